From an optimization exercise on the open Yosys and OpenROAD flow, aimed at small area; shortcuts taken in it are not production practice. At most, simulation tests tie the RTL to the original design; equivalence was not proved. Order is by start time. A run may have started before the one above it ended, and the first run may already hold edits. The series may have gaps, and a smaller design here may also do less where the tests do not look. No functional check of the RTL was part of run 11. The clock cells of runs 5 to 13 come from the design's own scripts or RTL, not from TritonCTS. The clock input has no modelled driver; a real chip could not lean on it and would need a root buffer or a full tree.

==> flow/design.v <==
module ckDiv(
    input clkin,
    input rst,
    output reg clkout
);
reg [31:0] countp;
always @(posedge clkin) begin
    if (rst) begin
        countp <= 0;
        clkout <= 0;
    end
    else if (countp < 3) begin
        countp <= countp + 1;
        clkout <= 0;
    end
    else begin
        clkout <= 1;
        countp <= 0;
    end
end
endmodule
module Simon(
    input clk,
    input tick,
    input rst,
    input gen,
    input in1,
    input in2,
    input in3,
    input in4,
    output reg rgen,
    output reg led1,
    output reg led2,
    output reg led3,
    output reg led4,
    output reg win,
    output reg lose
);
reg [7:0] cs;
reg [7:0] ns;
reg [31:0] counter, counterP, timer, timerP, timerOFF, timerOFFP;
reg [2:0] reg1, reg2, reg3, reg4, leds;
reg [2:0] reg1_q, reg2_q, reg3_q, reg4_q, leds_q;
reg rgen_q, led1_q, led2_q, led3_q, led4_q, win_q, lose_q;
always @ (posedge clk) begin
    if(rst)
        cs <= 8'd0;
    else if (tick)
        cs <= ns;
end
always @ (*) begin
    case(cs)
        8'd0: ns = 8'd1;
        8'd1: begin
            if (counter > 32'd160)
                ns = 8'd2;
            else if(gen && reg1 == 0)
                ns = 8'd3;
            else if(gen && reg2 == 0)
                ns = 8'd4;
            else if(gen && reg3 == 0)
                ns = 8'd5;
            else if(gen && reg4 == 0)
                ns = 8'd6;
            else
                ns = 8'd1;
        end
        8'd2: ns = 8'd1;
        8'd3: begin
            if(timer > 15)
                ns = 8'd2;
            else
                ns = 8'd3;
        end
        8'd4: begin
            if(timer > 15)
                ns = 8'd2;
            else
                ns = 8'd4;
        end
        8'd5: begin
            if(timer > 15)
                ns = 8'd2;
            else
                ns = 8'd5;
        end
        8'd6: begin
            if(timer > 15)
                ns = 8'd7;
            else
                ns = 8'd6;
        end
        8'd7: ns = 8'd8;
        8'd8: begin
            if(timer > 15)
                ns = 8'd9;
            else if(in1 == 1 || in2 == 1 || in3 == 1 || in4 == 1)
                ns = 8'd14;
            else
                ns = 8'd8;
        end
        8'd9: begin
            if(timerOFF > 15) begin
                case(leds)
                    3'd1: ns = 8'd10;
                    3'd2: ns = 8'd11;
                    3'd3: ns = 8'd12;
                    default: ns = 8'd0;
                endcase
            end
            else
                ns = 8'd9;
        end
        8'd10: begin
            if(timer > 15)
                ns = 8'd9;
            else if(in1 == 1 || in2 == 1 || in3 == 1 || in4 == 1)
                ns = 8'd14;
            else
                ns = 8'd10;
        end
        8'd11: begin
            if(timer > 15)
                ns = 8'd9;
            else if(in1 == 1 || in2 == 1 || in3 == 1 || in4 == 1)
                ns = 8'd14;
            else
                ns = 8'd11;
        end
        8'd12: begin
            if(timer > 15)
                ns = 8'd13;
            else if(in1 == 1 || in2 == 1 || in3 == 1 || in4 == 1)
                ns = 8'd14;
            else
                ns = 8'd12;
        end
        8'd13: begin
            if(timerOFF > 15)
                ns = 8'd7;
            else
                ns = 8'd13;
        end
        8'd14: begin
            case(reg1)
                3'd1: ns = in1 ? 8'd15 : 8'd16;
                3'd2: ns = in2 ? 8'd15 : 8'd16;
                3'd3: ns = in3 ? 8'd15 : 8'd16;
                3'd4: ns = in4 ? 8'd15 : 8'd16;
                default: ns = 8'd0;
            endcase
        end
        8'd15: begin
            if(in1 == 0 && in2 == 0 && in3 == 0 && in4 == 0)
                ns = 8'd17;
            else
                ns = 8'd15;
        end
        8'd16: ns = 8'd16;
        8'd17: begin
            if(in1 == 0 && in2 == 0 && in3 == 0 && in4 == 0)
                ns = 8'd17;
            else
                ns = 8'd18;
        end
        8'd18: ns = 8'd19;
        8'd19: begin
            case(reg2)
                3'd1: ns = (in1 == 1 && in2 == 0 && in3 == 0 && in4 == 0) ? 8'd20 : 8'd16;
                3'd2: ns = (in1 == 0 && in2 == 1 && in3 == 0 && in4 == 0) ? 8'd20 : 8'd16;
                3'd3: ns = (in1 == 0 && in2 == 0 && in3 == 1 && in4 == 0) ? 8'd20 : 8'd16;
                3'd4: ns = (in1 == 0 && in2 == 0 && in3 == 0 && in4 == 1) ? 8'd20 : 8'd16;
                default: ns = 8'd17;
            endcase
        end
        8'd20: begin
            if(in1 == 0 && in2 == 0 && in3 == 0 && in4 == 0)
                ns = 8'd21;
            else
                ns = 8'd20;
        end
        8'd21: begin
            if(in1 == 0 && in2 == 0 && in3 == 0 && in4 == 0)
                ns = 8'd21;
            else
                ns = 8'd22;
        end
        8'd22: ns = 8'd23;
        8'd23: begin
            case(reg3)
                3'd1: ns = (in1 == 1 && in2 == 0 && in3 == 0 && in4 == 0) ? 8'd24 : 8'd16;
                3'd2: ns = (in1 == 0 && in2 == 1 && in3 == 0 && in4 == 0) ? 8'd24 : 8'd16;
                3'd3: ns = (in1 == 0 && in2 == 0 && in3 == 1 && in4 == 0) ? 8'd24 : 8'd16;
                3'd4: ns = (in1 == 0 && in2 == 0 && in3 == 0 && in4 == 1) ? 8'd24 : 8'd16;
                default: ns = 8'd17;
            endcase
        end
        8'd24: begin
            if(in1 == 0 && in2 == 0 && in3 == 0 && in4 == 0)
                ns = 8'd25;
            else
                ns = 8'd24;
        end
        8'd25: begin
            if(in1 == 0 && in2 == 0 && in3 == 0 && in4 == 0)
                ns = 8'd25;
            else
                ns = 8'd26;
        end
        8'd26: ns = 8'd27;
        8'd27: begin
            case(reg4)
                3'd1: ns = (in1 == 1 && in2 == 0 && in3 == 0 && in4 == 0) ? 8'd28 : 8'd16;
                3'd2: ns = (in1 == 0 && in2 == 1 && in3 == 0 && in4 == 0) ? 8'd28 : 8'd16;
                3'd3: ns = (in1 == 0 && in2 == 0 && in3 == 1 && in4 == 0) ? 8'd28 : 8'd16;
                3'd4: ns = (in1 == 0 && in2 == 0 && in3 == 0 && in4 == 1) ? 8'd28 : 8'd16;
                default: ns = 8'd17;
            endcase
        end
        8'd28: ns = 8'd29;
        8'd29: ns = 8'd29;
        default: ns = 8'd0;
    endcase
end
always @ (*) begin
    counterP = counter;
    timerP = timer;
    timerOFFP = timerOFF;
    reg1 = reg1_q;
    reg2 = reg2_q;
    reg3 = reg3_q;
    reg4 = reg4_q;
    leds = leds_q;
    rgen = rgen_q;
    led1 = led1_q;
    led2 = led2_q;
    led3 = led3_q;
    led4 = led4_q;
    win = win_q;
    lose = lose_q;
    case(cs)
    8'd0: begin
        counterP = 0;
        timerP = 0;
        reg1 = 0;
        reg2 = 0;
        reg3 = 0;
        reg4 = 0;
        led1 = 0;
        led2 = 0;
        led3 = 0;
        led4 = 0;
        rgen = 0;
        win = 0;
        lose = 0;
    end
    8'd1: begin
        counterP = counter + 1;
        rgen = 1;
    end
    8'd2: begin
        timerP = 0;
        counterP = 0;
        rgen = 0;
    end
    8'd3: begin
        timerP = timer + 1;
        reg1 = (counter%4)+1;
        rgen = 1;
    end
    8'd4: begin
        timerP = timer + 1;
        reg2 = (counter%4)+1;
        rgen = 1;
    end
    8'd5: begin
        timerP = timer + 1;
        reg3 = (counter%4)+1;
        rgen = 1;
    end
    8'd6: begin
        timerP = timer + 1;
        reg4 = (counter%4)+1;
        rgen = 1;
    end
    8'd7: begin
        rgen = 0;
        timerP = 0;
        leds = 3'd0;
    end
    8'd8: begin
        timerP = timer + 1;
        timerOFFP = 0;
        leds = 3'd1;
        case(reg1)
            3'd1: led1 = 1;
            3'd2: led2 = 1;
            3'd3: led3 = 1;
            3'd4: led4 = 1;
            default: led1 = 1;
        endcase
    end
    8'd9: begin
        timerP = 0;
        timerOFFP = timerOFF + 1;
        led1 = 0;
        led2 = 0;
        led3 = 0;
        led4 = 0;
    end
    8'd10: begin
        timerP = timer + 1;
        timerOFFP = 0;
        leds = 3'd2;
        case(reg2)
            3'd1: led1 = 1;
            3'd2: led2 = 1;
            3'd3: led3 = 1;
            3'd4: led4 = 1;
            default: led1 = 1;
        endcase
    end
    8'd11: begin
        timerP = timer + 1;
        timerOFFP = 0;
        leds = 3'd3;
        case(reg3)
            3'd1: led1 = 1;
            3'd2: led2 = 1;
            3'd3: led3 = 1;
            3'd4: led4 = 1;
            default: led1 = 1;
        endcase
    end
    8'd12: begin
        timerP = timer + 1;
        timerOFFP = 0;
        case(reg4)
            3'd1: led1 = 1;
            3'd2: led2 = 1;
            3'd3: led3 = 1;
            3'd4: led4 = 1;
            default: led1 = 1;
        endcase
    end
    8'd13: begin
        timerOFFP = timerOFF + 1;
        rgen = 1;
        led1 = 0;
        led2 = 0;
        led3 = 0;
        led4 = 0;
    end
    8'd14: begin
        rgen = 0;
        timerP = 0;
    end
    8'd15: begin
        case(reg1)
            3'd1: led1 = 1;
            3'd2: led2 = 1;
            3'd3: led3 = 1;
            3'd4: led4 = 1;
            default: led1 = 1;
        endcase
    end
    8'd16: lose = 1;
    8'd18: begin
        led1 = 0;
        led2 = 0;
        led3 = 0;
        led4 = 0;
    end
    8'd20: begin
        case(reg2)
            3'd1: led1 = 1;
            3'd2: led2 = 1;
            3'd3: led3 = 1;
            3'd4: led4 = 1;
            default: led1 = 1;
        endcase
    end
    8'd23: begin
        led1 = 0;
        led2 = 0;
        led3 = 0;
        led4 = 0;
    end
    8'd24: begin
        case(reg3)
            3'd1: led1 = 1;
            3'd2: led2 = 1;
            3'd3: led3 = 1;
            3'd4: led4 = 1;
            default: led1 = 1;
        endcase
    end
    8'd27: begin
        case(reg4)
            3'd1: led1 = 1;
            3'd2: led2 = 1;
            3'd3: led3 = 1;
            3'd4: led4 = 1;
            default: led1 = 1;
        endcase
    end
    8'd29: begin
        win = 1;
        led1 = 1;
        led2 = 1;
        led3 = 1;
        led4 = 1;
    end
    default: led1 = 1;
    endcase
end
always @ (posedge clk) begin
    if (tick) begin
        counter <= counterP;
        timer <= timerP;
        timerOFF <= timerOFFP;
        reg1_q <= reg1;
        reg2_q <= reg2;
        reg3_q <= reg3;
        reg4_q <= reg4;
        leds_q <= leds;
        rgen_q <= rgen;
        led1_q <= led1;
        led2_q <= led2;
        led3_q <= led3;
        led4_q <= led4;
        win_q <= win;
        lose_q <= lose;
    end
end
endmodule
module DIG_Counter_Nbit
#(
    parameter Bits = 2
)
(
    output [(Bits-1):0] out,
    output ovf,
    input C,
    input rst,
    input ce,
    input en,
    input clr
);
    reg [(Bits-1):0] count;
    always @ (posedge C) begin
        if (rst)
            count <= 'h0;
        else if (ce) begin
            if (clr)
                count <= 'h0;
            else if (en)
                count <= count + 1'b1;
        end
    end
    assign out = count;
    assign ovf = en? &count : 1'b0;
endmodule
module NoteSelector
(
    input cdo,
    input cre,
    input cmi,
    input cfa,
    input csol,
    input cla,
    input bdo,
    input bre,
    input bmi,
    input bfa,
    input bsol,
    input bla,
    output reg cout,
    output eni
);
  assign eni = bdo | bre | bmi | bfa | bsol | bla;
  always @ (*) begin
       cout = 1'b0;
       if (bdo) begin
          cout = cdo;
       end
       else if(bre) begin
          cout = cre;
       end
       else if(bmi) begin
          cout = cmi;
       end
       else if(bfa) begin
          cout = cfa;
       end
       else if(bsol) begin
          cout = csol;
       end
       else if(bla) begin
          cout = cla;
       end
  end
endmodule
module CompUnsigned #(
    parameter Bits = 1
)
(
    input [(Bits -1):0] a,
    input [(Bits -1):0] b,
    output gt,
    output eq,
    output lt
);
    assign gt = a > b;
    assign eq = a == b;
    assign lt = a < b;
endmodule
module DIG_ROM_32X4 (
    input [4:0] A,
    input sel,
    output reg [3:0] D
);
    always @ (*) begin
        case (A)
            5'd0: D = 4'h8;
            5'd1: D = 4'h9;
            5'd2: D = 4'ha;
            5'd3: D = 4'hc;
            5'd4: D = 4'hd;
            5'd5: D = 4'he;
            5'd6: D = 4'hf;
            5'd7: D = 4'hf;
            5'd8: D = 4'hf;
            5'd9: D = 4'hf;
            5'd10: D = 4'he;
            5'd11: D = 4'hd;
            5'd12: D = 4'hc;
            5'd13: D = 4'hb;
            5'd14: D = 4'ha;
            5'd15: D = 4'h8;
            5'd16: D = 4'h7;
            5'd17: D = 4'h5;
            5'd18: D = 4'h4;
            5'd19: D = 4'h3;
            5'd20: D = 4'h2;
            5'd21: D = 4'h1;
            5'd22: D = 4'h0;
            5'd23: D = 4'h0;
            5'd24: D = 4'h0;
            5'd25: D = 4'h0;
            5'd26: D = 4'h1;
            5'd27: D = 4'h2;
            5'd28: D = 4'h3;
            5'd29: D = 4'h5;
            5'd30: D = 4'h6;
            default: D = 4'h8;
        endcase
        if (~sel)
            D = 4'h0;
    end
endmodule
module simondicefinal (
  input rst,
  input clk,
  input gen,
  input in1,
  input in2,
  input in3,
  input in4,
  output rgen,
  output led1,
  output led2,
  output led3,
  output led4,
  output win,
  output lose,
  output [3:0] oute  
);
  wire s0;
  wire s1;
  wire s2;
  wire ndo;
  wire re;
  wire mi;
  wire fa;
  wire win_temp;
  wire lose_temp;
  wire [4:0] s4;
  wire eni;
  wire cout;
  reg cout_q;
  wire clk_divdo;
  wire [31:0] s5;
  wire clk_divre;
  wire [31:0] s6;
  wire clk_divmi;
  wire [31:0] s7;
  wire clk_divfa;
  wire [31:0] s8;
  wire clk_divsol;
  wire [31:0] s9;
  wire clk_divla;
  wire [31:0] s10;
  assign s1 = ~ rst;
  assign s2 = ~ gen;
  assign ndo = ~ in1;
  assign re = ~ in2;
  assign mi = ~ in3;
  assign fa = ~ in4;
  ckDiv ckDiv_i1 (
    .clkin( clk ),
    .rst( s1 ),
    .clkout( s0 )
  );
  Simon Simon_i2 (
    .clk( clk ),
    .tick( s0 ),
    .rst( s1 ),
    .gen( s2 ),
    .in1( ndo ),
    .in2( re ),
    .in3( mi ),
    .in4( fa ),
    .rgen( rgen ),
    .led1( led1 ),
    .led2( led2 ),
    .led3( led3 ),
    .led4( led4 ),
    .win( win_temp ),
    .lose( lose_temp )
  );
  DIG_Counter_Nbit #(
    .Bits(32)
  )
  DIG_Counter_Nbit_i3 (
    .en( 1'b1 ),
    .C( clk ),
    .rst( s1 ),
    .ce( s0 ),
    .clr( clk_divdo ),
    .out( s5 )
  );
  DIG_Counter_Nbit #(
    .Bits(32)
  )
  DIG_Counter_Nbit_i4 (
    .en( 1'b1 ),
    .C( clk ),
    .rst( s1 ),
    .ce( s0 ),
    .clr( clk_divre ),
    .out( s6 )
  );
  DIG_Counter_Nbit #(
    .Bits(32)
  )
  DIG_Counter_Nbit_i5 (
    .en( 1'b1 ),
    .C( clk ),
    .rst( s1 ),
    .ce( s0 ),
    .clr( clk_divmi ),
    .out( s7 )
  );
  DIG_Counter_Nbit #(
    .Bits(32)
  )
  DIG_Counter_Nbit_i6 (
    .en( 1'b1 ),
    .C( clk ),
    .rst( s1 ),
    .ce( s0 ),
    .clr( clk_divfa ),
    .out( s8 )
  );
  DIG_Counter_Nbit #(
    .Bits(32)
  )
  DIG_Counter_Nbit_i7 (
    .en( 1'b1 ),
    .C( clk ),
    .rst( s1 ),
    .ce( s0 ),
    .clr( clk_divsol ),
    .out( s9 )
  );
  DIG_Counter_Nbit #(
    .Bits(32)
  )
  DIG_Counter_Nbit_i8 (
    .en( 1'b1 ),
    .C( clk ),
    .rst( s1 ),
    .ce( s0 ),
    .clr( clk_divla ),
    .out( s10 )
  );
  NoteSelector NoteSelector_i9 (
    .cdo( clk_divdo ),
    .cre( clk_divre ),
    .cmi( clk_divmi ),
    .cfa( clk_divfa ),
    .csol( clk_divsol ),
    .cla( clk_divla ),
    .bdo( ndo ),
    .bre( re ),
    .bmi( mi ),
    .bfa( fa ),
    .bsol( win_temp ),
    .bla( lose_temp ),
    .cout( cout ),
    .eni( eni )
  );
  always @(posedge clk) begin
    if (s1)
      cout_q <= 1'b0;
    else
      cout_q <= cout;
  end
  DIG_Counter_Nbit #(
    .Bits(5)
  )
  DIG_Counter_Nbit_i10 (
    .en( eni ),
    .C( clk ),
    .rst( s1 ),
    .ce( cout & ~cout_q ),
    .clr( 1'b0 ),
    .out( s4 )
  );
  CompUnsigned #(
    .Bits(32)
  )
  CompUnsigned_i11 (
    .a( 32'b1011101010100 ),
    .b( s5 ),
    .eq( clk_divdo )
  );
  CompUnsigned #(
    .Bits(32)
  )
  CompUnsigned_i12 (
    .a( 32'b1001001011011 ),
    .b( s6 ),
    .eq( clk_divre )
  );
  CompUnsigned #(
    .Bits(32)
  )
  CompUnsigned_i13 (
    .a( 32'b1001010000100 ),
    .b( s7 ),
    .eq( clk_divmi )
  );
  CompUnsigned #(
    .Bits(32)
  )
  CompUnsigned_i14 (
    .a( 32'b1000101111010 ),
    .b( s8 ),
    .eq( clk_divfa )
  );
  CompUnsigned #(
    .Bits(32)
  )
  CompUnsigned_i15 (
    .a( 32'b111110010010 ),
    .b( s9 ),
    .eq( clk_divsol )
  );
  CompUnsigned #(
    .Bits(32)
  )
  CompUnsigned_i16 (
    .a( 32'b110111011111 ),
    .b( s10 ),
    .eq( clk_divla )
  );
  DIG_ROM_32X4 DIG_ROM_32X4_i17 (
    .A( s4 ),
    .sel( 1'b1 ),
    .D( oute )
  );
  assign win = win_temp;
  assign lose = lose_temp;
endmodule
==> flow/run.sh <==
#!/bin/bash
# synth_recipe.tcl (not shown) runs the flow's synth.tcl, then flattens the netlist and writes it again
# the make line also repeats each setting of config.mk as NAME=value (left out here)
make -C /OpenROAD-flow-scripts/flow DESIGN_CONFIG=/design/flow/config.mk WORK_HOME=/design/flow/orfs CLKGATE_MAP_FILE= SYNTH_SCRIPT=/design/flow/synth_recipe.tcl finish
==> flow/config.mk <==
export PLATFORM = sky130hd
export DESIGN_NAME = simondicefinal
export DESIGN_NICKNAME = simondicefinal
export VERILOG_FILES = /design/flow/design.v
export SDC_FILE = /design/flow/constraint.sdc
export NUM_CORES = 4
export LEC_CHECK = 0
export CAP_MARGIN = 20
export CORE_MARGIN = 2
export CORE_UTILIZATION = 40
export SLEW_MARGIN = 20
==> flow/constraint.sdc <==
create_clock -name core_clock -period 10.0 [get_ports {clk}]
set_input_delay 2.0000 -clock core_clock [delete_from_list [all_inputs] [get_ports {clk}]]
set_output_delay 2.0000 -clock core_clock [all_outputs]
set_load 0.01 [all_outputs]
==> results of run 1 <==
[synth_stat cells, drive strengths merged (15+ instances only)]
master	n	area [sq um]
nor2	357	1340
dfxtp	240	4800
xor2	184	1610
nand2	160	601
edfxtp	118	3540
nand3	111	556
nand4	80	500
xnor2	76	666
nor4	63	428
o21ai	62	310
and3	59	369
a21oi	58	290
clkbuf	46	173
inv	46	173
nor3	42	215
or3	36	225
ha	23	288
and4	18	160
mux2i	15	154
nand2b	15	93.8
nor2b	15	93.8
[area by class of cell]
| class | instances | area share, % |
|---|---|---|
| timing repair buffer | 39 | 1.72 |
| clock buffer | 59 | 6.24 |
| clock inverter | 17 | 0.560 |
| inverter | 47 | 0.868 |
| sequential | 358 | 41.1 |
| tap | 592 | 3.64 |
| multi-input combinational | 1551 | 45.9 |
[per-stage QoR]
step           util [%]  std cells
2_1_floorplan         -       2016
3_3_place_gp       42.8       2585
3_5_place_dp       42.8       2585
4_1_cts            45.9       2661
5_1_grt            46.0       2663
6_report           46.0       2663
[path summary, 6_finish.rpt]
check,to,startpoint,slack (ps),cells after the start
setup / recovery,led2,Simon_i2.cs[0],4450,10
hold / removal,ckDiv_i1.countp[0],ckDiv_i1.countp[0],430,1
setup reg to reg,oute[1],DIG_Counter_Nbit_i6.count[0],5840,14
hold reg to reg,ckDiv_i1.countp[0],ckDiv_i1.countp[0],430,1
[layer usage]
| layer | vias up | share of wire, % |
|---|---|---|
| met5 | - | 0 |
| met3 | 77 | 4.7 |
| met2 | 290 | 46 |
| met4 | 0 | 2.3 |
| li1 | 7145 | - |
| met1 | 6710 | 47 |
[sequential cells by signal (all words and copies together) (netlist names), 3 cells and up]
register	cells
DIG_Counter_Nbit_i8.count	32
oute	4
DIG_Counter_Nbit_i10.count	5
Simon_i2.counter	32
Simon_i2.leds_q	3
DIG_Counter_Nbit_i5.count	32
Simon_i2.reg1_q	3
DIG_Counter_Nbit_i4.count	32
Simon_i2.timer	32
Simon_i2.reg3_q	3
Simon_i2.reg2_q	3
Simon_i2.reg4_q	3
Simon_i2.timerOFF	32
Simon_i2.cs	5
DIG_Counter_Nbit_i7.count	32
DIG_Counter_Nbit_i3.count	32
DIG_Counter_Nbit_i6.count	32
ckDiv_i1.countp	32
[logic make-up (layout without fill, tap and decap cells)]
kind of cell	count (synthesis)	count (layout)
flops	358	358
mux	17	17
xor+xnor	260	260
buf+inv	107	162
other cells	1	30
compound gates	215	215
fa+ha+maj	23	23
simple gates	1006	1006
[worst max-delay path: stages, from the launching register on]
cell             delay, ps
dfxtp_1                300
buf_4                  350
nor2b_1                510
a22oi_1                160
nor2_1                 210
nor4bb_1               340
a2111oi_0              120
o21ai_0                100
a21oi_1                 60
a21oi_1                240
clkdlybuf4s50_1        580
==> results_dict.tcl, run 1 <==
set metrics [dict create \
    status "no timing/DRC/antenna violations" \
    async_reset_ff_share_pct 0 \
    finalSetupTns_ps 0 \
    ctsHoldBuffers 0 \
    final_common_cell "nor2_1" \
    syn_area_per_cell_sq_um 9.00 \
    initial_core_util_pct 40.5 \
    regArea_sq_um 8350 \
    first_pass_iters 7 \
    synth_top_family_by_area "simple AND/OR/NAND/NOR gates" \
    nFillCells 4232 \
    muxShareOfSynthArea_pct 1.05 \
    place_hpwl_mm 27.0 \
    cts.sinks 358 \
    min_period_ps 5550 \
    grt_pass1_vias 13500 \
    met2_usage_pct 27.8 \
    max_slew_margin_pct 33.9 \
    routedWlPerCell_um 15.0 \
    die_area_sq_um 46400 \
    slew_viol_final 0 \
    clk_latency_ps 550 \
    grt-ovfl-total 0 \
    layout_common_cells "nor2_1 (356), dfxtp_1 (239), xor2_1 (184)" \
    synthSimpleGateAreaFrac_pct 28.0 \
    startpoint_type "register" \
    hold_ws_ps 426 \
    viasPerCell 5.34 \
    core_area_sq_um 44200 \
    num_vias 14200 \
    setup_viol 0 \
    drive_above_1_share_pct 5.84 \
    synth_cells 1987 \
    place.gp.congestion 0.892 \
    numCtsBuffers 42 \
    worstPathMaxFanout 35 \
    die_w_um 215 \
    max_freq_ghz 0.180 \
    critPathArrivalTime_ps 3550 \
    io_pins 18 \
    grt_max_degree 43 \
    rsz0062_at_grt "false" \
    multi_input_area_sq_um 9330 \
    nets 2069 \
    path_clk_slew_ps 60 \
    dp_slack_ps 4320 \
    fin_crit_sh_pct 55.5 \
    cp-end-kind "primary output" \
    antennaDiodeCount 0 \
    areaGrowthSynthToFinish_pct 13.6 \
    finalWirelength_mm 39.9 \
    drv_cap 0 \
    cts_max_level 2 \
    postCtsSetupBuffers 0 \
    placed_area_sq_um 18900 \
    clockBufferDepth 3 \
    postCtsResizedCells 0 \
    drc 0 \
    grt_pass1_wl_mm 66.6 \
    placementRows 77 \
    required_ps 8000 \
    grt_util_met3_pct 3.33 \
    cts-root-buf "clkbuf_16" \
    hold_class "register to register" \
    grt_use_total_pct 17.0 \
    die_y_um 215 \
    met1_usage_pct 22.7 \
    ant_nets 0 \
    synth.distinct_cells 81 \
    critical_path_class "register to primary output" \
    yosysWarnings 7 \
    synth-compound-area-share_pct 7.67 \
    worst_pin_slew_ps 982 \
    synth_adder_area_share_pct 1.61 \
    synth_xor_area_share_pct 12.7 \
    antenna_found_initial 0 \
    numPortBuffers 17 \
    cts_tree "built" \
    hold_viol_final 0 \
    design_area_sq_um 20300 \
    synth-seq-cells 358 \
    synth_area_sq_um 17900 \
    clock_skew_ps 16.8 \
    ys.flop_type "dfxtp_1" \
    first_iter_violations 1061 \
    ys_seq_area_share_pct 46.7 \
    synth_edf_count 118 \
    top_usage_layer "met2" \
    fin_ws_ps 4450 \
]
Power of run 1 is not shown: the default activity estimate is doubtful for this run.
==> inputs of run 2 (changes only) <==
==> flow/design.v (replaced) <==
module simondicefinal (
  input rst,
  input clk,
  input gen,
  input in1,
  input in2,
  input in3,
  input in4,
  output rgen,
  output led1,
  output led2,
  output led3,
  output led4,
  output win,
  output lose,
  output [3:0] oute
);
  wire r = ~rst;
  wire g = ~gen;
  wire [3:0] b = ~{in4, in3, in2, in1};
  wire any = |b;
  reg [6:0] q;
  reg tk;                
  always @(posedge clk) begin
    if (r) begin
      q <= 7'h7f;
      tk <= 1'b0;
    end else begin
      q <= q + 7'd1;
      tk <= q[1] & ~q[0];
    end
  end
  localparam [3:0] S0 = 4'd0, S1 = 4'd1, S2 = 4'd2, ST = 4'd3, S7 = 4'd4, SH = 4'd5,
                   SP = 4'd6, S13 = 4'd7, S14 = 4'd8, AS = 4'd9, AW = 4'd10, AD = 4'd11,
                   AC = 4'd12, S16 = 4'd13, S28 = 4'd14, S29 = 4'd15;
  reg [3:0] st, ns;
  reg [7:0] c;           
  reg [1:0] k;           
  reg [1:0] c1, c2, c3, c4;    
  reg [3:0] lq;          
  reg [3:0] l;
  wire first = (st == S0);
  wire t16 = c[4];
  wire c161 = c[7] & c[5] & c[0];
  wire [1:0] ck = (k == 2'd0) ? c1 : (k == 2'd1) ? c2 : (k == 2'd2) ? c3 : c4;
  wire [3:0] ohs = 4'b1 << ck;
  wire [3:0] ohk = {ohs[2:0], ohs[3]};     
  wire k3 = (k == 2'd3);
  always @(*) begin
    ns = st;
    case (st)
      S0: ns = S1;
      S1: if (c161) ns = S2; else if (g) ns = ST;
      S2: ns = S1;
      ST: if (t16) ns = k3 ? S7 : S2;
      S7: ns = SH;
      SH: if (t16) ns = k3 ? S13 : SP; else if (any) ns = S14;
      SP: if (t16) ns = SH;
      S13: if (t16) ns = S7;
      S14: ns = (b & ohk) != 4'd0 ? AS : S16;
      AS: if (!any) ns = AW;
      AW: if (any) ns = AD;
      AD: ns = AC;
      AC: ns = (b == ohk) ? (k3 ? S28 : AS) : S16;
      S16: ns = S16;
      S28: ns = S29;
      default: ns = S29;
    endcase
  end
  always @(*) begin
    case (st)
      S0, S1, S2, ST, S7, SP, S13: l = 4'b0;
      SH, AS: l = lq | ohk;
      AW, S28: l = lq | 4'b0001;
      AD: l = (k == 2'd1) ? 4'b0 : lq | 4'b0001;
      AC: l = (k == 2'd1) ? lq | 4'b0001 : (k == 2'd2) ? 4'b0 : lq | ohk;
      S29: l = 4'b1111;
      default: l = lq;
    endcase
  end
  wire cnt = (st == S1) | (st == ST) | (st == SH) | (st == SP) | (st == S13);
  wire cclr = (st == S1) ? (c161 | g) : (t16 | ~cnt);
  always @(posedge clk) begin
    if (r)
      st <= S0;
    else if (tk)
      st <= ns;
  end
  always @(posedge clk) begin
    lq <= l;
    c <= (tk & cclr) ? 8'd0 : c + {7'd0, tk};
    if (tk) begin
      if (first)
        k <= 2'd0;
      else if (((st == ST || st == SH) && t16) || (st == AS && !any))
        k <= k + 2'd1;
      else if (st == SH && any)
        k <= 2'd0;
      if (st == S1) begin
        case (k)
          2'd0: c1 <= c[1:0];
          2'd1: c2 <= c[1:0];
          2'd2: c3 <= c[1:0];
          default: c4 <= c[1:0];
        endcase
      end
    end
  end
  assign rgen = (st == S1) | (st == ST) | (st == S13);
  assign {led4, led3, led2, led1} = l;
  assign win = (st == S29);
  assign lose = (st == S16);
  reg [1:0] m3, m3h;
  wire w3 = m3[1];
  wire w9 = m3[1] & m3h[1];
  always @(posedge clk) begin
    if (r) begin
      m3 <= 2'd0;
      m3h <= 2'd0;
    end else if (tk) begin
      m3 <= w3 ? 2'd0 : m3 + 2'd1;
      if (w3)
        m3h <= m3h[1] ? 2'd0 : m3h + 2'd1;
    end
  end
  wire w4 = q[3] & q[2];
  wire w32 = &q[6:2];
  wire [1:0] p = q[1:0];
  reg [8:0] a0, a1, a2, a3;
  reg f431, f443, f181, f179;
  wire wa = (p == 2'd0) ? f431 : (p == 2'd1) ? f443 : (p == 2'd2) ? f181 : f179;
  wire [8:0] na = first ? 9'd1 : wa ? 9'd0 : a0 + 9'd1;
  always @(posedge clk) begin
    a0 <= a1;
    a1 <= a2;
    a2 <= a3;
    a3 <= na;
  end
  reg [5:0] b0, b1, b2, b3;
  reg f47, f37, f25, f11;
  wire wb = (p == 2'd0) ? f47 : (p == 2'd1) ? f37 : (p == 2'd2) ? f25 : f11;
  wire [5:0] nb = first ? 6'd1 : wb ? 6'd0 : b0 + 6'd1;
  always @(posedge clk) begin
    b0 <= b1;
    b1 <= b2;
    b2 <= b3;
    b3 <= nb;
  end
  always @(posedge clk) begin
    if (r | (tk & first)) begin
      f431 <= 1'b0; f443 <= 1'b0; f181 <= 1'b0; f179 <= 1'b0;
      f47 <= 1'b0; f37 <= 1'b0; f25 <= 1'b0; f11 <= 1'b0;
    end else if (tk) begin
      f431 <= a1[8] & a1[7] & a1[5] & a1[3] & a1[2] & a1[1];    
      f443 <= a2[8] & a2[7] & a2[5] & a2[4] & a2[3] & a2[1];    
      f181 <= a3[7] & a3[5] & a3[4] & a3[2];                    
      f179 <= na[7] & na[5] & na[4] & na[1];                    
      f47 <= b1[5] & b1[3] & b1[2] & b1[1];                     
      f37 <= b2[5] & b2[2];                                     
      f25 <= b3[4] & b3[3];                                     
      f11 <= nb[3] & nb[1];                                     
    end
  end
  wire e_do  = w3 & f11 & f181;
  wire e_re  = w4 & f25 & f47;
  wire e_mi  = f11 & f431;
  wire e_fa  = f25 & f179;
  wire e_sol = w9 & f443;
  wire e_la  = w32 & w3 & f37;
  wire eni = any | win | lose;
  wire co = b[0] ? e_do : b[1] ? e_re : b[2] ? e_mi : b[3] ? e_fa :
            win ? e_sol : lose ? e_la : 1'b0;
  reg coq;
  reg [4:0] ni;
  always @(posedge clk) begin
    if (r) begin
      coq <= 1'b0;
      ni <= 5'd0;
    end else begin
      coq <= co;
      ni <= ni + {4'd0, co & ~coq & eni};
    end
  end
  reg [3:0] d;
  always @(*) begin
    case (ni)
      5'd0: d = 4'h8;  5'd1: d = 4'h9;  5'd2: d = 4'ha;  5'd3: d = 4'hc;
      5'd4: d = 4'hd;  5'd5: d = 4'he;  5'd6: d = 4'hf;  5'd7: d = 4'hf;
      5'd8: d = 4'hf;  5'd9: d = 4'hf;  5'd10: d = 4'he; 5'd11: d = 4'hd;
      5'd12: d = 4'hc; 5'd13: d = 4'hb; 5'd14: d = 4'ha; 5'd15: d = 4'h8;
      5'd16: d = 4'h7; 5'd17: d = 4'h5; 5'd18: d = 4'h4; 5'd19: d = 4'h3;
      5'd20: d = 4'h2; 5'd21: d = 4'h1; 5'd22: d = 4'h0; 5'd23: d = 4'h0;
      5'd24: d = 4'h0; 5'd25: d = 4'h0; 5'd26: d = 4'h1; 5'd27: d = 4'h2;
      5'd28: d = 4'h3; 5'd29: d = 4'h5; 5'd30: d = 4'h6; default: d = 4'h8;
    endcase
  end
  assign oute = d;
endmodule
==> run 2 against run 1 <==
Compared with the run above: still clean; routed wire length shrank 77%; via count shrank 76%; area after synthesis decreased by 74%; largest cell class is now flip-flops and latches.
==> results_dict.tcl, run 2 <==
set metrics [dict create \
    ctsHoldBuffers 0 \
    finalSetupTns_ps 0 \
    core_area_sq_um 11500 \
    synth_xor_area_share_pct 4.63 \
    hold_class "register to register" \
    num_vias 3368 \
    finalWirelength_mm 9.01 \
    multi_input_area_sq_um 2140 \
    r2r_start "st[0]" \
    areaGrowthSynthToFinish_pct 18.7 \
    antennaDiodeCount 0 \
    design_area_sq_um 5610 \
    first_pass_iters 4 \
    synth_top_family_by_area "simple AND/OR/NAND/NOR gates" \
    cts.sinks 116 \
    cts_max_level 4 \
    clk_latency_ps 410 \
    async_reset_ff_share_pct 0 \
    die_area_sq_um 12700 \
    rsz0062_at_grt "false" \
    synth_adder_area_share_pct 7.10 \
    r2r_setup_slack_ps 6050 \
    synth_edf_count 10 \
    regArea_sq_um 2420 \
    dp_slack_ps 4650 \
    synth_top_area_share_pct 44.9 \
    numCtsBuffers 17 \
    cts_tree "built" \
    grt-ovfl-total 0 \
    initial_core_util_pct 41.2 \
    nFillCells 1037 \
    critical_path_class "register to primary output" \
    synth-seq-cells 116 \
    critPathArrivalTime_ps 2980 \
    slew_viol_final 0 \
    ys.flop_type "dfxtp_1" \
    synthSimpleGateAreaFrac_pct 19.9 \
    grt_pass1_vias 3220 \
    placementRows 39 \
    synth_top_cells_by_count "dfxtp_1 (106), nor2_1 (54), nand2_1 (40), ha_1 (26), inv_1 (24)" \
    yosysTopAreaCell "dfxtp_1" \
    required_ps 8000 \
    endpoint "led2" \
    startpoint "k[0]" \
    synth_cells 482 \
    status "no timing/DRC/antenna violations" \
    max_freq_ghz 0.201 \
    viasPerCell 5.11 \
    cts-root-buf "clkbuf_16" \
    die_w_um 113 \
    numPortBuffers 17 \
    postCtsSetupBuffers 0 \
    muxShareOfSynthArea_pct 3.42 \
    clock_skew_ps 8.34 \
    worst_pin_slew_ps 814 \
    synth_area_sq_um 4730 \
    clockBufferDepth 2 \
    r2r_end "oute[1]" \
    max_slew_margin_pct 45.7 \
    synth.distinct_cells 59 \
    grt_pass1_wl_mm 15.4 \
    min_period_ps 4980 \
    drc 0 \
    io_pins 18 \
    routedWlPerCell_um 13.7 \
    final_common_cell "dfxtp_1" \
    drv_cap 0 \
    path_clk_slew_ps 50 \
    ff2ff_path_depth 12 \
    placed_area_sq_um 5010 \
    place_hpwl_mm 6.32 \
    setup_viol 0 \
    die_y_um 113 \
    first_iter_violations 192 \
    yosysWarnings 1 \
    startpoint_type "register" \
    ys_seq_area_share_pct 51.3 \
    worstPathMaxFanout 7 \
    hold_ws_ps 322 \
    drive_above_1_share_pct 8.53 \
    fin_ws_ps 5020 \
    hold_viol_final 0 \
    fin_crit_sh_pct 49.8 \
    yosysMostFrequentCell "dfxtp_1" \
    synth-compound-area-share_pct 10.2 \
    antenna_found_initial 0 \
    grt_use_total_pct 15.5 \
    nets 536 \
    grt_max_degree 27 \
    syn_area_per_cell_sq_um 9.80 \
    place.gp.congestion 0.830 \
    ant_nets 0 \
    cp-end-kind "primary output" \
    postCtsResizedCells 0 \
    layout_common_cells "dfxtp_1 (106), nor2_1 (54), nand2_1 (40)" \
    netlist_top_cells_area "dfxtp_1 (45%), ha_1 (6.9%), edfxtp_1 (6.4%)" \
]
run 2: changes by cell type after synthesis, sizes merged, moves of 37 or more:
cell / previous run / this run
edfxtp: 118 / 10
a21oi: 58 / 21
and3: 59 / 7
nor4: 63 / 4
dfxtp: 240 / 106
xnor2: 76 / 9
nand4: 80 / 9
nand2: 160 / 40
o21ai: 62 / 17
nor2: 357 / 54
clkbuf: 46 / 9
xor2: 184 / 16
nand3: 111 / 21
run 2: metal layers:
layer	track usage [%]	wire length, um	part of all wire, %	vias up
met1	20.4	4340	48	1575
met4	6.59	50	0.56	0
met5	0	0	0	-
met2	23.5	4230	47	64
li1	-	-	-	1723
met3	5.03	382	4.2	6
run 2: worst min path at each step:
stage / startpoint / endpoint / slack, ps / depth (start not counted)
after CTS: a3[1] / a2[1] / 320 / 0
after floorplan: a1[0] / a0[0] / 310 / 0
after global routing: b3[2] / b2[2] / 330 / 0
final: a3[1] / a2[1] / 320 / 0
after detailed placement: a1[4] / a0[4] / 310 / 0
after global placement: b3[2] / b2[2] / 310 / 0
run 2: cell type report:
| cell class | count | area share, % |
|---|---|---|
| flip-flops and latches | 116 | 43.2 |
| multi-input cells | 325 | 38.2 |
| clock buffers | 21 | 8.39 |
| well taps | 143 | 3.19 |
| repair buffers | 18 | 3.17 |
| clock inverters | 11 | 2.21 |
| inverters | 25 | 1.67 |
run 2: metrics by stage:
stage,utilization (%),instances
floorplan,-,482
global placement,43.7,627
detailed placement,43.7,627
CTS,48.9,659
global route,48.9,659
finish,48.9,659
run 2: logic make-up after synthesis:
| group | Yosys count |
|---|---|
| mux | 12 |
| flops | 116 |
| fa+ha+maj | 27 |
| simple gates | 188 |
| compound gates | 73 |
| buf+inv | 41 |
| xor+xnor | 25 |
run 2: critical path, stage by stage (launching register included):
cell             delay [ps]
edfxtp_1                450
inv_1                   120
ha_1                    310
mux2_2                  370
mux2i_1                 130
o21ai_1                 160
nor3_1                  280
a221o_1                 200
clkdlybuf4s50_1         530
Power of run 2 is not shown: the default activity estimate is doubtful for this run.
==> inputs of run 3 (changes only) <==
--- a/flow/config.mk
+++ b/flow/config.mk
@@ -7,5 +7,6 @@
 export LEC_CHECK = 0
 export CAP_MARGIN = 20
 export CORE_MARGIN = 2
-export CORE_UTILIZATION = 40
+export CORE_UTILIZATION = 60
+export CTS_BUF_LIST = sky130_fd_sc_hd__clkbuf_4
 export SLEW_MARGIN = 20
==> run 3 against run 2 <==
Compared with the run above: worst setup slack worse by 140 ps; area after synthesis unchanged; register-to-register slack about the same; clock skew up 6.6 ps; cell area down 5.6%; critical path depth unchanged; utilization up 20 points; first-iteration DRC count down 13%; die area down 32%; cell count down 6.4%; synthesized cell count unchanged; critical path type unchanged; largest cell class unchanged.
==> results_dict.tcl, run 3 <==
set metrics [dict create \
    cp_top_family "buffers and inverters" \
    r2r_start "st[0]" \
    yosysWarnings 1 \
    cts-root-buf "clkbuf_4" \
    max_slew_margin_pct 37.9 \
    critical-path-max-stage-delay_ps 530 \
    cts_max_level 4 \
    synth_area_sq_um 4730 \
    critPathArrivalTime_ps 3120 \
    num_vias 3413 \
    min_period_ps 5120 \
    postCtsResizedCells 0 \
    clock_skew_ps 14.9 \
    core_area_sq_um 7690 \
    netlist_top_cells_area "dfxtp_1 (45%), ha_1 (6.9%), edfxtp_1 (6.4%)" \
    place.gp.congestion 0.854 \
    critPathBufInv 2 \
    nets 535 \
    ys_seq_area_share_pct 51.3 \
    synth_top_cells_by_count "dfxtp_1 (106), nor2_1 (54), nand2_1 (40), ha_1 (26), inv_1 (24)" \
    synth_top_area_share_pct 44.9 \
    grt_use_total_pct 22.5 \
    areaGrowthSynthToFinish_pct 12.0 \
    routedWlPerCell_um 14.6 \
    grt_pass1_vias 3245 \
    die_y_um 92.8 \
    clk_latency_ps 500 \
    max_freq_ghz 0.195 \
    die_w_um 92.8 \
    layout_common_cells "dfxtp_1 (106), nor2_1 (54), nand2_1 (40)" \
    yosysMostFrequentCell "dfxtp_1" \
    rsz0062_at_grt "false" \
    synth.distinct_cells 59 \
    finalSetupTns_ps 0 \
    numCtsBuffers 17 \
    synth_cells 482 \
    postCtsSetupBuffers 0 \
    finalWirelength_mm 8.98 \
    yosysTopAreaCell "dfxtp_1" \
    grt_pass1_wl_mm 15.1 \
    final_common_cell "dfxtp_1" \
    drive_above_1_share_pct 8.54 \
    cp-end-kind "primary output" \
    grt-ovfl-total 0 \
    place_hpwl_mm 6.26 \
    die_area_sq_um 8600 \
    numPortBuffers 17 \
    cts_tree "built" \
    antenna_found_initial 0 \
    hold_depth 0 \
    viasPerCell 5.53 \
    clockBufferDepth 2 \
    drv_cap 0 \
    cpMaxStageDelayCell "clkdlybuf4s50_1" \
    cts.sinks 116 \
    syn_area_per_cell_sq_um 9.80 \
    io_pins 18 \
    critical_path_class "register to primary output" \
    startpoint_type "register" \
    first_pass_iters 4 \
    worstHoldStart "a1[4]" \
    initial_core_util_pct 61.5 \
    hold_end "a0[4]" \
    cp_cell_sequence "inv_1, ha_1, mux2_2, mux2i_1, o21ai_1, nor3_1, a221o_1, clkdlybuf4s50_1" \
    ctsHoldBuffers 0 \
    ff2ff_path_depth 13 \
    fin_crit_sh_pct 51.2 \
    status "no timing/DRC/antenna violations" \
    hold_viol_final 0 \
    ant_nets 0 \
    first_iter_violations 168 \
    worst_pin_slew_ps 929 \
    nFillCells 628 \
    r2r_end "oute[0]" \
    placementRows 32 \
    drc 0 \
    antennaDiodeCount 0 \
    setup_viol 0 \
    hold_class "register to register" \
    grt_max_degree 27 \
    synth_edf_count 10 \
    synth-seq-cells 116 \
    worstPathMaxFanout 7 \
    ys.flop_type "dfxtp_1" \
    async_reset_ff_share_pct 0 \
    required_ps 8000 \
    path_clk_slew_ps 120 \
    slew_viol_final 0 \
    r2r_setup_slack_ps 6050 \
]
## run 3: cell counts after synthesis
No cell type changed its count.
## run 3: routing by layer
layer	vias up	routed length (um)	track usage, %
met4	0	85	8.95
met2	67	4370	36.6
met3	8	349	6.43
met5	-	0	0
li1	1736	-	-
met1	1602	4180	28.2
## run 3: how the worst max path moves through the flow
stage | cells past startpoint | end | start | slack (ps)
floorplan | 11 | oute[1] | in4 | 5550
global placement | 13 | oute[1] | in4 | 4850
detailed placement | 13 | oute[1] | in4 | 4710
CTS | 8 | led2 | k[0] | 4800
global route | 8 | led2 | k[0] | 4610
finish | 8 | led2 | k[0] | 4880
## run 3: final cells by class
type | count | area, sq um | area share (%)
Clock buffer | 18 | 135 | 2.55
Clock inverter | 14 | 201 | 3.81
Inverter | 25 | 93.8 | 1.77
Multi-Input combinational cell | 325 | 2140 | 40.5
Sequential cell | 116 | 2420 | 45.8
Tap cell | 102 | 128 | 2.41
Timing Repair Buffer | 17 | 170 | 3.22
## run 3: kinds of logic after synthesis
family	Yosys count	share of synthesized area, %
xor gates and xnor gates	25	4.63
AOI/OAI and AO/OA	73	10.2
DFF	116	51.3
buffers and inverters	41	3.44
and+or+nand+nor	188	19.9
muxes	12	3.42
adders and majority gates	27	7.10
## run 3: per-stage QoR
step,worst slack (ps),hold slack [ps],cell area [sq um],util [%],std cells
final,4880,324,5290,68.8,617
after global routing,4610,324,5290,68.8,617
after CTS,4800,324,5290,68.8,617
after detailed placement,4710,314,4950,64.5,585
after global placement,4850,310,4950,64.5,585
after floorplan,5550,310,4730,-,482
Power of run 3 is not shown: the default activity estimate is doubtful for this run.
==> inputs of run 4 (changes only) <==
--- a/flow/design.v
+++ b/flow/design.v
@@ -172,27 +172,61 @@
             win ? e_sol : lose ? e_la : 1'b0;
   reg coq;
   reg [4:0] ni;
+  wire step = co & ~coq & eni;
+  reg nf;
+  always @(*) begin
+    case (ni)
+      5'd0, 5'd1, 5'd2, 5'd3, 5'd4, 5'd5, 5'd6, 5'd7, 5'd8, 5'd9, 5'd11, 5'd13, 5'd15, 5'd26, 5'd28, 5'd30: nf = 1'b1;
+      default: nf = 1'b0;
+    endcase
+  end
+  reg [3:0] d;
+  always @(*) begin
+    case (ni)
+      5'd3: d = 4'h8;
+      5'd7: d = 4'h9;
+      5'd15: d = 4'ha;
+      5'd31: d = 4'hc;
+      5'd30: d = 4'hd;
+      5'd29: d = 4'he;
+      5'd26: d = 4'hf;
+      5'd21: d = 4'hf;
+      5'd10: d = 4'hf;
+      5'd20: d = 4'hf;
+      5'd8: d = 4'he;
+      5'd17: d = 4'hd;
+      5'd2: d = 4'hc;
+      5'd5: d = 4'hb;
+      5'd11: d = 4'ha;
+      5'd23: d = 4'h8;
+      5'd14: d = 4'h7;
+      5'd28: d = 4'h5;
+      5'd25: d = 4'h4;
+      5'd18: d = 4'h3;
+      5'd4: d = 4'h2;
+      5'd9: d = 4'h1;
+      5'd19: d = 4'h0;
+      5'd6: d = 4'h0;
+      5'd13: d = 4'h0;
+      5'd27: d = 4'h0;
+      5'd22: d = 4'h1;
+      5'd12: d = 4'h2;
+      5'd24: d = 4'h3;
+      5'd16: d = 4'h5;
+      5'd0: d = 4'h6;
+      5'd1: d = 4'h8;
+      default: d = 4'h0;
+    endcase
+  end
   always @(posedge clk) begin
     if (r) begin
       coq <= 1'b0;
-      ni <= 5'd0;
+      ni <= 5'd3;
     end else begin
       coq <= co;
-      ni <= ni + {4'd0, co & ~coq & eni};
-    end
-  end
-  reg [3:0] d;
-  always @(*) begin
-    case (ni)
-      5'd0: d = 4'h8;  5'd1: d = 4'h9;  5'd2: d = 4'ha;  5'd3: d = 4'hc;
-      5'd4: d = 4'hd;  5'd5: d = 4'he;  5'd6: d = 4'hf;  5'd7: d = 4'hf;
-      5'd8: d = 4'hf;  5'd9: d = 4'hf;  5'd10: d = 4'he; 5'd11: d = 4'hd;
-      5'd12: d = 4'hc; 5'd13: d = 4'hb; 5'd14: d = 4'ha; 5'd15: d = 4'h8;
-      5'd16: d = 4'h7; 5'd17: d = 4'h5; 5'd18: d = 4'h4; 5'd19: d = 4'h3;
-      5'd20: d = 4'h2; 5'd21: d = 4'h1; 5'd22: d = 4'h0; 5'd23: d = 4'h0;
-      5'd24: d = 4'h0; 5'd25: d = 4'h0; 5'd26: d = 4'h1; 5'd27: d = 4'h2;
-      5'd28: d = 4'h3; 5'd29: d = 4'h5; 5'd30: d = 4'h6; default: d = 4'h8;
-    endcase
+      if (step)
+        ni <= {ni[3:0], nf};
+    end
   end
   assign oute = d;
 endmodule
--- a/flow/config.mk
+++ b/flow/config.mk
@@ -5,8 +5,9 @@
 export SDC_FILE = /design/flow/constraint.sdc
 export NUM_CORES = 4
 export LEC_CHECK = 0
+export ABC_AREA = 1
 export CAP_MARGIN = 20
 export CORE_MARGIN = 2
-export CORE_UTILIZATION = 60
-export CTS_BUF_LIST = sky130_fd_sc_hd__clkbuf_4
+export CORE_UTILIZATION = 80
+export CTS_BUF_LIST = sky130_fd_sc_hd__clkbuf_8
 export SLEW_MARGIN = 20
==> run 4 against run 3 <==
Compared with the run above: clock skew grew 0.67 ps; via count is 15% higher; cell count rose by 2.3%; critical endpoint is now led4; first-iteration DRC count is 110% higher; critical path type unchanged; cell area is 6.5% lower; routed wire length is 31% higher; sequential share of layout area is 1.6 points higher; count of clock-buffer cells in the layout fell by 9; synthesized cell count up 10%; non-clock buffer count unchanged; flip-flop and latch count down 4; highest routed layer unchanged; global-route usage increased by 17 points.
==> results_dict.tcl, run 4 <==
set metrics [dict create \
    io_pins 18 \
    critPathArrivalTime_ps 2920 \
    synth_top_family_by_area "simple AND/OR/NAND/NOR gates" \
    synth_adder_area_share_pct 6.38 \
    placementRows 27 \
    cp_cell_sequence "inv_1, ha_1, inv_1, nand2_1, nand3_1, o211ai_1, o21ai_0, inv_1, nor2_1, or2_2, a21oi_1, nand3_1, clkdlybuf4s50_1" \
    drv_cap 0 \
    synth-seq-cells 112 \
    max_freq_ghz 0.203 \
    fin_crit_sh_pct 49.2 \
    routedWlPerCell_um 18.7 \
    postCtsResizedCells 0 \
    finalNonFillerCells 631 \
    num_vias 3931 \
    synthSimpleGateAreaFrac_pct 21.8 \
    numCtsBuffers 9 \
    r2r_start "k[0]" \
    grt_max_degree 23 \
    hold_viol_final 0 \
    fin_ws_ps 5080 \
    syn_area_per_cell_sq_um 8.48 \
    areaGrowthSynthToFinish_pct 9.71 \
    status "no timing/DRC/antenna violations" \
    synth_cells 532 \
    initial_core_util_pct 82.4 \
    path_clk_slew_ps 110 \
    cts_tree "built" \
    synth-compound-area-share_pct 11.8 \
    synth_top_area_share_pct 45.3 \
    muxShareOfSynthArea_pct 0.444 \
    async_reset_ff_share_pct 0 \
    yosysMostFrequentCell "dfxtp_1" \
    hold_class "register to register" \
    first_iter_violations 358 \
    clockBufferDepth 2 \
    antenna_found_initial 0 \
    ant_nets 0 \
    numPortBuffers 17 \
    ctsHoldBuffers 0 \
    nFillCells 244 \
    worstHoldStart "b1[4]" \
    die_w_um 79.1 \
    cts.sinks 112 \
    synth_edf_count 10 \
    postCtsSetupBuffers 0 \
    clk_latency_ps 380 \
    drive_above_1_share_pct 6.08 \
    cp-end-kind "primary output" \
    max_slew_margin_pct 42.9 \
    ff2ff_path_depth 15 \
    rsz0062_at_grt "false" \
    netlist_top_cells_area "dfxtp_1 (45%), nand2_1 (7.2%), edfxtp_1 (6.7%)" \
    synth_area_sq_um 4510 \
    viasPerCell 6.23 \
    grt_pass1_wl_mm 18.8 \
    yosysTopAreaCell "dfxtp_1" \
    nets 584 \
    place.gp.congestion 0.947 \
    clock_skew_ps 15.6 \
    startpoint_type "register" \
    cts_max_level 3 \
    die_y_um 79.1 \
    grt_use_total_pct 39.9 \
    final_common_cell "dfxtp_1" \
    synth.distinct_cells 38 \
    setup_viol 0 \
    cts-root-buf "clkbuf_8" \
    hold_depth 0 \
    slew_viol_final 0 \
    ys.flop_type "dfxtp_1" \
    finalSetupTns_ps 0 \
    synth_xor_area_share_pct 1.75 \
    grt-ovfl-total 0 \
    drc 0 \
    required_ps 8000 \
    dp.cells 615 \
    dp_slack_ps 5580 \
    layout_common_cells "dfxtp_1 (102), nand2_1 (86), nor2_1 (72)" \
    cp_common_cell "inv_1" \
    worstPathMaxFanout 5 \
    ys_seq_area_share_pct 51.9 \
    first_pass_iters 7 \
    die_area_sq_um 6260 \
    critical-path-max-stage-delay_ps 500 \
    grt_pass1_vias 3896 \
    min_period_ps 4920 \
    worst_pin_slew_ps 846 \
    critical_path_class "register to primary output" \
    yosysWarnings 1 \
    synth_top_cells_by_count "dfxtp_1 (102), nand2_1 (86), nor2_1 (72), inv_1 (61)" \
    startpoint "k[0]" \
    finalWirelength_mm 11.8 \
    core_area_sq_um 5470 \
    cpMaxStageDelayCell "edfxtp_1" \
    antennaDiodeCount 0 \
    place_hpwl_mm 7.51 \
]
run 4: cell count changes in the layout (fill, tap and decap cells not counted), moves of 8 or more:
cell	delta
inv_1	+37
nor2_1	+18
and2_1	-15
clkbuf_4	-18
nand2_1	+46
clkbuf_8	+9
xor2_1	-9
nor2b_1	-8
o21ai_0	+21
a21oi_1	+13
run 4: worst max-delay path, delay by kind of cell, from the launching register on:
family,cells,cell delay (ps)
AO/OA/AOI/OAI,3,350
adder cells (fa/ha/maj),1,240
buffers and inverters,4,820
flip-flops,1,500
AND/OR/NAND/NOR,5,610
run 4: path summary, 6_finish.rpt:
kind | endpoint | slack (ps)
hold / removal | b0[4] | 340
setup / recovery | led4 | 5080
hold reg to reg | b0[4] | 340
setup reg to reg | st[1] | 6800
run 4: per-stage QoR:
stage	hold slack (ps)	cell area, sq um	util, %
after CTS	335	4950	90.4
after global placement	310	4740	86.7
after floorplan	310	4510	-
after global routing	340	4950	90.4
after detailed placement	312	4740	86.7
final	339	4950	90.4
run 4: layout make-up:
class / count / area [sq um] / share of cell area (%)
clock inverter: 7 / 80.1 / 1.62
tap: 72 / 90.1 / 1.82
multi-input combinational: 351 / 1910 / 38.5
sequential: 112 / 2340 / 47.3
inverter: 63 / 236 / 4.78
clock buffer: 9 / 124 / 2.50
timing repair buffer: 17 / 170 / 3.44
run 4: cells by family (layout without fill, tap and decap cells):
logic type / after synthesis / count (layout)
adder cells (fa/ha/maj): 23 / 23
AND/OR/NAND/NOR: 223 / 223
multiplexers: 2 / 2
flip-flops: 112 / 112
AO/OA/AOI/OAI: 94 / 94
buffers and inverters: 69 / 96
XOR/XNOR: 9 / 9
run 4: per-layer routing:
metal,up-vias,share of wire (%),GRT usage [%]
met3,63,7.6,9.20
li1,1790,-,-
met5,-,0,0
met1,1844,37,45.6
met2,234,49,68.9
met4,0,5.5,21.9
Power of run 4 is not shown: the default activity estimate is doubtful for this run.
==> inputs of run 5 (changes only) <==
==> flow/flow/run.sh (new file) <==
#!/bin/bash
# Layout flow: the standard flow (standard.sh) for synthesis, floorplan,
# placement, routing and finishing; only the clock tree step is replaced by
# clock_tree.tcl, which has the clock port drive four clock buffers, one per
# quadrant of the placed flip-flops, instead of TritonCTS's H-tree with its
# dummy loads. Each tool's output goes to a log file of its own here.
set -euo pipefail
cd "$(dirname "$0")/.."
bash standard.sh synth floorplan place > standard_place.log 2>&1
openroad -no_init -exit flow/clock_tree.tcl > clock_tree.log 2>&1
bash standard.sh finish > standard_finish.log 2>&1
==> flow/flow/clock_tree.tcl (new file) <==
# Clock tree for the placed design: the clock port drives NB buffers, each
# buffer drives the flip-flops of one quadrant (flip-flops split in two by x,
# then each half in two by y). Writes the cts results the standard flow's make expects.
set P $::env(FLOW_HOME)/platforms/$::env(FLOW_PLATFORM)
set R orfs/results/$::env(FLOW_PLATFORM)/simondicefinal/base
read_lef $P/lef/sky130_fd_sc_hd.tlef
read_lef $P/lef/sky130_fd_sc_hd_merged.lef
read_liberty $P/lib/sky130_fd_sc_hd__tt_025C_1v80.lib
read_db $R/3_place.odb
read_sdc $R/3_place.sdc
source $P/setRC.tcl

set block [ord::get_db_block]
set clk [$block findNet clk]
set master [[ord::get_db] findMaster sky130_fd_sc_hd__clkbuf_16]

set sinks {}
foreach it [$clk getITerms] {
  set loc [[$it getInst] getLocation]
  lappend sinks [list [lindex $loc 0] [lindex $loc 1] $it]
}
proc halves {l idx} {
  set l [lsort -integer -index $idx $l]
  set h [expr {[llength $l] / 2}]
  return [list [lrange $l 0 [expr {$h - 1}]] [lrange $l $h end]]
}
set groups {}
foreach half [halves $sinks 0] {
  foreach q [halves $half 1] { lappend groups $q }
}
set i 0
foreach grp $groups {
  set b [odb::dbInst_create $block $master "clkbuf_q$i"]
  set net [odb::dbNet_create $block "clknet_q$i"]
  $net setSigType CLOCK
  [$b findITerm A] connect $clk
  [$b findITerm X] connect $net
  set sx 0
  set sy 0
  foreach s $grp {
    set it [lindex $s 2]
    $it disconnect
    $it connect $net
    set sx [expr {$sx + [lindex $s 0]}]
    set sy [expr {$sy + [lindex $s 1]}]
  }
  set k [llength $grp]
  $b setLocation [expr {$sx / $k}] [expr {$sy / $k}]
  $b setPlacementStatus PLACED
  incr i
}

set_propagated_clock [all_clocks]
detailed_placement
estimate_parasitics -placement
report_clock_skew
puts "worst setup slack [worst_slack -max] hold slack [worst_slack -min]"
check_placement -verbose
write_db $R/4_1_cts.odb
write_sdc -no_timestamp $R/4_cts.sdc
==> flow/standard.sh (new file) <==
#!/bin/bash
# synth_recipe.tcl (not shown) runs the flow's synth.tcl, then flattens the netlist and writes it again
# the make line also repeats each setting of config.mk as NAME=value (left out here)
make -C /OpenROAD-flow-scripts/flow DESIGN_CONFIG=/design/flow/config.mk WORK_HOME=/design/flow/orfs CLKGATE_MAP_FILE= SYNTH_SCRIPT=/design/flow/synth_recipe.tcl "${@:-finish}"
--- a/flow/config.mk
+++ b/flow/config.mk
@@ -9,5 +9,4 @@
 export CAP_MARGIN = 20
 export CORE_MARGIN = 2
 export CORE_UTILIZATION = 80
-export CTS_BUF_LIST = sky130_fd_sc_hd__clkbuf_8
 export SLEW_MARGIN = 20
removed: flow/run.sh
==> run 5 against run 4 <==
Compared with the run above: utilization down 1.9 points; critical path depth unchanged; still clean; via count down 4.5%.
==> results_dict.tcl, run 5 <==
set metrics [dict create \
    first_pass_iters 5 \
    grt_use_total_pct 33.1 \
    hold_end "a2[8]" \
    regArea_sq_um 2340 \
    routedWlPerCell_um 16.5 \
    cp_cell_sequence "inv_1, ha_1, inv_1, nand2_1, nand3_1, o211ai_1, o21ai_0, inv_1, nor2_1, or2_2, a21oi_1, nand3_1, clkdlybuf4s50_1" \
    synth-seq-cells 112 \
    place.gp.congestion 0.947 \
    status "no timing/DRC/antenna violations" \
    cp-end-kind "primary output" \
    max_freq_ghz 0.214 \
    drive_above_1_share_pct 4.02 \
    clock_skew_ps 18.0 \
    yosysTopAreaCell "dfxtp_1" \
    io_pins 18 \
    setup_viol 0 \
    r2r_start "k[0]" \
    async_reset_ff_share_pct 0 \
    grt_max_degree 29 \
    drv_cap 0 \
    path_clk_slew_ps 110 \
    hold_class "register to register" \
    min_period_ps 4680 \
    clk_latency_ps 170 \
    nFillCells 277 \
    viasPerCell 6.06 \
    drc 0 \
    synth_cells 532 \
    synth_top_area_share_pct 45.3 \
    grt_pass1_wl_mm 16.6 \
    core_area_sq_um 5470 \
    nets 579 \
    synth.distinct_cells 38 \
    place_hpwl_mm 7.51 \
    num_vias 3753 \
    ys.flop_type "dfxtp_1" \
    ff2ff_path_depth 16 \
    cp_common_cell "inv_1" \
    cpMaxStageDelayCell "edfxtp_1" \
    startpoint_type "register" \
    first_iter_violations 313 \
    layout_common_cells "dfxtp_1 (102), nand2_1 (86), nor2_1 (72)" \
    r2r_setup_slack_ps 7000 \
    worstPathMaxFanout 5 \
    ant_nets 0 \
    final_common_cell "dfxtp_1" \
    die_area_sq_um 6260 \
    worst_pin_slew_ps 837 \
    areaGrowthSynthToFinish_pct 7.41 \
    required_ps 8000 \
    synth_area_sq_um 4510 \
    placementRows 27 \
    synth_top_cells_by_count "dfxtp_1 (102), nand2_1 (86), nor2_1 (72), inv_1 (61)" \
    critical-path-max-stage-delay_ps 500 \
    numPortBuffers 17 \
    antenna_found_initial 0 \
    grt_pass1_vias 3605 \
    hold_depth 0 \
    multi_input_area_sq_um 1910 \
    synth_edf_count 10 \
    worstHoldStart "a3[8]" \
    rsz0062_at_grt "false" \
    antennaDiodeCount 0 \
    slew_viol_final 0 \
    finalSetupTns_ps 0 \
    max_slew_margin_pct 43.6 \
    syn_area_per_cell_sq_um 8.48 \
    initial_core_util_pct 82.4 \
    finalWirelength_mm 10.2 \
    critPathArrivalTime_ps 2680 \
    die_w_um 79.1 \
    ys_seq_area_share_pct 51.9 \
    yosysWarnings 1 \
    netlist_top_cells_area "dfxtp_1 (45%), nand2_1 (7.2%), edfxtp_1 (6.7%)" \
    die_y_um 79.1 \
    critical_path_class "register to primary output" \
    r2r_end "st[0]" \
    grt-ovfl-total 0 \
    fin_crit_sh_pct 46.8 \
    hold_viol_final 0 \
    yosysMostFrequentCell "dfxtp_1" \
]
run 5: cell counts after synthesis:
Identical to the previous run, type by type.
run 5: routing by layer:
metal	share of wire (%)	global-route usage (%)	vias up
met5	0	0	-
met4	2.6	8.45	0
met3	5.2	1.82	31
met2	51	61.2	173
met1	42	42.4	1767
li1	-	-	1782
run 5: worst max-delay path: cells and delay by family (launching register included):
family                     cells  cell delay (ps)
and+or+nand+nor                5              580
buffers and inverters          4              830
DFF                            1              500
AOI/OAI and AO/OA              3              350
adders and majority gates      1              250
run 5: area by class of cell:
type                            count  share of cell area [%]
Sequential cell                   112                    48.3
Timing Repair Buffer               17                    3.51
Inverter                           63                    4.88
Tap cell                           72                    1.86
Multi-Input combinational cell    351                    39.3
Buffer                              4                    2.07
run 5: through the flow:
step	hold slack (ps)	utilization [%]	instance area (sq um)	setup WS (ps)	cells
finish	320	88.5	4840	5320	619
global route	340	88.5	4840	5100	619
detailed placement	312	86.7	4740	5580	615
global placement	310	86.7	4740	5750	615
floorplan	310	-	4510	6250	532
run 5: logic make-up after synthesis:
logic type / Yosys count / share of synthesized area (%)
adders and majority gates: 23 / 6.38
xor gates and xnor gates: 9 / 1.75
buffers and inverters: 69 / 5.83
DFF: 112 / 51.9
and+or+nand+nor: 223 / 21.8
AOI/OAI and AO/OA: 94 / 11.8
muxes: 2 / 0.444
run 5: how the worst max path moves through the flow:
stage / start / to / slack, ps
global placement: k[0] / led4 / 5750
finish: k[0] / led4 / 5320
floorplan: k[0] / led4 / 6250
detailed placement: k[0] / led4 / 5580
global route: k[0] / led4 / 5100
Power of run 5 is not shown: the default activity estimate is doubtful for this run.
==> inputs of run 6 (changes only) <==
--- a/flow/design.v
+++ b/flow/design.v
@@ -129,7 +129,7 @@
   reg [8:0] a0, a1, a2, a3;
   reg f431, f443, f181, f179;
   wire wa = (p == 2'd0) ? f431 : (p == 2'd1) ? f443 : (p == 2'd2) ? f181 : f179;
-  wire [8:0] na = first ? 9'd1 : wa ? 9'd0 : a0 + 9'd1;
+  wire [8:0] na = first ? 9'd1 : wa ? 9'd0 : {a0[7:0], ~(a0[4] ^ a0[8])};
   always @(posedge clk) begin
     a0 <= a1;
     a1 <= a2;
@@ -139,7 +139,7 @@
   reg [5:0] b0, b1, b2, b3;
   reg f47, f37, f25, f11;
   wire wb = (p == 2'd0) ? f47 : (p == 2'd1) ? f37 : (p == 2'd2) ? f25 : f11;
-  wire [5:0] nb = first ? 6'd1 : wb ? 6'd0 : b0 + 6'd1;
+  wire [5:0] nb = first ? 6'd1 : wb ? 6'd0 : {b0[4:0], ~(b0[4] ^ b0[5])};
   always @(posedge clk) begin
     b0 <= b1;
     b1 <= b2;
@@ -151,14 +151,14 @@
       f431 <= 1'b0; f443 <= 1'b0; f181 <= 1'b0; f179 <= 1'b0;
       f47 <= 1'b0; f37 <= 1'b0; f25 <= 1'b0; f11 <= 1'b0;
     end else if (tk) begin
-      f431 <= a1[8] & a1[7] & a1[5] & a1[3] & a1[2] & a1[1];    
-      f443 <= a2[8] & a2[7] & a2[5] & a2[4] & a2[3] & a2[1];    
-      f181 <= a3[7] & a3[5] & a3[4] & a3[2];                    
-      f179 <= na[7] & na[5] & na[4] & na[1];                    
-      f47 <= b1[5] & b1[3] & b1[2] & b1[1];                     
-      f37 <= b2[5] & b2[2];                                     
-      f25 <= b3[4] & b3[3];                                     
-      f11 <= nb[3] & nb[1];                                     
+      f431 <= a1[8] & ~a1[7] & ~a1[6] & ~a1[5] & a1[4] & a1[2] & a1[1] & ~a1[0];
+      f443 <= ~a2[8] & ~a2[7] & ~a2[6] & a2[5] & ~a2[4] & a2[3] & ~a2[2] & ~a2[1] & ~a2[0];
+      f181 <= a3[8] & ~a3[7] & a3[6] & ~a3[4] & ~a3[1];
+      f179 <= ~na[8] & na[6] & ~na[5] & na[4] & ~na[2];
+      f47 <= ~b1[5] & b1[4] & ~b1[3] & ~b1[1];
+      f37 <= ~b2[4] & b2[3] & ~b2[1] & b2[0];
+      f25 <= b3[5] & ~b3[3] & ~b3[0];
+      f11 <= nb[5] & ~nb[4];
     end
   end
   wire e_do  = w3 & f11 & f181;
==> run 6 against run 5 <==
Compared with the run above: register-to-register slack about the same; still clean; flip-flop and latch count unchanged; worst setup slack got worse by 300 ps; critical endpoint is now led3; cell area decreased by 0.59%; synthesized cell count increased by 1.1%; largest cell class unchanged; via count about the same; clock skew decreased by 1.4 ps.
==> results_dict.tcl, run 6 <==
set metrics [dict create \
    clock_skew_ps 16.6 \
    critical_path_class "register to primary output" \
    place_hpwl_mm 7.77 \
    yosysTopAreaCell "dfxtp_1" \
    slew_viol_final 0 \
    ys.flop_type "dfxtp_1" \
    clk_latency_ps 170 \
    async_reset_ff_share_pct 0 \
    placementRows 27 \
    required_ps 8000 \
    ys_seq_area_share_pct 52.2 \
    dp.cells 620 \
    max_freq_ghz 0.201 \
    drv_cap 0 \
    fin_crit_sh_pct 49.9 \
    grt_pass1_vias 3753 \
    place.gp.congestion 0.973 \
    netlist_top_cells_area "dfxtp_1 (45%), nand2_1 (7.4%), edfxtp_1 (6.7%)" \
    status "no timing/DRC/antenna violations" \
    critPathArrivalTime_ps 2990 \
    cp-end-kind "primary output" \
    areaGrowthSynthToFinish_pct 7.24 \
    synth-seq-cells 112 \
    nets 582 \
    nFillCells 284 \
    finalNonFillerCells 624 \
    min_period_ps 4990 \
    first_pass_iters 5 \
    grt_use_total_pct 35.3 \
    syn_area_per_cell_sq_um 8.35 \
    synth_edf_count 10 \
    antenna_found_initial 0 \
    grt_pass1_wl_mm 17.5 \
    yosysMostFrequentCell "dfxtp_1" \
    first_iter_violations 369 \
    synth_area_sq_um 4490 \
    grt_max_degree 29 \
    layout_common_cells "dfxtp_1 (102), nand2_1 (88), inv_1 (80)" \
    routedWlPerCell_um 17.5 \
    initial_core_util_pct 82.1 \
    startpoint_type "register" \
    worst_pin_slew_ps 625 \
    hold_class "register to register" \
    io_pins 18 \
    r2r_setup_slack_ps 7010 \
    worstPathMaxFanout 7 \
    rsz0062_at_grt "false" \
    die_w_um 78.9 \
    synth_top_area_share_pct 45.5 \
    final_common_cell "dfxtp_1" \
    num_vias 3756 \
    drive_above_1_share_pct 3.26 \
    setup_viol 0 \
    synth_top_cells_by_count "dfxtp_1 (102), nand2_1 (88), inv_1 (80), nor2_1 (71), a21oi_1 (37)" \
    multi_input_area_sq_um 1800 \
    grt-ovfl-total 0 \
    synth.distinct_cells 40 \
    finalSetupTns_ps 0 \
    die_area_sq_um 6230 \
    yosysWarnings 1 \
    drc 0 \
    max_slew_margin_pct 58.2 \
    finalWirelength_mm 10.9 \
    ant_nets 0 \
    core_area_sq_um 5470 \
    numPortBuffers 17 \
    path_clk_slew_ps 100 \
    die_y_um 78.9 \
    synth_cells 538 \
    regArea_sq_um 2340 \
    viasPerCell 6.02 \
    antennaDiodeCount 0 \
    hold_viol_final 0 \
]
## run 6: changes by cell type in the layout (fill, tap and decap cells not counted), sizes merged, moves of 2 or more
cell	delta
nor4	+4
or2	-5
o32ai	+2
ha	-2
nand3	-10
nor3b	+2
inv	+19
a21oi	+3
xor2	-3
o21ai	-2
o22ai	+3
clkinv	+2
o211ai	-2
## run 6: routing by layer
layer  global-route usage [%]  up-vias  wire, um
met1                     41.7     1743      4200
met2                     66.5      191      5560
li1                         -     1772         -
met5                        0        -         0
met4                     11.4        0       441
met3                     4.20       50       710
## run 6: cell families after synthesis
group | after synthesis | share of synthesized area [%]
fa+ha+maj | 21 | 5.85
xor+xnor | 5 | 0.975
buf+inv | 91 | 7.80
compound gates | 94 | 11.8
simple gates | 213 | 21.0
flops | 112 | 52.2
mux | 2 | 0.474
## run 6: worst max-delay path, stage by stage, from the launching register on
cell and delay (ps):
edfxtp_1 470, inv_1 120, ha_1 280, inv_1 180, nand3_1 120, o21ai_0 90
o21ai_0 450, nand2_1 150, nand2_1 120, nand2_1 60, o21ai_0 80, nand2_1 70
nand4_1 90, clkdlybuf4s50_1 540
## run 6: worst paths after layout
check / start / endpoint / cells after the start
max: k[1] / led3 / 13
min: a3[2] / a2[2] / 0
max reg2reg: k[1] / st[0] / 15
min reg2reg: a3[2] / a2[2] / 0
## run 6: final cells by class
class                           count  share of cell area [%]
Buffer                              4                    2.08
Multi-Input combinational cell    335                    37.3
Tap cell                           72                    1.87
Sequential cell                   112                    48.6
Inverter                           84                    6.55
Timing Repair Buffer               17                    3.53
## run 6: through the flow
step | cell area, sq um | util [%] | hold slack (ps) | setup slack [ps]
floorplan | 4490 | - | 310 | 6270
global route | 4820 | 88.0 | 330 | 4830
detailed placement | 4720 | 86.2 | 316 | 5320
finish | 4820 | 88.0 | 323 | 5010
global placement | 4720 | 86.2 | 311 | 5580
Power of run 6 is not shown: the default activity estimate is doubtful for this run.
==> inputs of run 7 (changes only) <==
--- a/flow/design.v
+++ b/flow/design.v
@@ -147,10 +147,7 @@
     b3 <= nb;
   end
   always @(posedge clk) begin
-    if (r | (tk & first)) begin
-      f431 <= 1'b0; f443 <= 1'b0; f181 <= 1'b0; f179 <= 1'b0;
-      f47 <= 1'b0; f37 <= 1'b0; f25 <= 1'b0; f11 <= 1'b0;
-    end else if (tk) begin
+    if (tk) begin
       f431 <= a1[8] & ~a1[7] & ~a1[6] & ~a1[5] & a1[4] & a1[2] & a1[1] & ~a1[0];
       f443 <= ~a2[8] & ~a2[7] & ~a2[6] & a2[5] & ~a2[4] & a2[3] & ~a2[2] & ~a2[1] & ~a2[0];
       f181 <= a3[8] & ~a3[7] & a3[6] & ~a3[4] & ~a3[1];
@@ -168,8 +165,8 @@
   wire e_sol = w9 & f443;
   wire e_la  = w32 & w3 & f37;
   wire eni = any | win | lose;
-  wire co = b[0] ? e_do : b[1] ? e_re : b[2] ? e_mi : b[3] ? e_fa :
-            win ? e_sol : lose ? e_la : 1'b0;
+  wire co = ~first & (b[0] ? e_do : b[1] ? e_re : b[2] ? e_mi : b[3] ? e_fa :
+            win ? e_sol : lose ? e_la : 1'b0);
   reg coq;
   reg [4:0] ni;
   wire step = co & ~coq & eni;
==> flow/flow/run.sh (replaced) <==
#!/bin/bash
# Layout flow: the standard flow (standard.sh) with two changes.
#  - Synthesis is the standard one, except that ABC maps the logic with
#    flow/abc_area.script (repeated area mapping) instead of ORFS's
#    abc_area.script; the flip-flops are mapped before ABC, as usual.
#  - The clock tree is built by flow/clock_tree.tcl: the clock port drives
#    four clock buffers, one per quadrant of the placed flip-flops, instead of
#    TritonCTS's H-tree with its dummy loads.
# Each tool's output goes to a log file of its own here.
set -euo pipefail
cd "$(dirname "$0")/.."
rm -rf scripts_abc
cp -r "$FLOW_HOME/scripts" scripts_abc
cp flow/abc_area.script scripts_abc/abc_area.script
bash standard.sh SCRIPTS_DIR="$PWD/scripts_abc" synth > standard_synth.log 2>&1
bash standard.sh floorplan place > standard_place.log 2>&1
openroad -no_init -exit flow/clock_tree.tcl > clock_tree.log 2>&1
bash standard.sh finish > standard_finish.log 2>&1
==> flow/flow/abc_area.script (new file) <==
strash
dch -f
map -a
mfs2
strash
dch -f
map -a
mfs2
strash
dch -f
map -a
mfs2
strash
dch -f
map -a
topo
==> run 7 against run 6 <==
Compared with the run above: still clean on timing, DRC and antenna; sequential share of layout area grew 4.1 points; fmax grew 3.8%; worst setup slack gained 180 ps; critical path depth shrank 2; critical endpoint is now led2.
==> results_dict.tcl, run 7 <==
set metrics [dict create \
    fin_crit_sh_pct 48.0 \
    finalSetupTns_ps 0 \
    max_freq_ghz 0.208 \
    nets 516 \
    worstPathMaxFanout 8 \
    final_common_cell "dfxtp_1" \
    synth_cells 464 \
    clk_latency_ps 170 \
    numPortBuffers 17 \
    grt_pass1_wl_mm 16.3 \
    synth-seq-cells 112 \
    required_ps 8000 \
    yosysMostFrequentCell "dfxtp_1" \
    placementRows 26 \
    hold_class "register to register" \
    yosysTopAreaCell "dfxtp_1" \
    core_area_sq_um 5110 \
    synth.distinct_cells 30 \
    routedWlPerCell_um 17.7 \
    io_pins 18 \
    layout_common_cells "dfxtp_1 (94), clkinv_1 (77), nor2_1 (62)" \
    hold_viol_final 0 \
    initial_core_util_pct 82.9 \
    startpoint_type "register" \
    critPathArrivalTime_ps 2800 \
    grt_use_total_pct 34.3 \
    ant_nets 0 \
    min_period_ps 4800 \
    rsz0062_at_grt "false" \
    place_hpwl_mm 7.05 \
    drv_cap 0 \
    grt_max_degree 29 \
    fin_ws_ps 5200 \
    synth_top_cells_by_count "dfxtp_1 (94), clkinv_1 (77), nor2_1 (62), nand2_1 (52), o21ai_0 (33)" \
    num_vias 3326 \
    die_area_sq_um 5890 \
    die_y_um 76.8 \
    setup_viol 0 \
    hold_ws_ps 338 \
    yosysWarnings 1 \
    synth_edf_count 18 \
    syn_area_per_cell_sq_um 9.13 \
    grt-ovfl-total 0 \
    critical_path_class "register to primary output" \
    netlist_top_cells_area "dfxtp_1 (44%), edfxtp_1 (13%), clkinv_1 (6.8%)" \
    drc 0 \
    slew_viol_final 0 \
    grt_pass1_vias 3323 \
    antenna_found_initial 0 \
    synth_area_sq_um 4240 \
    die_w_um 76.8 \
    status "no timing/DRC/antenna violations" \
    ys_seq_area_share_pct 57.2 \
    ys.flop_type "dfxtp_1" \
    path_clk_slew_ps 110 \
    antennaDiodeCount 0 \
    finalNonFillerCells 555 \
    max_slew_margin_pct 49.7 \
    r2r_start "st[0]" \
    drive_above_1_share_pct 1.44 \
    async_reset_ff_share_pct 0 \
    first_iter_violations 326 \
    viasPerCell 5.99 \
    dp_slack_ps 5520 \
    cp-end-kind "primary output" \
    first_pass_iters 5 \
    place.gp.congestion 0.959 \
    worstHoldStart "b3[1]" \
    synth_top_area_share_pct 44.4 \
    worst_pin_slew_ps 754 \
    areaGrowthSynthToFinish_pct 8.45 \
    clock_skew_ps 12.4 \
    startpoint "st[0]" \
    dp.cells 551 \
    finalWirelength_mm 9.81 \
]
==> run 7: changes by cell type in the layout (fill, tap and decap cells not counted), moves of 8 or more <==
cell	delta
inv_1	-80
edfxtp_1	+8
a21oi_1	-9
clkinv_1	+75
nand2_1	-36
nor2_1	-9
dfxtp_1	-8
==> run 7: final timing paths <==
path,cells after the start,slack [ps],endpoint
worst max-delay path,11,5200,led2
worst max register to register,13,6730,ni[0]
worst min register to register,0,340,b2[1]
worst min-delay path,0,340,b2[1]
==> run 7: metrics by stage <==
stage	instance area, sq um	utilization (%)
2_1_floorplan	4240	-
3_3_place_gp	4490	88.0
3_5_place_dp	4490	88.0
5_1_grt	4590	90.0
6_report	4590	90.0
==> run 7: cell type report <==
cell class	count	area, sq um
repair buffers	17	170
fillers	230	513
flip-flops and latches	112	2420
multi-input cells	275	1530
plain buffers	4	100
well taps	70	87.6
inverters	77	289
==> run 7: logic make-up after synthesis <==
group / count (synthesis) / synth area share [%]
adders and majority gates: 22 / 6.50
AOI/OAI and AO/OA: 90 / 12.5
xor gates and xnor gates: 4 / 0.827
DFF: 112 / 57.2
buffers and inverters: 77 / 6.82
and+or+nand+nor: 159 / 16.2
==> run 7: per-layer routing <==
metal | part of all wire [%] | global-route usage, % | wire length, um
met5 | 0 | 0 | 0
met4 | 3.4 | 10.0 | 337
met3 | 5.2 | 2.12 | 514
met2 | 51 | 63.5 | 5050
met1 | 40 | 43.1 | 3910
==> run 7: worst max-delay path, stage by stage (launching register included) <==
cell,delay (ps)
dfxtp_1,510
clkinv_1,170
nor2_1,290
clkinv_1,110
nor2_1,380
clkinv_1,170
nand2_1,120
nor2_1,50
nand2_1,100
o21ai_0,90
nand2_1,100
clkdlybuf4s50_1,550
Power of run 7 is not shown: the default activity estimate is doubtful for this run.
==> inputs of run 8 (changes only) <==
--- a/flow/flow/run.sh
+++ b/flow/flow/run.sh
@@ -6,6 +6,8 @@
 #  - The clock tree is built by flow/clock_tree.tcl: the clock port drives
 #    four clock buffers, one per quadrant of the placed flip-flops, instead of
 #    TritonCTS's H-tree with its dummy loads.
+#  - Every input and output port still gets a buffer, but the smallest
+#    buffer cell (buf_1) instead of clkdlybuf4s50_1.
 # Each tool's output goes to a log file of its own here.
 set -euo pipefail
 cd "$(dirname "$0")/.."
@@ -13,6 +15,6 @@
 cp -r "$FLOW_HOME/scripts" scripts_abc
 cp flow/abc_area.script scripts_abc/abc_area.script
 bash standard.sh SCRIPTS_DIR="$PWD/scripts_abc" synth > standard_synth.log 2>&1
-bash standard.sh floorplan place > standard_place.log 2>&1
+BUFFER_PORTS_ARGS="-inputs -outputs -buffer_cell sky130_fd_sc_hd__buf_1" bash standard.sh floorplan place > standard_place.log 2>&1
 openroad -no_init -exit flow/clock_tree.tcl > clock_tree.log 2>&1
 bash standard.sh finish > standard_finish.log 2>&1
==> run 8 against run 7 <==
Compared with the run above: fmax is 9.5% higher; flip-flop and latch count stayed put; via count is 0.54% higher; clock skew is 3.7 ps higher; routed wire length is 5.2% lower; largest cell class unchanged.
==> results_dict.tcl, run 8 <==
set metrics [dict create \
    status "no timing/DRC/antenna violations" \
    yosysMostFrequentCell "dfxtp_1" \
    netlist_top_cells_area "dfxtp_1 (44%), edfxtp_1 (13%), clkinv_1 (6.8%)" \
    finalSetupTns_ps 0 \
    fin_crit_sh_pct 43.9 \
    ys_seq_area_share_pct 57.2 \
    areaGrowthSynthToFinish_pct 5.94 \
    synth-seq-cells 112 \
    finalWirelength_mm 9.30 \
    antennaDiodeCount 0 \
    max_freq_ghz 0.228 \
    design_area_sq_um 4490 \
    hold_viol_final 0 \
    viasPerCell 6.03 \
    ant_nets 0 \
    die_y_um 76.8 \
    placed_area_sq_um 4390 \
    ys.flop_type "dfxtp_1" \
    first_iter_violations 237 \
    grt_util_met3_pct 2.59 \
    num_vias 3344 \
    synth.distinct_cells 30 \
    hold_class "register to register" \
    drc 0 \
    synth_edf_count 18 \
    die_w_um 76.8 \
    setup_viol 0 \
    clk_latency_ps 170 \
    place.gp.congestion 0.949 \
    syn_area_per_cell_sq_um 9.13 \
    synth_area_sq_um 4240 \
    die_area_sq_um 5890 \
    worstPathMaxFanout 8 \
    grt-ovfl-total 0 \
    drv_cap 0 \
    critical_path_class "register to primary output" \
    async_reset_ff_share_pct 0 \
    antenna_found_initial 0 \
    worst_pin_slew_ps 794 \
    met1_usage_pct 40.7 \
    routedWlPerCell_um 16.8 \
    place_hpwl_mm 6.80 \
    critPathArrivalTime_ps 2390 \
    grt_pass1_wl_mm 15.4 \
    min_period_ps 4390 \
    final_common_cell "dfxtp_1" \
    placementRows 26 \
    rsz0062_at_grt "false" \
    yosysTopAreaCell "dfxtp_1" \
    drive_above_1_share_pct 1.44 \
    core_area_sq_um 5110 \
    synth_cells 464 \
    startpoint_type "register" \
    clock_skew_ps 16.1 \
    synth_top_area_share_pct 44.4 \
    required_ps 8000 \
    layout_common_cells "dfxtp_1 (94), clkinv_1 (77), nor2_1 (62)" \
    io_pins 18 \
    numPortBuffers 17 \
    slew_viol_final 0 \
    cp-end-kind "primary output" \
    yosysWarnings 1 \
    synth_top_cells_by_count "dfxtp_1 (94), clkinv_1 (77), nor2_1 (62), nand2_1 (52), o21ai_0 (33)" \
    met2_usage_pct 57.5 \
    path_clk_slew_ps 110 \
    max_slew_margin_pct 46.8 \
    fin_ws_ps 5610 \
    dp_slack_ps 5890 \
    grt_max_degree 29 \
    first_pass_iters 5 \
    top_usage_layer "met2" \
    dp.cells 551 \
    grt_pass1_vias 3312 \
    finalNonFillerCells 555 \
    initial_core_util_pct 82.9 \
    nets 516 \
    grt_use_total_pct 31.8 \
]
## run 8: cell types whose count changed in the layout (fill, tap and decap cells not counted)
cell and change:
clkdlybuf4s50_1 -17, buf_1 +17
## run 8: final cells by class
type | count | area [sq um]
Fill cell | 266 | 619
Multi-Input combinational cell | 275 | 1530
Timing Repair Buffer | 17 | 63.8
Inverter | 77 | 289
Tap cell | 70 | 87.6
Sequential cell | 112 | 2420
Buffer | 4 | 100
## run 8: final timing paths
kind,endpoint,slack (ps),startpoint,depth (start not counted)
setup / recovery,led2,5610,st[0],11
setup reg to reg,ni[0],6630,st[0],13
hold reg to reg,b1[2],320,b2[2],0
hold / removal,b1[2],320,b2[2],0
## run 8: critical path, stage by stage (launching register included)
cell,delay [ps]
dfxtp_1,480
clkinv_1,160
nor2_1,310
clkinv_1,130
nor2_1,350
clkinv_1,180
nand2_1,110
nor2_1,50
nand2_1,100
o21ai_0,100
nand2_1,90
buf_1,150
## run 8: cells by family after synthesis
kind of cell / after synthesis / share of synthesized area, %
xor gates and xnor gates: 4 / 0.827
adders and majority gates: 22 / 6.50
AOI/OAI and AO/OA: 90 / 12.5
buffers and inverters: 77 / 6.82
DFF: 112 / 57.2
and+or+nand+nor: 159 / 16.2
## run 8: layer usage
| metal | vias up | wire, um |
|---|---|---|
| li1 | 1594 | - |
| met1 | 1565 | 3850 |
| met2 | 144 | 4670 |
| met3 | 41 | 481 |
| met4 | 0 | 297 |
| met5 | - | 0 |
## run 8: through the flow
stage	hold WS [ps]	util [%]
3_5_place_dp	312	85.9
3_3_place_gp	312	85.9
2_1_floorplan	310	-
6_report	317	87.9
5_1_grt	336	87.9
Power of run 8 is not shown: the default activity estimate is doubtful for this run.
==> inputs of run 9 (changes only) <==
--- a/flow/flow/run.sh
+++ b/flow/flow/run.sh
@@ -1,5 +1,5 @@
 #!/bin/bash
-# Layout flow: the standard flow (standard.sh) with two changes.
+# Layout flow: the standard flow (standard.sh) with these changes.
 #  - Synthesis is the standard one, except that ABC maps the logic with
 #    flow/abc_area.script (repeated area mapping) instead of ORFS's
 #    abc_area.script; the flip-flops are mapped before ABC, as usual.
==> run 9 against run 8 <==
Compared with the run above: global-route usage unchanged; die area stayed put; clock skew unchanged; critical endpoint unchanged; still clean; routed wire length is the same; worst setup slack unchanged; worst hold slack stayed put; area after synthesis unchanged; first-iteration DRC count unchanged; cell area unchanged; fmax stayed put.
==> results_dict.tcl, run 9 <==
set metrics [dict create \
    status "no timing/DRC/antenna violations" \
    regArea_sq_um 2420 \
    async_reset_ff_share_pct 0 \
    drive_above_1_share_pct 1.44 \
    place.gp.congestion 0.949 \
    ant_nets 0 \
    min_period_ps 4390 \
    worstPathMaxFanout 8 \
    initial_core_util_pct 82.9 \
    layout_common_cells "dfxtp_1 (94), clkinv_1 (77), nor2_1 (62)" \
    required_ps 8000 \
    core_area_sq_um 5110 \
    areaGrowthSynthToFinish_pct 5.94 \
    critical_path_class "register to primary output" \
    cp-end-kind "primary output" \
    final_common_cell "dfxtp_1" \
    die_area_sq_um 5890 \
    multi_input_area_sq_um 1530 \
    syn_area_per_cell_sq_um 9.13 \
    num_vias 3344 \
    die_y_um 76.8 \
    finalWirelength_mm 9.30 \
    grt-ovfl-total 0 \
    synth-seq-cells 112 \
    path_clk_slew_ps 110 \
    slew_viol_final 0 \
    yosysWarnings 1 \
    hold_viol_final 0 \
    synth_edf_count 18 \
    fin_crit_sh_pct 43.9 \
    antennaDiodeCount 0 \
    setup_viol 0 \
    viasPerCell 6.03 \
    routedWlPerCell_um 16.8 \
    drc 0 \
    numPortBuffers 17 \
    drv_cap 0 \
    synth_cells 464 \
    max_slew_margin_pct 46.8 \
    max_freq_ghz 0.228 \
    yosysMostFrequentCell "dfxtp_1" \
    antenna_found_initial 0 \
    ys_seq_area_share_pct 57.2 \
    first_iter_violations 237 \
    synth_area_sq_um 4240 \
    ys.flop_type "dfxtp_1" \
    synth_top_cells_by_count "dfxtp_1 (94), clkinv_1 (77), nor2_1 (62), nand2_1 (52), o21ai_0 (33)" \
    finalSetupTns_ps 0 \
    netlist_top_cells_area "dfxtp_1 (44%), edfxtp_1 (13%), clkinv_1 (6.8%)" \
    worst_pin_slew_ps 794 \
    placementRows 26 \
    nFillCells 266 \
    grt_pass1_vias 3312 \
    first_pass_iters 5 \
    rsz0062_at_grt "false" \
    clk_latency_ps 170 \
    grt_pass1_wl_mm 15.4 \
    io_pins 18 \
    clock_skew_ps 16.1 \
    place_hpwl_mm 6.80 \
    die_w_um 76.8 \
    synth.distinct_cells 30 \
    synth_top_area_share_pct 44.4 \
    nets 516 \
    startpoint_type "register" \
    grt_use_total_pct 31.8 \
    yosysTopAreaCell "dfxtp_1" \
    hold_class "register to register" \
    critPathArrivalTime_ps 2390 \
    grt_max_degree 29 \
]
## run 9: worst paths after layout
check / start / end / slack, ps / cells past startpoint
setup reg to reg: st[0] / ni[0] / 6630 / 13
hold reg to reg: b2[2] / b1[2] / 320 / 0
hold / removal: b2[2] / b1[2] / 320 / 0
setup / recovery: st[0] / led2 / 5610 / 11
## run 9: logic make-up after synthesis
kind of cell | synth area share (%)
simple gates | 16.2
compound gates | 12.5
buf+inv | 6.82
fa+ha+maj | 6.50
flops | 57.2
xor+xnor | 0.827
## run 9: stage by stage
step / std cells / instance area [sq um] / hold WS [ps] / setup slack [ps] / util (%)
floorplan: 464 / 4240 / 310 / 6340 / -
global placement: 551 / 4390 / 312 / 6030 / 85.9
detailed placement: 551 / 4390 / 312 / 5890 / 85.9
global route: 555 / 4490 / 336 / 5400 / 87.9
finish: 555 / 4490 / 317 / 5610 / 87.9
## run 9: final cells by class
| type | instances | share of cell area [%] |
|---|---|---|
| sequential | 112 | 54.0 |
| multi-input combinational | 275 | 34.0 |
| inverter | 77 | 6.44 |
| buffer | 4 | 2.23 |
| tap | 70 | 1.95 |
| timing repair buffer | 17 | 1.42 |
## run 9: per-layer routing
layer | track usage, % | vias up | part of all wire, %
li1 | - | 1594 | -
met1 | 40.7 | 1565 | 41
met2 | 57.5 | 144 | 50
met3 | 2.59 | 41 | 5.2
met4 | 9.45 | 0 | 3.2
met5 | 0 | - | 0
## run 9: worst max-delay path: stages (launching register included)
cell,delay (ps)
dfxtp_1,480
clkinv_1,160
nor2_1,310
clkinv_1,130
nor2_1,350
clkinv_1,180
nand2_1,110
nor2_1,50
nand2_1,100
o21ai_0,100
nand2_1,90
buf_1,150
Power of run 9 is not shown: the default activity estimate is doubtful for this run.
==> inputs of run 10 (changes only) <==
==> flow/flow/run.sh (replaced) <==
#!/bin/bash
# Layout flow: the standard flow (standard.sh) with these changes.
#  - Synthesis is the standard one, except that ABC maps the logic with
#    flow/abc_area.script (repeated area mapping) instead of ORFS's
#    abc_area.script, and adders are left to ABC instead of being mapped to
#    half/full adder cells first; the flip-flops are mapped before ABC, as
#    usual.
#  - The clock tree is built by flow/clock_tree.tcl: the clock port drives
#    four clock buffers, one per quadrant of the placed flip-flops, instead of
#    TritonCTS's H-tree with its dummy loads.
#  - Every input and output port still gets a buffer, but the smallest
#    buffer cell (buf_1) instead of clkdlybuf4s50_1.
# Each tool's output goes to a log file of its own here.
set -euo pipefail
cd "$(dirname "$0")/.."
rm -rf scripts_abc
cp -r "$FLOW_HOME/scripts" scripts_abc
cp flow/abc_area.script scripts_abc/abc_area.script
bash standard.sh SCRIPTS_DIR="$PWD/scripts_abc" ADDER_MAP_FILE= synth > standard_synth.log 2>&1
BUFFER_PORTS_ARGS="-inputs -outputs -buffer_cell sky130_fd_sc_hd__buf_1" bash standard.sh floorplan place > standard_place.log 2>&1
openroad -no_init -exit flow/clock_tree.tcl > clock_tree.log 2>&1
bash standard.sh finish > standard_finish.log 2>&1
==> flow/flow/abc_area.script (replaced) <==
strash
&get -n
&fraig -x
&put
dc2
dch -f
amap
mfs2
strash
dch -f
amap
mfs2
strash
dch -f
amap
topo
==> run 10 against run 9 <==
Compared with the run above: cell area shrank 8.3%; worst setup slack lost 110 ps; worst hold slack gained 18 ps; area after synthesis shrank 8.3%; via count shrank 6.4%; synthesized cell count shrank 12%; global-route usage grew 0.052 points; utilization shrank 0.11 points; cell count shrank 13%.
==> results_dict.tcl, run 10 <==
set metrics [dict create \
    drv_cap 0 \
    ys.flop_type "dfxtp_1" \
    drc 0 \
    die_area_sq_um 5430 \
    max_slew_margin_pct 44.8 \
    place_hpwl_mm 5.90 \
    required_ps 8000 \
    ant_nets 0 \
    synth-seq-cells 112 \
    numPortBuffers 17 \
    cpMaxStageDelayCell "or4_1" \
    max_freq_ghz 0.222 \
    grt_pass1_vias 2914 \
    async_reset_ff_share_pct 0 \
    cp_common_cell "nor2_1" \
    num_vias 3130 \
    place.gp.congestion 1.05 \
    synth_area_sq_um 3890 \
    ys_seq_area_share_pct 62.3 \
    min_period_ps 4500 \
    netlist_top_cells_area "dfxtp_1 (48%), edfxtp_1 (14%), nor2_1 (7.4%)" \
    drive_above_1_share_pct 0.930 \
    critical_path_class "register to primary output" \
    critPathArrivalTime_ps 2500 \
    path_clk_slew_ps 100 \
    die_w_um 73.7 \
    rsz0062_at_grt "false" \
    initial_core_util_pct 82.8 \
    yosysTopAreaCell "dfxtp_1" \
    nets 439 \
    yosysMostFrequentCell "dfxtp_1" \
    worst_pin_slew_ps 825 \
    first_pass_iters 8 \
    status "no timing/DRC/antenna violations" \
    grt_use_total_pct 31.8 \
    yosysWarnings 1 \
    clk_latency_ps 170 \
    synth.distinct_cells 39 \
    placementRows 25 \
    critPathBufInv 2 \
    grt-ovfl-total 0 \
    first_iter_violations 455 \
    viasPerCell 6.47 \
    grt_max_degree 29 \
    startpoint_type "register" \
    io_pins 18 \
    final_common_cell "dfxtp_1" \
    synth_top_family_by_area "simple AND/OR/NAND/NOR gates" \
    synth_edf_count 18 \
    areaGrowthSynthToFinish_pct 5.96 \
    synth_adder_area_share_pct 0 \
    cp_cell_sequence "clkinv_1, nor2_1, nor2_1, a222oi_1, nor2_1, a21oi_1, nor2_1, o21a_1, or4_1, buf_1" \
    layout_common_cells "dfxtp_1 (94), nor2_1 (77), clkinv_1 (49)" \
    routedWlPerCell_um 17.5 \
    clock_skew_ps 15.4 \
    grt_pass1_wl_mm 13.4 \
    fin_crit_sh_pct 45.0 \
    core_area_sq_um 4690 \
    worstPathMaxFanout 4 \
    antenna_found_initial 0 \
    die_y_um 73.7 \
    synth_cells 409 \
    critical-path-max-stage-delay_ps 410 \
    cp-end-kind "primary output" \
    antennaDiodeCount 0 \
    hold_class "register to register" \
    synth-compound-area-share_pct 13.8 \
    synth_top_area_share_pct 48.4 \
    synth_top_cells_by_count "dfxtp_1 (94), nor2_1 (77), clkinv_1 (49), nand2_1 (28)" \
    synth_xor_area_share_pct 0 \
    hold_viol_final 0 \
    cp_top_family "simple AND/OR/NAND/NOR gates" \
    finalWirelength_mm 8.46 \
    muxShareOfSynthArea_pct 0 \
    finalSetupTns_ps 0 \
    setup_viol 0 \
    synthSimpleGateAreaFrac_pct 19.1 \
    syn_area_per_cell_sq_um 9.50 \
    slew_viol_final 0 \
]
-- run 10: path summary, 6_finish.rpt --
kind / startpoint / end / slack [ps] / depth (start not counted)
max: k[1] / led1 / 5500 / 10
min: a3[0] / a2[0] / 340 / 0
max reg2reg: st[3] / ni[0] / 6370 / 15
min reg2reg: a3[0] / a2[0] / 340 / 0
-- run 10: area by class of cell --
class                   instances  area, sq um
well taps                      54         67.6
fillers                       231          574
plain buffers                   4          100
flip-flops and latches        112         2420
inverters                      49          184
repair buffers                 17         63.8
multi-input cells             248         1280
-- run 10: routing by layer --
layer	share of wire [%]	track usage [%]	up-vias
met3	7.2	3.43	42
met1	39	40.0	1432
met4	3.7	11.5	0
met5	0	0	-
li1	-	-	1464
met2	50	56.5	192
-- run 10: metrics by stage --
step / hold slack, ps / setup WS [ps] / util [%] / std cells / instance area [sq um]
final: 335 / 5500 / 87.8 / 484 / 4120
after global routing: 342 / 5260 / 87.8 / 484 / 4120
after floorplan: 310 / 6020 / - / 409 / 3890
after global placement: 311 / 5850 / 85.6 / 480 / 4020
after detailed placement: 312 / 5730 / 85.6 / 480 / 4020
-- run 10: cells by family after synthesis --
kind of cell    count (synthesis)
compound gates                 84
buf+inv                        49
flops                         112
simple gates                  164
Power of run 10 is not shown: the default activity estimate is doubtful for this run.
==> inputs of run 11 (changes only) <==
--- a/flow/design.v
+++ b/flow/design.v
@@ -20,15 +20,11 @@
   wire [3:0] b = ~{in4, in3, in2, in1};
   wire any = |b;
   reg [6:0] q;
-  reg tk;                
-  always @(posedge clk) begin
-    if (r) begin
+  always @(posedge clk) begin
+    if (r)
       q <= 7'h7f;
-      tk <= 1'b0;
-    end else begin
+    else
       q <= q + 7'd1;
-      tk <= q[1] & ~q[0];
-    end
   end
   localparam [3:0] S0 = 4'd0, S1 = 4'd1, S2 = 4'd2, ST = 4'd3, S7 = 4'd4, SH = 4'd5,
                    SP = 4'd6, S13 = 4'd7, S14 = 4'd8, AS = 4'd9, AW = 4'd10, AD = 4'd11,
@@ -40,6 +36,7 @@
   reg [3:0] lq;          
   reg [3:0] l;
   wire first = (st == S0);
+  wire tk = q[1] & q[0] & ~(first & (&q[6:2]));
   wire t16 = c[4];
   wire c161 = c[7] & c[5] & c[0];
   wire [1:0] ck = (k == 2'd0) ? c1 : (k == 2'd1) ? c2 : (k == 2'd2) ? c3 : c4;
--- a/flow/flow/run.sh
+++ b/flow/flow/run.sh
@@ -6,8 +6,8 @@
 #    half/full adder cells first; the flip-flops are mapped before ABC, as
 #    usual.
 #  - The clock tree is built by flow/clock_tree.tcl: the clock port drives
-#    four clock buffers, one per quadrant of the placed flip-flops, instead of
-#    TritonCTS's H-tree with its dummy loads.
+#    an inverter that drives four inverters, one per quadrant of the placed
+#    flip-flops, instead of TritonCTS's H-tree with its dummy loads.
 #  - Every input and output port still gets a buffer, but the smallest
 #    buffer cell (buf_1) instead of clkdlybuf4s50_1.
 # Each tool's output goes to a log file of its own here.
--- a/flow/flow/clock_tree.tcl
+++ b/flow/flow/clock_tree.tcl
@@ -1,6 +1,6 @@
-# Clock tree for the placed design: the clock port drives NB buffers, each
-# buffer drives the flip-flops of one quadrant (flip-flops split in two by x,
-# then each half in two by y). Writes the cts results the standard flow's make expects.
+# Clock tree for the placed design: the clock port drives one inverter,
+# which drives four inverters, each driving the flip-flops of one quadrant
+# (flip-flops split in two by x, then each half in two by y). Writes the cts results the standard flow's make expects.
 set P $::env(FLOW_HOME)/platforms/$::env(FLOW_PLATFORM)
 set R orfs/results/$::env(FLOW_PLATFORM)/simondicefinal/base
 read_lef $P/lef/sky130_fd_sc_hd.tlef
@@ -11,14 +11,32 @@
 source $P/setRC.tcl
 
 set block [ord::get_db_block]
+set db [ord::get_db]
 set clk [$block findNet clk]
-set master [[ord::get_db] findMaster sky130_fd_sc_hd__clkbuf_16]
 
 set sinks {}
 foreach it [$clk getITerms] {
   set loc [[$it getInst] getLocation]
   lappend sinks [list [lindex $loc 0] [lindex $loc 1] $it]
 }
+
+# root: an inverter at the centre of the flip-flops, driven by the clock port
+set sx 0
+set sy 0
+foreach s $sinks {
+  set sx [expr {$sx + [lindex $s 0]}]
+  set sy [expr {$sy + [lindex $s 1]}]
+}
+set root [odb::dbInst_create $block [$db findMaster sky130_fd_sc_hd__inv_4] "clkinv_root"]
+set rnet [odb::dbNet_create $block "clknet_root"]
+$rnet setSigType CLOCK
+[$root findITerm A] connect $clk
+[$root findITerm Y] connect $rnet
+$root setLocation [expr {$sx / [llength $sinks]}] [expr {$sy / [llength $sinks]}]
+$root setPlacementStatus PLACED
+
+# leaves: one inverter per quadrant of the flip-flops, driven by the root,
+# so every flip-flop sees the clock through two inverters
 proc halves {l idx} {
   set l [lsort -integer -index $idx $l]
   set h [expr {[llength $l] / 2}]
@@ -28,13 +46,14 @@
 foreach half [halves $sinks 0] {
   foreach q [halves $half 1] { lappend groups $q }
 }
+set leaf [$db findMaster sky130_fd_sc_hd__inv_12]
 set i 0
 foreach grp $groups {
-  set b [odb::dbInst_create $block $master "clkbuf_q$i"]
+  set b [odb::dbInst_create $block $leaf "clkinv_q$i"]
   set net [odb::dbNet_create $block "clknet_q$i"]
   $net setSigType CLOCK
-  [$b findITerm A] connect $clk
-  [$b findITerm X] connect $net
+  [$b findITerm A] connect $rnet
+  [$b findITerm Y] connect $net
   set sx 0
   set sy 0
   foreach s $grp {
==> run 11 against run 10 <==
Compared with the run above: sequential share of layout area barely moved; die area fell by 0.45%; largest cell class unchanged; still clean on timing, DRC and antenna; via count fell by 3.8%; critical path depth rose by 2; register-to-register slack improved by 130 ps; area after synthesis fell by 0.48%.
==> results_dict.tcl, run 11 <==
set metrics [dict create \
    required_ps 8000 \
    core_area_sq_um 4690 \
    grt_max_degree 29 \
    antenna_found_initial 0 \
    ff2ff_path_depth 9 \
    worst_pin_slew_ps 952 \
    max_slew_margin_pct 35.9 \
    cp_top_family "simple AND/OR/NAND/NOR gates" \
    setup_viol 0 \
    drc 0 \
    num_vias 3011 \
    critPathBufInv 4 \
    finalSetupTns_ps 0 \
    yosysTopAreaCell "dfxtp_1" \
    place.gp.congestion 1.10 \
    status "no timing/DRC/antenna violations" \
    grt_pass1_wl_mm 13.0 \
    cpMaxStageDelayCell "edfxtp_1" \
    critical_path_class "register to primary output" \
    numPortBuffers 17 \
    place_hpwl_mm 5.94 \
    yosysMostFrequentCell "dfxtp_1" \
    cp_cell_sequence "clkinv_1, nor2_1, nor2_1, a221o_1, o21ai_0, clkinv_1, nor2_1, clkinv_1, nor2_1, nor2_1, o21ai_0, buf_1" \
    first_iter_violations 407 \
    fin_crit_sh_pct 46.5 \
    grt_pass1_vias 2844 \
    nFillCells 235 \
    clock_skew_ps 15.0 \
    synth_top_cells_by_count "dfxtp_1 (93), nor2_1 (75), clkinv_1 (39), nand2_1 (35), nor3_1 (29)" \
    syn_area_per_cell_sq_um 9.46 \
    finalWirelength_mm 7.88 \
    final_common_cell "dfxtp_1" \
    layout_common_cells "dfxtp_1 (93), nor2_1 (75), clkinv_1 (39)" \
    worstHoldStart "b1[2]" \
    critical-path-max-stage-delay_ps 360 \
    async_reset_ff_share_pct 0 \
    grt_use_total_pct 30.7 \
    grt-ovfl-total 0 \
    max_freq_ghz 0.215 \
    yosysWarnings 1 \
    synth_edf_count 18 \
    synth.distinct_cells 31 \
    routedWlPerCell_um 16.2 \
    hold_class "register to register" \
    r2r_start "st[1]" \
    r2r_setup_slack_ps 6500 \
    cp_common_cell "nor2_1" \
    netlist_top_cells_area "dfxtp_1 (48%), edfxtp_1 (14%), nor2_1 (7.3%)" \
    critPathArrivalTime_ps 2650 \
    rsz0062_at_grt "false" \
    clk_latency_ps 260 \
    first_pass_iters 5 \
    worstPathMaxFanout 5 \
    synth_area_sq_um 3870 \
    viasPerCell 6.18 \
    areaGrowthSynthToFinish_pct 5.63 \
    synth-seq-cells 111 \
    antennaDiodeCount 0 \
    initial_core_util_pct 82.4 \
    die_y_um 73.5 \
    slew_viol_final 0 \
    hold_end "b0[2]" \
    die_area_sq_um 5410 \
    synth_cells 409 \
    ys.flop_type "dfxtp_1" \
    ant_nets 0 \
    synth_top_area_share_pct 48.1 \
    placementRows 25 \
    hold_depth 0 \
    hold_viol_final 0 \
    startpoint_type "register" \
    path_clk_slew_ps 100 \
    drv_cap 0 \
    r2r_end "c[2]" \
    drive_above_1_share_pct 1.62 \
    cp-end-kind "primary output" \
    ys_seq_area_share_pct 62.1 \
    min_period_ps 4650 \
    die_w_um 73.5 \
    nets 442 \
    io_pins 18 \
]
-- run 11: cell types whose count changed in the layout (fill, tap and decap cells not counted), moves of 5 or more --
cell / change
nand2_1: +7
nor3_1: +8
a211oi_1: +5
a21oi_1: -5
clkinv_1: -10
-- run 11: cell type report --
type                    count  area [sq um]  area share, %
well taps                  54          67.6           1.65
flip-flops and latches    111          2400           58.8
multi-input cells         259          1320           32.3
repair buffers             19          78.8           1.93
inverters                  44           218           5.33
-- run 11: through the flow --
step	hold WS [ps]	cells	setup WS, ps	area (sq um)	util, %
6_report	335	487	5350	4090	87.1
5_1_grt	342	487	5060	4090	87.1
3_5_place_dp	313	482	5670	4010	85.5
3_3_place_gp	311	482	5840	4010	85.5
2_1_floorplan	310	409	5970	3870	-
-- run 11: cells by family after synthesis --
logic type             synth area share [%]
and+or+nand+nor                        21.7
DFF                                    62.1
AOI/OAI and AO/OA                      12.4
buffers and inverters                  3.79
-- run 11: layer usage --
metal	routed length, um	track usage [%]	up-vias
met5	0	0	-
met4	207	8.69	0
met3	453	3.57	26
met2	3990	52.9	141
met1	3230	41.2	1371
li1	-	-	1473
-- run 11: worst max-delay path by stage --
stage	slack, ps	end	depth (start not counted)	from
final	5350	led3	12	k[1]
after global routing	5060	led3	12	k[1]
after detailed placement	5670	led3	12	k[1]
after global placement	5840	led3	12	k[1]
after floorplan	5970	led3	11	k[1]
Power of run 11 is not shown: the default activity estimate is doubtful for this run.
==> inputs of run 12 (changes only) <==
--- a/flow/design.v
+++ b/flow/design.v
@@ -32,14 +32,15 @@
   reg [3:0] st, ns;
   reg [7:0] c;           
   reg [1:0] k;           
-  reg [1:0] c1, c2, c3, c4;    
+  reg [1:0] cr0, cr1, cr2, cr3;
   reg [3:0] lq;          
   reg [3:0] l;
   wire first = (st == S0);
   wire tk = q[1] & q[0] & ~(first & (&q[6:2]));
   wire t16 = c[4];
   wire c161 = c[7] & c[5] & c[0];
-  wire [1:0] ck = (k == 2'd0) ? c1 : (k == 2'd1) ? c2 : (k == 2'd2) ? c3 : c4;
+  wire [1:0] ks = k - q[1:0];   
+  wire [1:0] ck = (ks == 2'd0) ? cr0 : (ks == 2'd1) ? cr1 : (ks == 2'd2) ? cr2 : cr3;
   wire [3:0] ohs = 4'b1 << ck;
   wire [3:0] ohk = {ohs[2:0], ohs[3]};     
   wire k3 = (k == 2'd3);
@@ -93,15 +94,13 @@
         k <= k + 2'd1;
       else if (st == SH && any)
         k <= 2'd0;
-      if (st == S1) begin
-        case (k)
-          2'd0: c1 <= c[1:0];
-          2'd1: c2 <= c[1:0];
-          2'd2: c3 <= c[1:0];
-          default: c4 <= c[1:0];
-        endcase
-      end
-    end
+    end
+  end
+  always @(posedge clk) begin
+    cr0 <= cr1;
+    cr1 <= cr2;
+    cr2 <= cr3;
+    cr3 <= (st == S1 && k == q[1:0]) ? c[1:0] : cr0;
   end
   assign rgen = (st == S1) | (st == ST) | (st == S13);
   assign {led4, led3, led2, led1} = l;
==> run 12 against run 11 <==
Compared with the run above: utilization down 0.19 points; worst hold slack got worse by 14 ps; cell area shrank 0.89%; via count is 7.7% higher; sequential share of layout area decreased by 1.5 points; worst setup slack worse by 490 ps; critical endpoint unchanged; largest cell class unchanged.
==> results_dict.tcl, run 12 <==
set metrics [dict create \
    status "no timing/DRC/antenna violations" \
    met1_usage_pct 44.3 \
    clk_latency_ps 260 \
    worstPathMaxFanout 8 \
    path_clk_slew_ps 110 \
    finalSetupTns_ps 0 \
    layout_common_cells "dfxtp_1 (101), nor2_1 (80), clkinv_1 (47)" \
    nets 452 \
    drc 0 \
    clock_skew_ps 16.8 \
    hold_viol_final 0 \
    placementRows 25 \
    areaGrowthSynthToFinish_pct 5.89 \
    slew_viol_final 0 \
    synth_top_area_share_pct 52.9 \
    critPathArrivalTime_ps 3130 \
    core_area_sq_um 4660 \
    grt_pass1_wl_mm 14.8 \
    met2_usage_pct 63.5 \
    worstHoldStart "b3[4]" \
    drv_cap 0 \
    ant_nets 0 \
    r2r_start "q[0]" \
    yosysWarnings 1 \
    hold_class "register to register" \
    rsz0062_at_grt "false" \
    grt-ovfl-total 0 \
    first_pass_iters 5 \
    synth_top_cells_by_count "dfxtp_1 (101), nor2_1 (80), clkinv_1 (47), nand2_1 (33), o21ai_0 (27)" \
    place.gp.congestion 0.943 \
    max_freq_ghz 0.195 \
    die_w_um 73.1 \
    top_usage_layer "met2" \
    startpoint "q[0]" \
    initial_core_util_pct 82.0 \
    ys_seq_area_share_pct 60.7 \
    critical_path_class "register to primary output" \
    min_period_ps 5130 \
    syn_area_per_cell_sq_um 9.15 \
    routedWlPerCell_um 18.4 \
    synth-seq-cells 111 \
    final_common_cell "dfxtp_1" \
    synth.distinct_cells 35 \
    max_slew_margin_pct 50.1 \
    cp-end-kind "primary output" \
    die_y_um 73.1 \
    antennaDiodeCount 0 \
    synth_cells 418 \
    die_area_sq_um 5350 \
    antenna_found_initial 0 \
    fin_crit_sh_pct 51.3 \
    num_vias 3242 \
    grt_use_total_pct 35.3 \
    startpoint_type "register" \
    place_hpwl_mm 6.62 \
    yosysMostFrequentCell "dfxtp_1" \
    grt_max_degree 29 \
    viasPerCell 6.52 \
    ys.flop_type "dfxtp_1" \
    io_pins 18 \
    worst_pin_slew_ps 745 \
    drive_above_1_share_pct 1.81 \
    required_ps 8000 \
    grt_util_met3_pct 3.87 \
    first_iter_violations 439 \
    async_reset_ff_share_pct 0 \
    synth_area_sq_um 3820 \
    setup_viol 0 \
    numPortBuffers 17 \
    synth_edf_count 10 \
    grt_pass1_vias 3056 \
    netlist_top_cells_area "dfxtp_1 (53%), edfxtp_1 (7.9%), nor2_1 (7.9%)" \
    yosysTopAreaCell "dfxtp_1" \
    finalWirelength_mm 9.15 \
]
[run 12: layer usage]
| metal | vias up | part of all wire (%) |
|---|---|---|
| li1 | 1493 | - |
| met1 | 1488 | 39 |
| met2 | 211 | 50 |
| met3 | 50 | 7.5 |
| met4 | 0 | 3.7 |
| met5 | - | 0 |
[run 12: final cells by class]
class	count	area, sq um
Sequential cell	111	2320
Multi-Input combinational cell	260	1330
Fill cell	207	612
Inverter	52	248
Timing Repair Buffer	20	86.3
Tap cell	54	67.6
[run 12: final timing paths]
| path | depth (start not counted) | slack (ps) | to |
|---|---|---|---|
| min | 0 | 320 | b2[4] |
| min reg2reg | 0 | 320 | b2[4] |
| max | 13 | 4870 | led3 |
| max reg2reg | 17 | 6280 | st[0] |
[run 12: cell families (layout without fill, tap and decap cells)]
group / after synthesis / after routing / synth area share [%]
flops: 111 / 111 / 60.7
compound gates: 83 / 83 / 13.9
buf+inv: 47 / 72 / 4.61
simple gates: 177 / 177 / 20.7
[run 12: critical path: stages, from the launching register on]
cell      delay [ps]
dfxtp_1          500
clkinv_1         260
a21oi_1          340
clkinv_1         210
o22ai_1          180
nor2_1            60
a21oi_1          160
nor2_1            50
a21oi_1          250
clkinv_1         130
nor2_1           160
clkinv_1         120
o221ai_1         260
buf_1            180
[run 12: metrics by stage]
step	util [%]	setup WS [ps]	hold slack, ps	instances	cell area [sq um]
floorplan	-	5800	310	418	3820
detailed placement	85.3	5420	312	492	3980
finish	86.9	4870	321	497	4050
global placement	85.3	5590	310	492	3980
global route	86.9	4630	333	497	4050
Power of run 12 is not shown: the default activity estimate is doubtful for this run.
==> inputs of run 13 (changes only) <==
--- a/flow/design.v
+++ b/flow/design.v
@@ -26,9 +26,9 @@
     else
       q <= q + 7'd1;
   end
-  localparam [3:0] S0 = 4'd0, S1 = 4'd1, S2 = 4'd2, ST = 4'd3, S7 = 4'd4, SH = 4'd5,
-                   SP = 4'd6, S13 = 4'd7, S14 = 4'd8, AS = 4'd9, AW = 4'd10, AD = 4'd11,
-                   AC = 4'd12, S16 = 4'd13, S28 = 4'd14, S29 = 4'd15;
+  localparam [3:0] S0 = 4'd5, S1 = 4'd3, S2 = 4'd7, ST = 4'd4, S7 = 4'd6, SH = 4'd0,
+                   SP = 4'd1, S13 = 4'd2, S14 = 4'd9, AS = 4'd12, AW = 4'd10, AD = 4'd11,
+                   AC = 4'd15, S16 = 4'd13, S28 = 4'd14, S29 = 4'd8;
   reg [3:0] st, ns;
   reg [7:0] c;           
   reg [1:0] k;           
==> flow/flow/abc_area.script (replaced) <==
strash
&get -n
&fraig -x
&put
dc2
dch -f
amap
mfs3 -a
strash
dch -f
amap
mfs3 -a
strash
dch -f
amap
topo
==> run 13 against run 12 <==
Compared with the run above: utilization increased by 2.5 points; still clean; routed wire length shrank 6.9%; area after synthesis decreased by 1.8%; cell area is 1.9% lower; die area down 1.7%; highest routed layer unchanged; worst setup slack improved by 250 ps; worst hold slack improved by 7.2 ps.
==> results_dict.tcl, run 13 <==
set metrics [dict create \
    netlist_top_cells_area "dfxtp_1 (54%), edfxtp_1 (8.0%), nor2_1 (6.9%)" \
    final_common_cell "dfxtp_1" \
    worstPathMaxFanout 7 \
    io_pins 18 \
    grt_pass1_vias 2904 \
    place.gp.congestion 0.959 \
    die_w_um 72.5 \
    synth_top_cells_by_count "dfxtp_1 (101), nor2_1 (69), clkinv_1 (42), o21ai_0 (35), nand2_1 (29)" \
    r2r_start "k[1]" \
    finalSetupTns_ps 0 \
    numPortBuffers 17 \
    nets 434 \
    synth.distinct_cells 33 \
    status "no timing/DRC/antenna violations" \
    endpoint "led1" \
    grt_pass1_wl_mm 13.5 \
    nFillCells 187 \
    yosysWarnings 1 \
    synth_cells 401 \
    areaGrowthSynthToFinish_pct 5.73 \
    core_area_sq_um 4440 \
    path_clk_slew_ps 100 \
    ys_seq_area_share_pct 61.8 \
    layout_common_cells "dfxtp_1 (101), nor2_1 (69), clkinv_1 (42)" \
    hold_class "register to register" \
    yosysTopAreaCell "dfxtp_1" \
    cpMaxStageDelayCell "edfxtp_1" \
    hold_viol_final 0 \
    critPathArrivalTime_ps 2880 \
    clk_latency_ps 260 \
    clock_skew_ps 8.62 \
    place_hpwl_mm 6.22 \
    multi_input_area_sq_um 1270 \
    ys.flop_type "dfxtp_1" \
    met1_usage_pct 42.1 \
    initial_core_util_pct 84.5 \
    grt_util_met3_pct 3.19 \
    routedWlPerCell_um 17.8 \
    hold_ws_ps 329 \
    startpoint "k[0]" \
    grt_use_total_pct 32.7 \
    antennaDiodeCount 0 \
    ant_nets 0 \
    ff2ff_path_depth 16 \
    num_vias 3105 \
    grt_max_degree 29 \
    r2r_end "st[1]" \
    rsz0062_at_grt "false" \
    synth-seq-cells 111 \
    critical_path_class "register to primary output" \
    first_iter_violations 353 \
    die_y_um 72.5 \
    antenna_found_initial 0 \
    synth_top_area_share_pct 53.8 \
    drc 0 \
    required_ps 8000 \
    slew_viol_final 0 \
    met2_usage_pct 56.4 \
    grt-ovfl-total 0 \
    viasPerCell 6.51 \
    r2r_setup_slack_ps 6540 \
    cp-end-kind "primary output" \
    startpoint_type "register" \
    die_area_sq_um 5260 \
    top_usage_layer "met2" \
    worst_pin_slew_ps 834 \
    synth_area_sq_um 3750 \
    synth_edf_count 10 \
    max_freq_ghz 0.205 \
    drive_above_1_share_pct 1.65 \
    first_pass_iters 6 \
    finalWirelength_mm 8.51 \
    placementRows 24 \
    yosysMostFrequentCell "dfxtp_1" \
    cp_cell_sequence "clkinv_1, o21ai_0, clkinv_1, a22oi_1, o221ai_1, o21ai_0, nor2_1, o21a_1, or4_1, buf_1" \
    syn_area_per_cell_sq_um 9.36 \
    min_period_ps 4880 \
    critical-path-max-stage-delay_ps 510 \
    fin_crit_sh_pct 48.8 \
    setup_viol 0 \
    async_reset_ff_share_pct 0 \
    regArea_sq_um 2320 \
    drv_cap 0 \
    max_slew_margin_pct 43.8 \
]
[run 13: cell types whose count changed after synthesis, sizes merged, moves of 3 or more]
cell     previous run  this run
clkinv             47        42
o21ai              27        35
nand2              33        29
nor2               80        69
a2111oi             4         0
o311ai              3         0
nor4                4         7
o21a                0         3
nand3              10         7
[run 13: layer usage]
layer	wire [um]	vias up
met5	0	-
met4	398	0
met3	667	48
met2	4090	202
met1	3350	1420
li1	-	1435
[run 13: worst max-delay path, delay by kind of cell (launching register included)]
kind | cells | cell delay (ps)
flip-flops | 1 | 510
buffers and inverters | 3 | 460
AO/OA/AOI/OAI | 5 | 1110
AND/OR/NAND/NOR | 2 | 560
[run 13: kinds of logic after synthesis]
| family | synth area share, % |
|---|---|
| buf+inv | 4.20 |
| compound gates | 14.9 |
| simple gates | 19.1 |
| flops | 61.8 |
[run 13: how the worst min path moves through the flow]
stage	to	start	depth (start not counted)
final	b0[0]	b1[0]	0
after global placement	a2[0]	a3[0]	0
after floorplan	a0[3]	a1[3]	0
after detailed placement	b2[4]	b3[4]	0
after global routing	b0[0]	b1[0]	0
[run 13: area by class of cell]
class / count / area share, %
Timing Repair Buffer: 19 / 1.99
Tap cell: 52 / 1.64
Multi-Input combinational cell: 248 / 32.1
Inverter: 47 / 5.77
Sequential cell: 111 / 58.5
[run 13: metrics by stage]
stage | utilization [%] | instance area, sq um | cells | setup WS [ps]
floorplan | - | 3750 | 401 | 5860
global placement | 87.7 | 3900 | 472 | 5690
detailed placement | 87.7 | 3900 | 472 | 5470
global route | 89.3 | 3970 | 477 | 4940
finish | 89.3 | 3970 | 477 | 5120
Power of run 13 is not shown: the default activity estimate is doubtful for this run.

## static timing again, ports no longer ideal
The results above use ideal ports. As a check the final layouts listed here were re-extracted and re-timed, cells and wires unchanged. Step 1 sets driving cells, clkbuf_16 on the clock port and buf_2 on the other inputs (assumed; they add their load-dependent delay and slew). Step 2, shift: input delay + t, output delay - t, t = (earliest + latest rising clock arrival at the registers) / 2. This alone moves slack from input paths to output paths. Slacks: ideal ports / drivers / drivers and shift; pairs: ideal ports / drivers.
| run | t (ns) | slack for setup (ns) | hold WS [ns] | worst slew at a driven data input, ns | cell pins on the clock port's net |
|---|---|---|---|---|---|
| run 1 | 0.598 | 4.448 / 4.394 / 4.299 | 0.426 / 0.426 / 0.426 | 0.05 | 1 |
| run 2 | 0.444 | 5.020 / 4.984 / 4.708 | 0.322 / 0.322 / 0.322 | 0.03 | 1 |
| run 3 | 0.524 | 4.877 / 4.847 / 4.686 | 0.324 / 0.324 / 0.324 | 0.03 | 1 |
| run 4 | 0.409 | 5.078 / 5.046 / 5.455 | 0.339 / 0.339 / 0.339 | 0.03 | 1 |
| run 5 | 0.240 | 5.317 / 5.238 / 5.479 | 0.320 / 0.320 / 0.320 | 0.03 | 4 |
| run 6 | 0.237 | 5.012 / 4.936 / 5.173 | 0.323 / 0.323 / 0.323 | 0.05 | 4 |
| run 7 | 0.232 | 5.197 / 5.125 / 5.357 | 0.338 / 0.338 / 0.338 | 0.04 | 4 |
| run 8 | 0.236 | 5.613 / 5.537 / 5.773 | 0.317 / 0.317 / 0.317 | 0.03 | 4 |
| run 9 | 0.236 | 5.613 / 5.537 / 5.773 | 0.317 / 0.317 / 0.317 | 0.03 | 4 |
| run 10 | 0.235 | 5.498 / 5.425 / 5.660 | 0.335 / 0.335 / 0.335 | 0.03 | 4 |
| run 11 | 0.289 | 5.352 / 5.319 / 5.608 | 0.335 / 0.335 / 0.335 | 0.03 | 1 |
| run 12 | 0.284 | 4.867 / 4.837 / 5.122 | 0.321 / 0.321 / 0.321 | 0.03 | 1 |
| run 13 | 0.284 | 5.119 / 5.088 / 5.372 | 0.329 / 0.329 / 0.329 | 0.04 | 1 |
After both steps every run listed still meets setup and hold. For run 2, which loses most, drivers alone change the setup slack by -0.036 ns; drivers and shift together by -0.312 ns.
